This is an optimization exercise on Yosys and OpenROAD, whose aim is small area, a short achievable clock period and few clock cycles, not a production implementation.
At most, simulation tests tie the RTL to the original design; equivalence was not proved.
The runs stand in the order in which they began. Some may have run side by side, so a run need not build on the results above it, and the first need not be the original design.
Some runs may be left out. An edit can pass the tests and still lose a function that they never use.
Function not checked in run 1: the RTL went through the layout flow alone.
No activity file was given, so power comes from the tool's default toggle rates.

## flow/design.v

```verilog
module axi4_lite_system_top #(
    parameter ADDR_WIDTH = 32,
    parameter DATA_WIDTH = 32,
    parameter STRB_WIDTH = DATA_WIDTH/8
)(
    input wire clk,
    input wire reset_n,
    input wire                    write_req,
    input wire [ADDR_WIDTH-1:0]   write_addr,
    input wire [DATA_WIDTH-1:0]   write_data,
    input wire [STRB_WIDTH-1:0]   write_strb,
    output reg                    write_done,
    output reg [1:0]              write_resp,
    input wire                    read_req,
    input wire [ADDR_WIDTH-1:0]   read_addr,
    output reg [DATA_WIDTH-1:0]   read_data,
    output reg                    read_done,
    output reg [1:0]              read_resp
);
    localparam RESP_OKAY   = 2'b00;
    localparam RESP_SLVERR = 2'b10;
    wire wr_valid = (write_addr[ADDR_WIDTH-1:10] == 0);
    wire rd_valid = (read_addr[ADDR_WIDTH-1:10] == 0);
    wire wr_en    = write_req & reset_n & wr_valid;
    wire [31:0] mem [0:255];
    genvar w, b;
    generate
        for (w = 0; w < 256; w = w + 1) begin : g_word
            for (b = 0; b < 4; b = b + 1) begin : g_byte
                reg [7:0] q;
                always @(posedge clk)
                    if (wr_en && write_addr[9:2] == w && write_strb[b])
                        q <= write_data[8*b +: 8];
                assign mem[w][8*b +: 8] = q;
            end
        end
    endgenerate
    always @(posedge clk or negedge reset_n) begin
        if (!reset_n) begin
            write_done <= 1'b0;
            read_done  <= 1'b0;
        end else begin
            write_done <= write_req;
            read_done  <= read_req;
        end
    end
    always @(posedge clk) begin
        write_resp <= wr_valid ? RESP_OKAY : RESP_SLVERR;
        read_resp  <= rd_valid ? RESP_OKAY : RESP_SLVERR;
        read_data  <= rd_valid ? mem[read_addr[9:2]] : {DATA_WIDTH{1'b0}};
    end
endmodule
```

## flow/run.sh

```bash
#!/bin/bash
# synth_recipe.tcl (not shown) runs the flow's synth.tcl, then flattens the netlist and writes it again
# the make line also repeats each setting of config.mk as NAME=value (left out here)
make -C /OpenROAD-flow-scripts/flow DESIGN_CONFIG=/design/flow/config.mk WORK_HOME=/design/flow/orfs CLKGATE_MAP_FILE= SYNTH_SCRIPT=/design/flow/synth_recipe.tcl finish
```

## flow/config.mk

```make
export PLATFORM = sky130hd
export DESIGN_NAME = axi4_lite_system_top
export DESIGN_NICKNAME = axi4_lite_system_top
export VERILOG_FILES = /design/flow/design.v
export SDC_FILE = /design/flow/constraint.sdc
export NUM_CORES = 8
export LEC_CHECK = 0
export ABC_CLOCK_PERIOD_IN_PS = 3000
export CAP_MARGIN = 30
export CORE_MARGIN = 2
export CORE_UTILIZATION = 60
export SETUP_SLACK_MARGIN = 3.8
export SLEW_MARGIN = 50
```

## flow/constraint.sdc

```tcl
create_clock -name core_clock -period 7.0 [get_ports {clk}]
set_input_delay 1.4000 -clock core_clock [delete_from_list [all_inputs] [get_ports {clk}]]
set_output_delay 1.4000 -clock core_clock [all_outputs]
set_load 0.01 [all_outputs]
```

==> metrics.yaml, run 1 <==
outcome: "aborted with a tool error"
lastStage: "5_1_grt"
firstError: "[ERROR GRT-0116] Global routing finished with congestion. Check the congestion regions in the DRC Viewer."
gp_congestion: 1.25
overflow: 10404
fp.dieW_um: 714
synth_seq_area_share_pct: 81.6
first_global_vias: 284626
syn-cell-area_sq_um: 302000
synth_top_cell_area_share_pct: 81.4
synthTopCellsByArea: "edfxtp_1, a22oi_1, nor2_1"
grt_util_all_layers_pct: 95.8
num_rows: 260
numCtsBuffers: 794
netlist_instances: 17160
die_y_um: 714
dp_hpwl_mm: 1480
yosysWarnings: 1
synth_cell_type_count: 85
htree_levels: 6
clock_sinks: 8228
cts_hold_buffers: 0
cts.path.max_buffers: 4
synth_seq_cells: 8228
ioPinCount: 142
async_flop_share_pct: 0.0243
grt_pass1_wl_mm: 3200
initial_utilization_pct: 60.3
postSynthAreaPerCell_sq_um: 17.6
synth_flop_cell: "edfxtp_1"
synth_top_area_cell: "edfxtp_1"
grt_max_degree: 155
io_buffers: 135
clockRootBuffer: "clkbuf_16"
synth_edf_count: 8192
[cells in the mapped netlist, types with 59 or more instances]
library cell / n
nor3_1: 115
o22ai_1: 359
edfxtp_1: 8192
clkbuf_1: 657
nand3_1: 226
nand4_1: 306
a222oi_1: 278
nand2_1: 503
nor2_1: 1358
o21ai_0: 87
a221oi_1: 181
buf_2: 365
a21oi_1: 121
nor4_1: 234
buf_1: 99
a22o_1: 360
and3_1: 159
a22oi_1: 2988
or4_1: 59
[cells by family after synthesis]
kind of cell,share of synthesized area [%]
AOI/OAI and AO/OA,11.8
and+or+nand+nor,4.93
DFF,81.6
buffers and inverters,1.67
other,0.00124
muxes,0.0315
xor gates and xnor gates,0.00290
[stage by stage]
stage / area, sq um / std cells / hold WS (ps) / setup slack, ps
detailed placement: 343000 / 25461 / 516 / 723
floorplan: 309000 / 17161 / 493 / 2950
CTS: 404000 / 28554 / 337 / 3340
global placement: 333000 / 24938 / 510 / 443
[power by group through the flow]
stage,Clock (mW),Combinational (mW),Sequential [mW]
after floorplan,0,0.769,55.2
after global placement,0,3.01,55.2
after detailed placement,0,3.21,55.2
after CTS,42.6,3.61,54.1
[how the worst max path moves through the flow]
stage / from / to / cells past startpoint
after detailed placement: read_addr[3] / read_data[4] / 17
after global placement: read_addr[3] / read_data[4] / 15
after CTS: read_addr[6] / read_data[11] / 13
after floorplan: write_addr[14] / g_word[146].g_byte[2].q[0] / 6
[metal layers]
metal | overflow | track usage, %
met2 | 4337 | 100
met5 | 197 | 85.8
met1 | 1743 | 95.5
met3 | 1540 | 92.9
met4 | 2587 | 93.7
[timing repair]
action                     4_1_cts
setup endpoints to repair     8258
pin swaps                      961
gates cloned                   111
setup buffers                 1535
resized for setup             3542
==> run 2: changes to the inputs <==
--- a/flow/design.v
+++ b/flow/design.v
@@ -1,3 +1,74 @@
+module mem_rd_sel2 (
+    input  wire [31:0] a,
+    input  wire        sa,
+    input  wire [31:0] b,
+    input  wire        sb,
+    output wire [31:0] yn
+);
+    assign yn = ~((a & {32{sa}}) | (b & {32{sb}}));
+endmodule
+module mem_nand4 (
+    input  wire [31:0] a, b, c, d,
+    output wire [31:0] y
+);
+    assign y = ~(a & b & c & d);
+endmodule
+module mem_nor2 (
+    input  wire [31:0] a, b,
+    output wire [31:0] y
+);
+    assign y = ~(a | b);
+endmodule
+module mem_nand2 (
+    input  wire [31:0] a, b,
+    output wire [31:0] y
+);
+    assign y = ~(a & b);
+endmodule
+module mem_dec2 (
+    input  wire [1:0] a,
+    input  wire       en,
+    output wire [3:0] y
+);
+    assign y[0] = en & ~a[1] & ~a[0];
+    assign y[1] = en & ~a[1] &  a[0];
+    assign y[2] = en &  a[1] & ~a[0];
+    assign y[3] = en &  a[1] &  a[0];
+endmodule
+module mem_nor4 (
+    input  wire [3:0] a,
+    output wire       y
+);
+    assign y = ~|a;
+endmodule
+module mem_nor3 (
+    input  wire [2:0] a,
+    output wire       y
+);
+    assign y = ~|a;
+endmodule
+module mem_nand3 (
+    input  wire [2:0] a,
+    output wire       y
+);
+    assign y = ~&a;
+endmodule
+module mem_in_range (
+    input  wire [21:0] a,
+    output wire        y
+);
+    wire [5:0] z;
+    wire [1:0] n;
+    mem_nor4  u_z0 (.a(a[3:0]),   .y(z[0]));
+    mem_nor4  u_z1 (.a(a[7:4]),   .y(z[1]));
+    mem_nor4  u_z2 (.a(a[11:8]),  .y(z[2]));
+    mem_nor4  u_z3 (.a(a[15:12]), .y(z[3]));
+    mem_nor3  u_z4 (.a(a[18:16]), .y(z[4]));
+    mem_nor3  u_z5 (.a(a[21:19]), .y(z[5]));
+    mem_nand3 u_n0 (.a(z[2:0]),   .y(n[0]));
+    mem_nand3 u_n1 (.a(z[5:3]),   .y(n[1]));
+    assign y = ~(n[0] | n[1]);
+endmodule
 module axi4_lite_system_top #(
     parameter ADDR_WIDTH = 32,
     parameter DATA_WIDTH = 32,
@@ -19,22 +90,73 @@
 );
     localparam RESP_OKAY   = 2'b00;
     localparam RESP_SLVERR = 2'b10;
-    wire wr_valid = (write_addr[ADDR_WIDTH-1:10] == 0);
-    wire rd_valid = (read_addr[ADDR_WIDTH-1:10] == 0);
-    wire wr_en    = write_req & reset_n & wr_valid;
-    wire [31:0] mem [0:255];
-    genvar w, b;
+    wire wr_valid, rd_valid;
+    mem_in_range u_wr_range (.a(write_addr[31:10]), .y(wr_valid));
+    mem_in_range u_rd_range (.a(read_addr[31:10]),  .y(rd_valid));
+    wire [3:0] wstrb = write_strb & {4{write_req & reset_n & wr_valid}};
+    wire [3:0] wp0, wp1, wp2, wp3;
+    mem_dec2 u_wdec0 (.a(write_addr[3:2]), .en(1'b1),  .y(wp0));
+    mem_dec2 u_wdec1 (.a(write_addr[5:4]), .en(1'b1),  .y(wp1));
+    mem_dec2 u_wdec2 (.a(write_addr[7:6]), .en(1'b1),  .y(wp2));
+    mem_dec2 u_wdec3 (.a(write_addr[9:8]), .en(1'b1),  .y(wp3));
+    wire [15:0] whi = {{4{wp3[3]}} & wp2, {4{wp3[2]}} & wp2, {4{wp3[1]}} & wp2, {4{wp3[0]}} & wp2};
+    wire [15:0] wlo = {{4{wp1[3]}} & wp0, {4{wp1[2]}} & wp0, {4{wp1[1]}} & wp0, {4{wp1[0]}} & wp0};
+    wire [63:0] whb;    
+    genvar h, b, w;
+    generate
+        for (h = 0; h < 16; h = h + 1) begin : g_whb
+            assign whb[4*h +: 4] = wstrb & {4{whi[h]}};
+        end
+    endgenerate
+    wire [3:0] rp0, rp1, rp2, rp3;
+    mem_dec2 u_rdec0 (.a(read_addr[3:2]), .en(1'b1),     .y(rp0));
+    mem_dec2 u_rdec1 (.a(read_addr[5:4]), .en(1'b1),     .y(rp1));
+    mem_dec2 u_rdec2 (.a(read_addr[7:6]), .en(1'b1),     .y(rp2));
+    mem_dec2 u_rdec3 (.a(read_addr[9:8]), .en(1'b1),     .y(rp3));
+    wire [15:0] rhi = {{4{rp3[3]}} & rp2, {4{rp3[2]}} & rp2, {4{rp3[1]}} & rp2, {4{rp3[0]}} & rp2};
+    wire [15:0] rlo = {{4{rp1[3]}} & rp0, {4{rp1[2]}} & rp0, {4{rp1[1]}} & rp0, {4{rp1[0]}} & rp0};
+    wire [31:0] word [0:255];
+    wire [255:0] rsel;
     generate
         for (w = 0; w < 256; w = w + 1) begin : g_word
+            assign rsel[w] = rhi[w / 16] & rlo[w % 16];
             for (b = 0; b < 4; b = b + 1) begin : g_byte
                 reg [7:0] q;
                 always @(posedge clk)
-                    if (wr_en && write_addr[9:2] == w && write_strb[b])
+                    if (whb[4 * (w / 16) + b] & wlo[w % 16])
                         q <= write_data[8*b +: 8];
-                assign mem[w][8*b +: 8] = q;
+                assign word[w][8*b +: 8] = q;
             end
         end
     endgenerate
+    wire [31:0] l1 [0:127];
+    wire [31:0] l2 [0:31];
+    wire [31:0] l3 [0:15];
+    wire [31:0] l4 [0:7];
+    wire [31:0] l5 [0:3];
+    wire [31:0] l6 [0:1];
+    genvar j;
+    generate
+        for (j = 0; j < 128; j = j + 1) begin : g_l1
+            mem_rd_sel2 u (.a(word[2*j]), .sa(rsel[2*j]), .b(word[2*j+1]), .sb(rsel[2*j+1]), .yn(l1[j]));
+        end
+        for (j = 0; j < 32; j = j + 1) begin : g_l2
+            mem_nand4 u (.a(l1[4*j]), .b(l1[4*j+1]), .c(l1[4*j+2]), .d(l1[4*j+3]), .y(l2[j]));
+        end
+        for (j = 0; j < 16; j = j + 1) begin : g_l3
+            mem_nor2 u (.a(l2[2*j]), .b(l2[2*j+1]), .y(l3[j]));
+        end
+        for (j = 0; j < 8; j = j + 1) begin : g_l4
+            mem_nand2 u (.a(l3[2*j]), .b(l3[2*j+1]), .y(l4[j]));
+        end
+        for (j = 0; j < 4; j = j + 1) begin : g_l5
+            mem_nor2 u (.a(l4[2*j]), .b(l4[2*j+1]), .y(l5[j]));
+        end
+        for (j = 0; j < 2; j = j + 1) begin : g_l6
+            mem_nand2 u (.a(l5[2*j]), .b(l5[2*j+1]), .y(l6[j]));
+        end
+    endgenerate
+    wire [31:0] rd_word = (l6[0] | l6[1]) & {32{rd_valid}};
     always @(posedge clk or negedge reset_n) begin
         if (!reset_n) begin
             write_done <= 1'b0;
@@ -47,6 +169,6 @@
     always @(posedge clk) begin
         write_resp <= wr_valid ? RESP_OKAY : RESP_SLVERR;
         read_resp  <= rd_valid ? RESP_OKAY : RESP_SLVERR;
-        read_data  <= rd_valid ? mem[read_addr[9:2]] : {DATA_WIDTH{1'b0}};
+        read_data  <= rd_word;
     end
 endmodule
==> flow/config.mk (replaced) <==
export PLATFORM = sky130hd
export DESIGN_NAME = axi4_lite_system_top
export DESIGN_NICKNAME = axi4_lite_system_top
export VERILOG_FILES = /design/flow/design.v
export SDC_FILE = /design/flow/constraint.sdc
export NUM_CORES = 8
export LEC_CHECK = 0
export CAP_MARGIN = 20
export CORE_MARGIN = 2
export CORE_UTILIZATION = 55
export CTS_CLUSTER_DIAMETER = 100
export CTS_CLUSTER_SIZE = 30
export SETUP_SLACK_MARGIN = 3.6
export SLEW_MARGIN = 20
export SYNTH_HIERARCHICAL = 1
==> run 2 against run 1 <==
Against the previous run: now clean on timing, DRC and antenna; area after synthesis increased by 0.43%; synthesized cell count decreased by 1.3%.
==> metrics.yaml, run 2 <==
outcome: "no timing/DRC/antenna violations"
internal_power_mw: 62.8
numCtsBuffers: 313
timing.rr.end: "read_data[20]"
grt_max_degree: 137
combPwrFrac_pct: 2.0
gp_congestion: 0.877
syn-cell-area_sq_um: 304000
required_ps: 7690
yosysWarnings: 7
hold_viol_final: 0
yosysMostFrequentCell: "edfxtp_1"
fill_cells: 39022
mostFrequentLayoutCell: "edfxtp_1"
synth_cell_type_count: 22
finalCritPeriodShare_pct: 54.9
maxClockFrequency_ghz: 0.260
syn2layout_area_growth_pct: 12.2
sw_frac_of_total_pct: 20.1
cts_hold_buffers: 0
htree_levels: 5
synth_seq_cells: 8228
dp_hpwl_mm: 571
rsz0062_at_grt: "yes"
arrival_ps: 4530
tns_ps: 0
path_clk_slew_ps: 110
dieArea_sq_um: 558000
ioPinCount: 142
largest_register: "g_word.g_byte.q"
ir_drop_v: 0.000209
reg_top3: "g_word.g_byte.q: 8192 flops, read_data: 32 flops"
drv_cap: 0
path_max_fanout: 32
path_class: "in2reg"
antenna_found_initial: 45
p_seq_share_pct: 68.8
num_rows: 272
synth_top_cell_area_share_pct: 81.0
setup_violations: 0
overflow: 0
firstDrtPassIters: 7
coreArea_sq_um: 549000
largest_reg_flops: 8192
synth_common_cells: "edfxtp_1, a22oi_1, nor2_1"
clkPwrFrac_pct: 29.2
worstSkewPairLatency_ps: 1070
netlist_instances: 16937
grt_util_all_layers_pct: 31.8
final_cell_mix: "edfxtp_1, a22oi_1, nand4_1"
r2r_slack_ps: 4700
drc_errors: 0
ant_nets: 0
post-route-min-period_ps: 3840
skew_ps: 79.2
vias: 171690
clock_sinks: 8228
slew_headroom_pct: 14.7
wl_per_cell_um: 36.9
reg2reg_from: "g_word[234].g_byte[2].q[4]"
leakagePower_nw: 109
io_buffers: 135
cts.path.max_buffers: 4
post-place-cells: 23979
synth_flop_cell: "edfxtp_1"
synthTopCellsByArea: "edfxtp_1, a22oi_1, nand4_1"
hold_slack_ps: 394
grt_pass1_wl_mm: 1250
drtIter0Drc: 27125
initial_utilization_pct: 55.3
drive_above_1_share_pct: 19.8
worstMarginPinSlew_ps: 1280
synth_seq_area_share_pct: 81.3
first_global_vias: 159139
synth_top_area_cell: "edfxtp_1"
nNetsFinal: 17641
async_flop_share_pct: 0.0243
report.final.slew_viol_count: 0
total_power_mw: 78.6
viasPerCell: 6.89
postSynthAreaPerCell_sq_um: 17.9
power_switching_mw: 15.8
min_path_type: "in2async"
cellPowerDensity_nw_per_um2: 231
die_y_um: 747
endpoint_kind: "flop"
fp.dieW_um: 747
clockRootBuffer: "clkbuf_16"
cts_tree: "built"
cp-start-kind: "primary input"
totalWireLength_mm: 921
synth_edf_count: 8192
layout.cells.non_filler: 24925
rr_worst_depth: 11
run 2: cell count changes after synthesis, moves of 278 or more:
cell	previous run	this run
a22o_1	360	0
a222oi_1	278	0
nand4_1	306	1072
nor3_1	115	638
buf_6	18	412
a22oi_1	2988	4096
clkbuf_1	657	139
o22ai_1	359	0
run 2: kinds of logic (layout without fill, tap and decap cells):
logic type | Yosys count | after routing | share of synthesized area (%)
buffers and inverters | 1097 | 1727 | 2.58
other | 2 | 80 | 0.00247
AND/OR/NAND/NOR | 3514 | 3533 | 6.02
flip-flops | 8228 | 8228 | 81.3
AO/OA/AOI/OAI | 4096 | 4096 | 10.1
run 2: worst max-delay path, stage by stage:
cell	delay, ps
clkdlybuf4s50_1	510
and3b_4	870
buf_4	500
nand4_1	570
nor2_2	620
run 2: per-stage QoR:
stage	setup WS, ps	util [%]	cell area, sq um
after global routing	3150	62.0	341000
final	3160	62.0	341000
after floorplan	3490	-	305000
after CTS	3240	60.9	334000
after detailed placement	611	57.5	316000
after global placement	610	57.4	315000
run 2: routing by layer:
metal  global-route usage [%]  routed length, um
met5                        0                 47
met4                     10.6              35600
met3                     6.77             115000
met2                     47.4             414000
met1                     47.2             356000
run 2: area by class of cell:
class	count	area, sq um	share of cell area, %
diodes	46	115	0.0338
clock buffers	372	8220	2.41
clock inverters	24	330	0.0970
repair buffers	1329	14700	4.31
well taps	7261	9080	2.67
flip-flops and latches	8228	247000	72.5
multi-input cells	7663	61300	18.0
inverters	2	7.51	0.00220
run 2: timing repair:
item / CTS / global route
buffers inserted: 241 / 224
pin swaps: 281 / 318
setup endpoints to repair: 8138 / 6398
resized for setup: 1769 / 513
hold endpoints to repair: 0 / 0
gates cloned: 18 / 18
run 2: worst max path at each step:
stage | from | to | slack (ps) | depth (start not counted)
finish | write_addr[6] | g_word[167].g_byte[1].q[4] | 3160 | 5
global route | write_addr[6] | g_word[167].g_byte[1].q[4] | 3150 | 5
CTS | write_addr[6] | g_word[164].g_byte[3].q[5] | 3240 | 5
detailed placement | read_addr[7] | read_data[13] | 610 | 14
global placement | read_addr[7] | read_data[13] | 610 | 14
floorplan | write_addr[23] | g_word[64].g_byte[2].q[0] | 3490 | 8
run 2: modules after synthesis (local to each module, per instance):
module / cells inside / flops+latches / area [sq um] / copies in the design
mem_in_range: 1 / 0 / 3.75 / 2
mem_rd_sel2: 38 / 0 / 289 / 128
mem_nor3: 1 / 0 / 10.0 / 4
mem_dec2: 4 / 0 / 37.5 / 8
mem_nor4: 1 / 0 / 12.5 / 8
mem_nand2: 32 / 0 / 120 / 10
mem_nand3: 1 / 0 / 5.00 / 4
axi4_lite_system_top: 10039 / 8228 / 256000 / 1
mem_nor2: 32 / 0 / 120 / 20
mem_nand4: 32 / 0 / 200 / 32
run 2: power groups by stage:
stage	combinational [mW]	sequential [mW]	clock, mW
6_report	1.56	54.1	22.9
5_1_grt	1.59	54.1	24.5
4_1_cts	1.49	54.1	23.0
3_5_place_dp	1.40	55.2	0
3_3_place_gp	1.35	55.2	0
2_1_floorplan	0.116	55.2	0
Testbench counts for the RTL of run 2, summed over its fixed seeds: cycles 4,800.
==> run 3: changes to the inputs <==
--- a/flow/config.mk
+++ b/flow/config.mk
@@ -5,11 +5,11 @@
 export SDC_FILE = /design/flow/constraint.sdc
 export NUM_CORES = 8
 export LEC_CHECK = 0
-export CAP_MARGIN = 20
+export CAP_MARGIN = 40
 export CORE_MARGIN = 2
 export CORE_UTILIZATION = 55
 export CTS_CLUSTER_DIAMETER = 100
 export CTS_CLUSTER_SIZE = 30
 export SETUP_SLACK_MARGIN = 3.6
-export SLEW_MARGIN = 20
+export SLEW_MARGIN = 60
 export SYNTH_HIERARCHICAL = 1
==> run 3 against run 2 <==
Against the previous run: global-route usage increased by 0.14 points; highest routed layer unchanged; power grew 0.11%; non-clock buffer count grew 368; area after synthesis unchanged; die area stayed put; combinational power rose by 12%; register-to-register slack got worse by 40 ps; critical endpoint is now read_data[2]; largest cell class unchanged; worst hold slack got worse by 130 ps; final cell count up 1.3%; sequential cell count stayed put; still clean on timing, DRC and antenna.
==> metrics.yaml, run 3 <==
skew_ps: 61.8
path_buf_inv: 4
vias: 173216
wl_per_cell_um: 36.4
worstSkewPairLatency_ps: 1060
htree_levels: 5
gp_congestion: 0.877
tns_ps: 0
numCtsBuffers: 313
synthTopCellsByArea: "edfxtp_1, a22oi_1, nand4_1"
synth_flop_cell: "edfxtp_1"
finalCritPeriodShare_pct: 50.1
slew_headroom_pct: 48.8
path_max_fanout: 6
overflow: 0
hold_viol_final: 0
ioPinCount: 142
fill_cells: 38428
crit_chain: "clkdlybuf4s15_2 -> and3b_4 -> nand2_8 -> buf_4 -> buf_4 -> nor2_4 -> buf_4 -> a22oi_1 -> nand4_1 -> nor2_1 -> nand2_2 -> nor2_4 -> nand2_4 -> nor2_1 -> nor2_1"
grt_util_all_layers_pct: 31.9
antenna_found_initial: 46
clockRootBuffer: "clkbuf_16"
fp.dieW_um: 747
cpPeakStageDelay_ps: 330
drtIter0Drc: 26197
final_cell_mix: "edfxtp_1, a22oi_1, nand4_1"
synth_cell_type_count: 22
synth_top_cell_area_share_pct: 81.0
cts.path.max_buffers: 4
stdcell_area_sq_um: 346000
cpLargestDelayFamily: "simple AND/OR/NAND/NOR gates"
maxClockFrequency_ghz: 0.285
postSynthAreaPerCell_sq_um: 17.9
firstDrtPassIters: 6
initial_utilization_pct: 55.3
post-route-min-period_ps: 3510
coreArea_sq_um: 549000
ir_drop_v: 0.000223
worstMarginPinSlew_ps: 765
min_path_type: "in2async"
async_flop_share_pct: 0.0243
nNetsFinal: 17994
largest_register: "g_word.g_byte.q"
drv_cap: 0
r2r_slack_ps: 4660
drive_above_1_share_pct: 21.6
synth_edf_count: 8192
endpoint_kind: "flop"
required_ps: 7900
rsz0062_at_grt: "yes"
cpMaxStageDelayCell: "nor2_1"
syn-cell-area_sq_um: 304000
yosysMostFrequentCell: "edfxtp_1"
timing.rr.end: "read_data[2]"
synth_top_area_cell: "edfxtp_1"
io_buffers: 135
reg2reg_from: "g_word[232].g_byte[0].q[2]"
netlist_instances: 16937
setup_violations: 0
grt_max_degree: 113
report.final.slew_viol_count: 0
syn2layout_area_growth_pct: 13.9
cts_tree: "built"
synth_seq_area_share_pct: 81.3
place_area_sq_um: 326000
yosysWarnings: 7
mostFrequentLayoutCell: "edfxtp_1"
num_rows: 272
synth_seq_cells: 8228
ant_nets: 0
leakagePower_nw: 112
die_y_um: 747
outcome: "no timing/DRC/antenna violations"
dieArea_sq_um: 558000
rr_worst_depth: 8
grt_pass1_wl_mm: 1250
totalWireLength_mm: 919
dp_hpwl_mm: 600
path_clk_slew_ps: 110
path_class: "in2reg"
viasPerCell: 6.86
reg_top3: "g_word.g_byte.q: 8192 flops, read_data: 32 flops"
cp-start-kind: "primary input"
drc_errors: 0
first_global_vias: 160800
clock_sinks: 8228
synth_common_cells: "edfxtp_1, a22oi_1, nor2_1"
largest_reg_flops: 8192
arrival_ps: 4410
cellPowerDensity_nw_per_um2: 227
[run 3: cell types whose count changed in the layout (fill, tap and decap cells not counted), sizes merged, moves of 2 or more]
cell / before / now
dlygate4sd2: 30 / 34
buf: 1218 / 1551
diode: 46 / 22
bufbuf: 2 / 5
clkdlybuf4s18: 0 / 9
clkinv: 11 / 8
inv: 15 / 10
clkbuf: 389 / 409
dlymetal6s2s: 3 / 6
nor2: 1169 / 1158
clkdlybuf4s15: 1 / 3
clkdlybuf4s50: 58 / 51
[run 3: through the flow]
| step | setup WS [ps] | cells | total power, mW | hold WS, ps | util, % |
|---|---|---|---|---|---|
| 2_1_floorplan | 3490 | 16969 | 55.3 | 686 | - |
| 3_3_place_gp | 610 | 23974 | 56.6 | 811 | 57.4 |
| 3_5_place_dp | 951 | 24344 | 56.8 | 810 | 59.3 |
| 4_1_cts | 3560 | 24973 | 78.7 | 176 | 62.0 |
| 5_1_grt | 3490 | 25232 | 80.3 | 220 | 63.0 |
| 6_report | 3490 | 25246 | 78.6 | 267 | 63.0 |
[run 3: kinds of logic (layout without fill, tap and decap cells)]
kind of cell	after synthesis	count (layout)	synth area share [%]
other	2	56	0.00247
buffers and inverters	1097	2087	2.58
DFF	8228	8228	81.3
AOI/OAI and AO/OA	4096	4096	10.1
and+or+nand+nor	3514	3518	6.02
[run 3: how the worst max path moves through the flow]
stage	slack (ps)	from	endpoint	cells after the start
2_1_floorplan	3490	write_addr[23]	g_word[64].g_byte[2].q[0]	8
3_3_place_gp	610	read_addr[7]	read_data[13]	14
3_5_place_dp	950	read_addr[3]	read_data[13]	15
4_1_cts	3560	write_addr[19]	g_word[72].g_byte[1].q[6]	11
5_1_grt	3490	write_addr[14]	g_word[231].g_byte[3].q[3]	11
6_report	3490	read_addr[4]	read_data[2]	15
[run 3: worst register-to-register path, stage by stage, from the launching register on]
cell	delay, ps
edfxtp_1	390
a22oi_1	320
nand4_1	220
nor2_1	330
nand2_2	230
nor2_4	300
nand2_4	200
nor2_1	150
nor2_1	50
[run 3: cell type report]
cell class | count | area, sq um | share of cell area [%]
Timing Repair Buffer | 1697 | 19600 | 5.67
Tap cell | 7261 | 9080 | 2.63
Inverter | 2 | 7.51 | 0.00217
Clock inverter | 17 | 225 | 0.0651
Antenna cell | 22 | 55.1 | 0.0159
Multi-Input combinational cell | 7648 | 61900 | 17.9
Clock buffer | 371 | 8240 | 2.38
Sequential cell | 8228 | 247000 | 71.3
[run 3: power by group]
group	total (mW)	leakage (nW)	switching (mW)	internal, mW
clock	22.8	4.13	14.3	8.53
sequential	54.1	73.9	0.000186	54.1
combinational	1.74	33.8	1.40	0.344
total	78.6	112	15.7	62.9
[run 3: what timing repair did]
item | CTS | global route
gates cloned | 8 | 25
setup buffers | 233 | 180
pin swaps | 290 | 289
gates resized for setup | 987 | 398
setup endpoints to repair | 2556 | 3190
hold buffers | 0 | 0
[run 3: layer usage]
| metal | up-vias | global-route usage, % | part of all wire, % |
|---|---|---|---|
| met1 | 90378 | 47.7 | 39 |
| met3 | 1152 | 6.46 | 12 |
| met4 | 8 | 10.8 | 4.1 |
| li1 | 71938 | - | - |
| met2 | 9740 | 47.4 | 45 |
| met5 | - | 0 | 0.0065 |
[run 3: per-module statistics from Yosys, one instance, submodules excluded]
| module | area, sq um | copies in the design | cells |
|---|---|---|---|
| axi4_lite_system_top | 256000 | 1 | 10039 |
| mem_dec2 | 37.5 | 8 | 4 |
| mem_in_range | 3.75 | 2 | 1 |
| mem_nand2 | 120 | 10 | 32 |
| mem_nand3 | 5.00 | 4 | 1 |
| mem_nand4 | 200 | 32 | 32 |
| mem_nor2 | 120 | 20 | 32 |
| mem_nor3 | 10.0 | 4 | 1 |
| mem_nor4 | 12.5 | 8 | 1 |
| mem_rd_sel2 | 289 | 128 | 38 |
==> run 4: changes to the inputs <==
--- a/flow/config.mk
+++ b/flow/config.mk
@@ -10,6 +10,6 @@
 export CORE_UTILIZATION = 55
 export CTS_CLUSTER_DIAMETER = 100
 export CTS_CLUSTER_SIZE = 30
-export SETUP_SLACK_MARGIN = 3.6
+export SETUP_SLACK_MARGIN = 4.0
 export SLEW_MARGIN = 60
 export SYNTH_HIERARCHICAL = 1
==> run 4 against run 3 <==
Against the previous run: non-clock buffer count grew 329; power is essentially flat; wire length grew 2.1%; setup slack gained 320 ps; clock skew shrank 17 ps; area after synthesis is the same; clock power is essentially flat; die area is the same; via count grew 0.54%; critical endpoint is now read_data[0].
==> metrics.yaml, run 4 <==
worstSkewPairLatency_ps: 1040
htree_levels: 5
nNetsFinal: 18325
cpLargestDelayFamily: "simple AND/OR/NAND/NOR gates"
crit_chain: "buf_8 -> and3b_4 -> nand2_8 -> buf_12 -> buf_12 -> nor2_4 -> buf_12 -> a22oi_2 -> nand4_1 -> nor2_4 -> nand2_4 -> nor2_2 -> nand2_1 -> nor2_2 -> nor2_1"
place_ws_ps: 924
synth_top_area_cell: "edfxtp_1"
grt_max_degree: 105
path_clk_slew_ps: 110
wl_per_cell_um: 36.7
grt_util_all_layers_pct: 32.6
final_util_pct: 64.4
totalWireLength_mm: 939
layout.cells.non_filler: 25585
hold_slack_ps: 332
tns_ps: 0
antenna_found_initial: 31
ioPinCount: 142
cp-start-kind: "primary input"
required_ps: 7900
clkPwrFrac_pct: 29.0
synth_common_cells: "edfxtp_1, a22oi_1, nor2_1"
synth_flop_cell: "edfxtp_1"
io_buffers: 135
skew_ps: 44.7
async_flop_share_pct: 0.0243
viasPerCell: 6.81
postSynthAreaPerCell_sq_um: 17.9
ir_drop_v: 0.000198
place_area_sq_um: 326000
cp_common_cell: "buf_12"
synth_cell_type_count: 22
synth_top_cell_area_share_pct: 81.0
post-place-cells: 24365
total_power_mw: 78.6
slew_headroom_pct: 50.0
synth_edf_count: 8192
coreArea_sq_um: 549000
overflow: 0
drive_above_1_share_pct: 25.3
cts_tree: "built"
gp_congestion: 0.915
finalCritPeriodShare_pct: 45.5
p_seq_share_pct: 68.7
dp_hpwl_mm: 613
cts.path.max_buffers: 4
outcome: "no timing/DRC/antenna violations"
grt_pass1_wl_mm: 1280
path_buf_inv: 4
report.final.slew_viol_count: 0
drv_cap: 0
initial_utilization_pct: 55.3
synth_seq_area_share_pct: 81.3
yosysWarnings: 7
rsz0062_at_grt: "yes"
num_rows: 272
yosysMostFrequentCell: "edfxtp_1"
cpMaxStageDelayCell: "nor2_4"
ant_nets: 0
busiest_layer: "met2"
fp.dieW_um: 747
drc_errors: 0
grt_util_met1_pct: 46.5
combPwrFrac_pct: 2.3
clockRootBuffer: "clkbuf_16"
largest_reg_flops: 8192
netlist_instances: 16937
power_switching_mw: 15.7
first_global_vias: 163187
die_y_um: 747
sw_frac_of_total_pct: 20.0
dieArea_sq_um: 558000
use_met3_pct: 4.98
r2r_slack_ps: 4890
synthTopCellsByArea: "edfxtp_1, a22oi_1, nand4_1"
numCtsBuffers: 312
path_class: "in2reg"
setup_violations: 0
cts_hold_buffers: 0
syn2layout_area_growth_pct: 16.5
endpoint_kind: "flop"
syn-cell-area_sq_um: 304000
final_cell_mix: "edfxtp_1, a22oi_1, nand4_1"
synth_seq_cells: 8228
drtIter0Drc: 26238
clock_sinks: 8228
fin_ws_ps: 3810
largest_register: "g_word.g_byte.q"
met2_usage_pct: 51.1
arrival_ps: 4090
path_max_fanout: 7
min_path_type: "in2async"
firstDrtPassIters: 8
stdcell_area_sq_um: 354000
internal_power_mw: 62.9
maxClockFrequency_ghz: 0.314
cpPeakStageDelay_ps: 480
mostFrequentLayoutCell: "edfxtp_1"
post-route-min-period_ps: 3190
reg_top3: "g_word.g_byte.q: 8192 flops, read_data: 32 flops"
cellPowerDensity_nw_per_um2: 222
worstMarginPinSlew_ps: 747
leakagePower_nw: 114
hold_viol_final: 0
vias: 174155
run 4: cell count changes in the layout (fill, tap and decap cells not counted), moves of 69 or more:
cell,previous run,this run
a22oi_1,3988,3741
a22oi_2,108,355
nor2_4,393,570
buf_4,766,921
buf_12,252,386
nor2_1,376,266
buf_6,160,256
nand2_4,68,146
nor2_2,389,320
run 4: Yosys stat by module, one instance, submodules excluded, a selection:
module	copies in the design	cells	area, sq um	flops+latches
mem_nand3	4	1	5.00	0
mem_rd_sel2	128	38	289	0
mem_dec2	8	4	37.5	0
mem_nor2	20	32	120	0
mem_nor3	4	1	10.0	0
mem_nand4	32	32	200	0
run 4: layout make-up:
class                      instances  area [sq um]
multi-input combinational       7651         64500
clock inverter                    16           153
antenna                           25          62.6
fill                           37659        196000
sequential                      8228        247000
clock buffer                     376          8280
inverter                           2          7.51
timing repair buffer            2026         24600
tap                             7261          9080
run 4: final timing paths:
| path | cells after the start | start | end |
|---|---|---|---|
| hold reg to reg | 8 | g_word[115].g_byte[3].q[7] | read_data[31] |
| min in group core_clock | 1 | write_data[23] | g_word[20].g_byte[2].q[7] |
| hold / removal | 1 | reset_n | read_done |
| max in group asynchronous | 1 | reset_n | write_done |
| setup reg to reg | 8 | g_word[100].g_byte[0].q[0] | read_data[0] |
| setup / recovery | 15 | read_addr[4] | read_data[0] |
run 4: layer usage:
metal | vias up | share of wire (%)
met1 | 90927 | 38
met5 | - | 0.0034
li1 | 72590 | -
met2 | 9358 | 47
met3 | 1274 | 10
met4 | 6 | 5.2
run 4: power by group through the flow:
stage               logic [mW]  registers (mW)  clock network [mW]
finish                    1.78            54.1                22.8
global route              1.81            54.1                24.4
CTS                       1.67            54.1                23.0
detailed placement        1.59            55.2                   0
global placement          1.40            55.2                   0
floorplan                0.144            55.2                   0
run 4: logic make-up (layout without fill, tap and decap cells):
| kind of cell | after synthesis | after routing | synth area share [%] |
|---|---|---|---|
| AO/OA/AOI/OAI | 4096 | 4096 | 10.1 |
| buffers and inverters | 1097 | 2420 | 2.58 |
| flip-flops | 8228 | 8228 | 81.3 |
| other | 2 | 59 | 0.00247 |
| AND/OR/NAND/NOR | 3514 | 3521 | 6.02 |
run 4: repair_timing:
action / in CTS / in global routing
gates resized for setup: 1780 / 748
pin swaps: 581 / 634
endpoints found under the setup margin: 7766 / 3740
gates cloned: 37 / 27
buffers inserted: 521 / 190
run 4: worst register-to-register path: stages (launching register included):
cell and delay [ps]:
edfxtp_1 400, a22oi_2 210, nand4_1 410, nor2_4 480, nand2_4 160, nor2_2 130
nand2_1 60, nor2_2 90, nor2_1 40
==> run 5: changes to the inputs <==
--- a/flow/design.v
+++ b/flow/design.v
@@ -25,15 +25,65 @@
 );
     assign y = ~(a & b);
 endmodule
-module mem_dec2 (
-    input  wire [1:0] a,
-    input  wire       en,
-    output wire [3:0] y
-);
-    assign y[0] = en & ~a[1] & ~a[0];
-    assign y[1] = en & ~a[1] &  a[0];
-    assign y[2] = en &  a[1] & ~a[0];
-    assign y[3] = en &  a[1] &  a[0];
+module mem_dec4 (
+    input  wire [3:0]  a,
+    output wire [15:0] y
+);
+    genvar k;
+    generate
+        for (k = 0; k < 16; k = k + 1) begin : g_k
+            assign y[k] = (a == k);
+        end
+    endgenerate
+endmodule
+module mem_dec4_n (
+    input  wire [3:0]  a,
+    output wire [15:0] y_n
+);
+    genvar k;
+    generate
+        for (k = 0; k < 16; k = k + 1) begin : g_k
+            assign y_n[k] = ~(a == k);
+        end
+    endgenerate
+endmodule
+module mem_whb (
+    input  wire [15:0] whi,
+    input  wire [3:0]  wstrb,
+    output wire [63:0] whb_n
+);
+    genvar h;
+    generate
+        for (h = 0; h < 16; h = h + 1) begin : g_h
+            assign whb_n[4*h +: 4] = ~(wstrb & {4{whi[h]}});
+        end
+    endgenerate
+endmodule
+module mem_wen (
+    input  wire [3:0] whb_n,
+    input  wire       wlo_n,
+    output wire [3:0] en
+);
+    assign en = ~(whb_n | {4{wlo_n}});
+endmodule
+module mem_rsel (
+    input  wire [15:0]  hi_n,
+    input  wire [15:0]  lo_n,
+    output wire [255:0] sel
+);
+    genvar w;
+    generate
+        for (w = 0; w < 256; w = w + 1) begin : g_w
+            assign sel[w] = ~(hi_n[w / 16] | lo_n[w % 16]);
+        end
+    endgenerate
+endmodule
+module mem_rd_out (
+    input  wire [31:0] a, b,
+    input  wire        v,
+    output wire [31:0] y
+);
+    assign y = (a | b) & {32{v}};
 endmodule
 module mem_nor4 (
     input  wire [3:0] a,
@@ -93,37 +143,27 @@
     wire wr_valid, rd_valid;
     mem_in_range u_wr_range (.a(write_addr[31:10]), .y(wr_valid));
     mem_in_range u_rd_range (.a(read_addr[31:10]),  .y(rd_valid));
-    wire [3:0] wstrb = write_strb & {4{write_req & reset_n & wr_valid}};
-    wire [3:0] wp0, wp1, wp2, wp3;
-    mem_dec2 u_wdec0 (.a(write_addr[3:2]), .en(1'b1),  .y(wp0));
-    mem_dec2 u_wdec1 (.a(write_addr[5:4]), .en(1'b1),  .y(wp1));
-    mem_dec2 u_wdec2 (.a(write_addr[7:6]), .en(1'b1),  .y(wp2));
-    mem_dec2 u_wdec3 (.a(write_addr[9:8]), .en(1'b1),  .y(wp3));
-    wire [15:0] whi = {{4{wp3[3]}} & wp2, {4{wp3[2]}} & wp2, {4{wp3[1]}} & wp2, {4{wp3[0]}} & wp2};
-    wire [15:0] wlo = {{4{wp1[3]}} & wp0, {4{wp1[2]}} & wp0, {4{wp1[1]}} & wp0, {4{wp1[0]}} & wp0};
-    wire [63:0] whb;    
-    genvar h, b, w;
-    generate
-        for (h = 0; h < 16; h = h + 1) begin : g_whb
-            assign whb[4*h +: 4] = wstrb & {4{whi[h]}};
-        end
-    endgenerate
-    wire [3:0] rp0, rp1, rp2, rp3;
-    mem_dec2 u_rdec0 (.a(read_addr[3:2]), .en(1'b1),     .y(rp0));
-    mem_dec2 u_rdec1 (.a(read_addr[5:4]), .en(1'b1),     .y(rp1));
-    mem_dec2 u_rdec2 (.a(read_addr[7:6]), .en(1'b1),     .y(rp2));
-    mem_dec2 u_rdec3 (.a(read_addr[9:8]), .en(1'b1),     .y(rp3));
-    wire [15:0] rhi = {{4{rp3[3]}} & rp2, {4{rp3[2]}} & rp2, {4{rp3[1]}} & rp2, {4{rp3[0]}} & rp2};
-    wire [15:0] rlo = {{4{rp1[3]}} & rp0, {4{rp1[2]}} & rp0, {4{rp1[1]}} & rp0, {4{rp1[0]}} & rp0};
+    wire [3:0]  wstrb = write_strb & {4{write_req & reset_n & wr_valid}};
+    wire [15:0] whi, wlo_n;
+    wire [63:0] whb_n;
+    mem_dec4   u_wdec_hi (.a(write_addr[9:6]), .y(whi));
+    mem_dec4_n u_wdec_lo (.a(write_addr[5:2]), .y_n(wlo_n));
+    mem_whb    u_whb     (.whi(whi), .wstrb(wstrb), .whb_n(whb_n));
+    wire [15:0]  rhi_n, rlo_n;
+    wire [255:0] rsel;
+    mem_dec4_n u_rdec_hi (.a(read_addr[9:6]), .y_n(rhi_n));
+    mem_dec4_n u_rdec_lo (.a(read_addr[5:2]), .y_n(rlo_n));
+    mem_rsel   u_rsel    (.hi_n(rhi_n), .lo_n(rlo_n), .sel(rsel));
     wire [31:0] word [0:255];
-    wire [255:0] rsel;
+    genvar b, w;
     generate
         for (w = 0; w < 256; w = w + 1) begin : g_word
-            assign rsel[w] = rhi[w / 16] & rlo[w % 16];
+            wire [3:0] wen;
+            mem_wen u_wen (.whb_n(whb_n[4 * (w / 16) +: 4]), .wlo_n(wlo_n[w % 16]), .en(wen));
             for (b = 0; b < 4; b = b + 1) begin : g_byte
                 reg [7:0] q;
                 always @(posedge clk)
-                    if (whb[4 * (w / 16) + b] & wlo[w % 16])
+                    if (wen[b])
                         q <= write_data[8*b +: 8];
                 assign word[w][8*b +: 8] = q;
             end
@@ -156,7 +196,8 @@
             mem_nand2 u (.a(l5[2*j]), .b(l5[2*j+1]), .y(l6[j]));
         end
     endgenerate
-    wire [31:0] rd_word = (l6[0] | l6[1]) & {32{rd_valid}};
+    wire [31:0] rd_word;
+    mem_rd_out u_rd_out (.a(l6[0]), .b(l6[1]), .v(rd_valid), .y(rd_word));
     always @(posedge clk or negedge reset_n) begin
         if (!reset_n) begin
             write_done <= 1'b0;
==> run 5 against run 4 <==
Against the previous run: still clean; register-to-register slack hardly changed; sequential cell count stayed put; wire length is 3.8% lower; fmax is 0.58% lower; sequential share of layout area is 2.2 points higher; clock power hardly changed; power is 1.1% higher; sequential power hardly changed; worst hold slack better by 240 ps.
==> metrics.yaml, run 5 <==
outcome: "no timing/DRC/antenna violations"
cpPeakStageDelay_ps: 620
mostFrequentLayoutCell: "edfxtp_1"
num_rows: 271
finalCritPeriodShare_pct: 45.8
cpMaxStageDelayCell: "or4_4"
clockRootBuffer: "clkbuf_16"
worstSkewPairLatency_ps: 1030
die_y_um: 744
total_power_mw: 79.5
synth_cell_type_count: 30
path_buf_inv: 6
ant_nets: 0
post-place-cells: 23903
postSynthAreaPerCell_sq_um: 18.1
dieArea_sq_um: 553000
clock_sinks: 8228
initial_utilization_pct: 55.2
synth_edf_count: 8192
synth_top_area_cell: "edfxtp_1"
drv_cap: 0
report.final.slew_viol_count: 0
multiInputGateArea_sq_um: 60100
cts.path.max_buffers: 4
dp_hpwl_mm: 593
timing.rr.end: "read_data[14]"
fp.dieW_um: 744
first_global_vias: 157797
min_path_type: "in2async"
yosysWarnings: 7
overflow: 0
nNetsFinal: 17603
cp-start-kind: "primary input"
rr_worst_depth: 7
cp_common_cell: "buf_12"
layout.cells.non_filler: 24810
path_class: "in2reg"
required_ps: 7960
tns_ps: 0
largest_register: "g_word.g_byte.q"
antenna_found_initial: 22
slew_headroom_pct: 54.3
skew_ps: 54.7
gp_congestion: 0.898
r2r_slack_ps: 4890
synth_seq_area_share_pct: 82.0
drc_errors: 0
vias: 169163
setup_violations: 0
place_ws_ps: 1460
cellPowerDensity_nw_per_um2: 232
htree_levels: 5
rsz0062_at_grt: "yes"
leakagePower_nw: 101
grt_pass1_wl_mm: 1230
crit_chain: "buf_12 -> or4_4 -> buf_12 -> buf_6 -> buf_12 -> nor2_4 -> buf_12 -> buf_12 -> a22oi_2 -> nand4_1 -> nor2_4 -> nand2_4 -> nor2_4 -> nand2_4 -> o21a_1"
syn2layout_area_growth_pct: 13.9
reg_top3: "g_word.g_byte.q: 8192 flops, read_data: 32 flops"
fill_cells: 37759
endpoint_kind: "flop"
cpLargestDelayFamily: "simple AND/OR/NAND/NOR gates"
final_cell_mix: "edfxtp_1, a22oi_1, nand4_1, nor2_4, nor2_2"
synth_top_cell_area_share_pct: 81.7
worstMarginPinSlew_ps: 685
path_clk_slew_ps: 110
ir_drop_v: 0.000196
grt_util_all_layers_pct: 31.8
netlist_instances: 16634
synth_common_cells: "edfxtp_1, a22oi_1, nor2_1"
wl_per_cell_um: 36.4
async_flop_share_pct: 0.0243
synthTopCellsByArea: "edfxtp_1, a22oi_1, nor2_1"
yosysMostFrequentCell: "edfxtp_1"
hold_viol_final: 0
largest_reg_flops: 8192
drive_above_1_share_pct: 22.8
viasPerCell: 6.82
grt_max_degree: 99
drtIter0Drc: 24821
path_max_fanout: 8
cts_tree: "built"
totalWireLength_mm: 903
final_util_pct: 62.9
final-seq-area_sq_um: 247000
maxClockFrequency_ghz: 0.312
post-route-min-period_ps: 3210
synth_flop_cell: "edfxtp_1"
io_buffers: 135
coreArea_sq_um: 545000
stdcell_area_sq_um: 343000
fin_ws_ps: 3790
syn-cell-area_sq_um: 301000
hold_slack_ps: 576
numCtsBuffers: 312
path_depth: 15
firstDrtPassIters: 6
arrival_ps: 4170
reg2reg_from: "g_word[120].g_byte[1].q[6]"
ioPinCount: 142
place_area_sq_um: 320000
synth_seq_cells: 8228
run 5: cell count changes after synthesis, moves of 16 or more:
cell	before	now
clkbuf_1	139	9
nor3_1	638	0
nand4bb_1	0	18
nand4_1	1072	1027
nand2_1	402	382
o21a_1	0	32
and3b_1	16	0
buf_1	58	0
buf_2	476	390
nor3_2	198	4
nor2_1	1154	1907
buf_6	412	453
run 5: per-module statistics from Yosys (local to each module, per instance), a selection:
module	flip-flops and latches	cell area (sq um)	cells inside	times used
mem_nor2	0	120	32	20
mem_wen	0	15.0	4	256
mem_nand4	0	200	32	32
mem_in_range	0	3.75	1	2
mem_whb	0	339	72	1
mem_rd_out	0	274	35	1
run 5: kinds of logic (layout without fill, tap and decap cells):
group           count (synthesis)  after routing  share of synthesized area, %
buf+inv                       863           1779                          2.39
compound gates               4128           4128                          10.3
flops                        8228           8228                          82.0
other cells                     1             15                       0.00125
simple gates                 3414           3426                          5.32
run 5: per-layer routing:
metal	track usage, %	up-vias	share of wire, %
met4	11.1	14	4.2
li1	-	70170	-
met5	0	-	0.010
met1	47.9	88764	40
met2	48.1	9095	45
met3	4.60	1120	10
run 5: worst reg2reg max path: cells and delay by family, from the launching register on:
kind | cells | cell delay (ps)
AO/OA/AOI/OAI | 2 | 470
flip-flops | 1 | 380
AND/OR/NAND/NOR | 5 | 1220
run 5: final cells by class:
| class | count | area share (%) |
|---|---|---|
| timing repair buffer | 1399 | 5.31 |
| tap | 7234 | 2.64 |
| sequential | 8228 | 72.0 |
| inverter | 2 | 0.00219 |
| antenna | 13 | 0.00949 |
| clock buffer | 362 | 2.41 |
| multi-input combinational | 7556 | 17.5 |
| clock inverter | 16 | 0.0559 |
run 5: how the worst max path moves through the flow:
stage / startpoint / to / slack [ps]
after floorplan: write_addr[5] / g_word[103].g_byte[0].q[0] / 2740
after global placement: read_addr[4] / read_data[16] / 850
after detailed placement: read_addr[7] / read_data[1] / 1460
after CTS: read_addr[2] / read_data[12] / 3870
after global routing: read_addr[7] / read_data[12] / 3880
final: read_addr[4] / read_data[1] / 3790
run 5: where the power goes:
part           switching, mW  leakage [nW]  internal (mW)
logic                   2.16          23.0          0.623
registers           0.000160          73.9           54.1
clock network           14.1          4.13           8.53
total                   16.3           101           63.2
run 5: timing repair:
action / 4_1_cts / 5_1_grt
buffers inserted: 312 / 134
setup endpoints to repair: 7412 / 3987
gates cloned: 18 / 23
resized for setup: 1496 / 647
hold buffers: 0 / 0
pin swaps: 366 / 433
Testbench counts for the RTL of run 5, summed over its fixed seeds: cycles 4,800.
==> run 6: changes to the inputs <==
--- a/flow/config.mk
+++ b/flow/config.mk
@@ -7,7 +7,7 @@
 export LEC_CHECK = 0
 export CAP_MARGIN = 40
 export CORE_MARGIN = 2
-export CORE_UTILIZATION = 55
+export CORE_UTILIZATION = 65
 export CTS_CLUSTER_DIAMETER = 100
 export CTS_CLUSTER_SIZE = 30
 export SETUP_SLACK_MARGIN = 4.0
==> run 6 against run 5 <==
Against the previous run: global-route usage increased by 5.7 points; first-iteration DRC count grew 8.2%; area after synthesis is the same; power fell by 0.37%; die area fell by 15%; wire length is 0.76% lower; via count rose by 2.0%; setup slack improved by 33 ps.
==> metrics.yaml, run 6 <==
clock_sinks: 8228
yosysMostFrequentCell: "edfxtp_1"
path_clk_slew_ps: 110
worstMarginPinSlew_ps: 740
antenna_found_initial: 18
report.final.slew_viol_count: 0
ant_nets: 0
gp_congestion: 0.915
synth_top_cell_area_share_pct: 81.7
vias: 172512
synthTopCellsByArea: "edfxtp_1, a22oi_1, nor2_1"
cpMaxStageDelayCell: "a22oi_1"
crit_chain: "clkbuf_16 -> buf_12 -> nand4bb_4 -> buf_12 -> buf_8 -> nor2_2 -> buf_4 -> a22oi_1 -> nand4_1 -> nor2_1 -> nand2_2 -> nor2_2 -> nand2_4 -> o21a_1"
htree_levels: 5
overflow: 0
largest_reg_flops: 8192
ioPinCount: 142
total_power_mw: 79.2
die_y_um: 684
min_path_type: "in2async"
initial_utilization_pct: 65.4
path_buf_inv: 5
final_util_pct: 74.6
async_flop_share_pct: 0.0243
yosysWarnings: 7
dp_hpwl_mm: 588
synth_top_area_cell: "edfxtp_1"
place_area_sq_um: 319000
leakagePower_nw: 101
largest_register: "g_word.g_byte.q"
rsz0062_at_grt: "yes"
maxClockFrequency_ghz: 0.315
cts.path.max_buffers: 4
r2r_slack_ps: 4920
grt_util_all_layers_pct: 37.5
syn-cell-area_sq_um: 301000
drtIter0Drc: 26859
fp.dieW_um: 684
mostFrequentLayoutCell: "edfxtp_1"
synth_common_cells: "edfxtp_1, a22oi_1, nor2_1"
num_rows: 249
cp-start-kind: "primary input"
cpPeakStageDelay_ps: 350
path_max_fanout: 32
postSynthAreaPerCell_sq_um: 18.1
drive_above_1_share_pct: 22.8
firstDrtPassIters: 7
reg_top3: "g_word.g_byte.q: 8192 flops, read_data: 32 flops"
arrival_ps: 4080
viasPerCell: 7.27
syn2layout_area_growth_pct: 14.2
hold_viol_final: 0
cellPowerDensity_nw_per_um2: 231
worstSkewPairLatency_ps: 1030
tns_ps: 0
drv_cap: 0
wl_per_cell_um: 37.8
fill_cells: 26276
totalWireLength_mm: 896
io_buffers: 135
cts_tree: "built"
post-route-min-period_ps: 3170
synth_seq_area_share_pct: 82.0
synth_edf_count: 8192
finalCritPeriodShare_pct: 45.3
synth_flop_cell: "edfxtp_1"
stdcell_area_sq_um: 344000
coreArea_sq_um: 460000
skew_ps: 42.4
ir_drop_v: 0.000209
first_global_vias: 163299
outcome: "no timing/DRC/antenna violations"
required_ps: 7910
synth_cell_type_count: 30
slew_headroom_pct: 50.7
grt_pass1_wl_mm: 1220
drc_errors: 0
synth_seq_cells: 8228
grt_max_degree: 107
cpLargestDelayFamily: "simple AND/OR/NAND/NOR gates"
netlist_instances: 16634
path_class: "in2reg"
cts_hold_buffers: 0
dieArea_sq_um: 468000
numCtsBuffers: 312
setup_violations: 0
endpoint_kind: "flop"
clockRootBuffer: "clkbuf_16"
nNetsFinal: 17615
final_cell_mix: "edfxtp_1, a22oi_1, nor2_4"
[run 6: cell counts after synthesis]
No cell type changed its count.
[run 6: report_power, final]
part / switching (mW) / total (mW) / internal [mW]
Clock: 13.8 / 22.3 / 8.51
Combinational: 2.24 / 2.85 / 0.610
Sequential: 0.000175 / 54.1 / 54.1
[run 6: per-module statistics from Yosys, one instance, submodules excluded, excerpt]
module	flops+latches	area [sq um]
mem_whb	0	339
mem_nand2	0	120
axi4_lite_system_top	8228	247000
mem_dec4	0	277
mem_rd_out	0	274
mem_in_range	0	3.75
[run 6: kinds of logic after synthesis]
| family | Yosys count | share of synthesized area (%) |
|---|---|---|
| flops | 8228 | 82.0 |
| simple gates | 3414 | 5.32 |
| other cells | 1 | 0.00125 |
| buf+inv | 863 | 2.39 |
| compound gates | 4128 | 10.3 |
[run 6: area by class of cell]
| type | count | area, sq um | share of cell area (%) |
|---|---|---|---|
| antenna | 12 | 30.0 | 0.00874 |
| clock buffer | 368 | 8290 | 2.41 |
| multi-input combinational | 7584 | 62300 | 18.1 |
| tap | 6149 | 7690 | 2.24 |
| timing repair buffer | 1383 | 18300 | 5.33 |
| inverter | 2 | 7.51 | 0.00218 |
| sequential | 8228 | 247000 | 71.8 |
| clock inverter | 10 | 95.1 | 0.0277 |
[run 6: layer usage]
metal  up-vias  global-route usage [%]  part of all wire [%]
met5         -                       0                     0
met4         0                    18.5                   5.9
met3      1734                    7.54                    13
met2     11806                    57.1                    46
met1     88667                    52.7                    35
li1      70305                       -                     -
[run 6: path summary, 6_finish.rpt]
path	from	cells past startpoint	end
min in group core_clock	write_data[27]	1	g_word[0].g_byte[3].q[3]
worst max register to register	g_word[254].g_byte[0].q[1]	7	read_data[1]
max in group asynchronous	reset_n	1	write_done
worst min-delay path	reset_n	1	read_done
worst max-delay path	read_addr[5]	14	read_data[4]
worst min register to register	g_word[187].g_byte[1].q[2]	7	read_data[10]
[run 6: through the flow]
step	hold WS, ps	setup WS [ps]	cells
finish	586	3830	23736
detailed placement	777	1480	22801
global route	569	3830	23726
CTS	524	3920	23454
global placement	788	220	22526
floorplan	680	2740	16635
[run 6: what timing repair did]
item	4_1_cts	5_1_grt
cloned	28	27
setup buffers	247	220
endpoints found under the setup margin	8260	7066
resized for setup	2069	567
pin swaps	367	465
==> run 7: changes to the inputs <==
--- a/flow/design.v
+++ b/flow/design.v
@@ -44,6 +44,18 @@
     generate
         for (k = 0; k < 16; k = k + 1) begin : g_k
             assign y_n[k] = ~(a == k);
+        end
+    endgenerate
+endmodule
+module mem_dec4_en_n (
+    input  wire [3:0]  a,
+    input  wire        en,
+    output wire [15:0] y_n
+);
+    genvar k;
+    generate
+        for (k = 0; k < 16; k = k + 1) begin : g_k
+            assign y_n[k] = ~((a == k) & en);
         end
     endgenerate
 endmodule
@@ -143,11 +155,11 @@
     wire wr_valid, rd_valid;
     mem_in_range u_wr_range (.a(write_addr[31:10]), .y(wr_valid));
     mem_in_range u_rd_range (.a(read_addr[31:10]),  .y(rd_valid));
-    wire [3:0]  wstrb = write_strb & {4{write_req & reset_n & wr_valid}};
+    wire [3:0]  wstrb = write_strb & {4{write_req & reset_n}};
     wire [15:0] whi, wlo_n;
     wire [63:0] whb_n;
-    mem_dec4   u_wdec_hi (.a(write_addr[9:6]), .y(whi));
-    mem_dec4_n u_wdec_lo (.a(write_addr[5:2]), .y_n(wlo_n));
+    mem_dec4      u_wdec_hi (.a(write_addr[9:6]), .y(whi));
+    mem_dec4_en_n u_wdec_lo (.a(write_addr[5:2]), .en(wr_valid), .y_n(wlo_n));
     mem_whb    u_whb     (.whi(whi), .wstrb(wstrb), .whb_n(whb_n));
     wire [15:0]  rhi_n, rlo_n;
     wire [255:0] rsel;
==> run 7 against run 6 <==
Against the previous run: cell area down 1.3%; wire length is 2.4% lower; clock-buffer cell count up 22; highest routed layer is now met5; synthesized cell count about the same; largest power group unchanged; critical path depth is 3 higher.
==> metrics.yaml, run 7 <==
antenna_found_initial: 26
drtIter0Drc: 25938
synth_edf_count: 8192
path_max_fanout: 7
syn2layout_area_growth_pct: 12.7
reg2reg_from: "g_word[128].g_byte[1].q[7]"
numCtsBuffers: 312
synth_cell_type_count: 34
reg_top3: "g_word.g_byte.q: 8192 flops, read_data: 32 flops"
rsz0062_at_grt: "yes"
worstSkewPairLatency_ps: 1030
mostFrequentLayoutCell: "edfxtp_1"
required_ps: 7900
endpoint_kind: "flop"
largest_reg_flops: 8192
cpLargestDelayFamily: "simple AND/OR/NAND/NOR gates"
viasPerCell: 7.19
grt_util_all_layers_pct: 36.6
place_area_sq_um: 316000
first_global_vias: 161849
synth_flop_cell: "edfxtp_1"
arrival_ps: 4260
cts.path.max_buffers: 4
ir_drop_v: 0.000230
clock_sinks: 8228
cts_hold_buffers: 0
ioPinCount: 142
clockRootBuffer: "clkbuf_16"
stdcell_area_sq_um: 339000
crit_chain: "buf_12 -> buf_8 -> nand4b_1 -> buf_6 -> buf_6 -> buf_8 -> buf_12 -> nor2_4 -> buf_12 -> a22oi_1 -> nand4_1 -> nor2_4 -> nand2_4 -> nor2_4 -> nand2_4 -> buf_4 -> o21a_1"
die_y_um: 684
setup_violations: 0
syn-cell-area_sq_um: 301000
yosysWarnings: 7
cellPowerDensity_nw_per_um2: 233
cts_tree: "built"
ant_nets: 0
maxClockFrequency_ghz: 0.298
totalWireLength_mm: 875
synth_seq_area_share_pct: 82.0
cpMaxStageDelayCell: "nor2_4"
worstMarginPinSlew_ps: 753
outcome: "no timing/DRC/antenna violations"
overflow: 0
cpPeakStageDelay_ps: 310
num_rows: 249
largest_register: "g_word.g_byte.q"
io_buffers: 135
drive_above_1_share_pct: 21.7
min_path_type: "in2async"
post-route-min-period_ps: 3350
vias: 169947
htree_levels: 5
initial_utilization_pct: 65.3
cp-start-kind: "primary input"
grt_max_degree: 102
place_ws_ps: 650
finalCritPeriodShare_pct: 47.9
grt_pass1_wl_mm: 1200
fp.dieW_um: 684
synth_seq_cells: 8228
firstDrtPassIters: 6
worstSetupStartpoint: "read_addr[8]"
r2r_slack_ps: 4680
path_clk_slew_ps: 110
gp_congestion: 0.909
leakagePower_nw: 100
synth_top_cell_area_share_pct: 81.8
slew_headroom_pct: 49.8
path_depth: 17
coreArea_sq_um: 460000
async_flop_share_pct: 0.0243
fin_ws_ps: 3650
path_class: "in2reg"
report.final.slew_viol_count: 0
synth_common_cells: "edfxtp_1, a22oi_1, nor2_1"
timing.rr.end: "read_data[15]"
synthTopCellsByArea: "edfxtp_1, a22oi_1, nor2_1"
dieArea_sq_um: 468000
hold_viol_final: 0
path_buf_inv: 8
drv_cap: 0
yosysMostFrequentCell: "edfxtp_1"
dp_hpwl_mm: 577
final_cell_mix: "edfxtp_1, a22oi_1, nand4_1"
wl_per_cell_um: 37.0
synth_top_area_cell: "edfxtp_1"
tns_ps: 0
skew_ps: 50.9
postSynthAreaPerCell_sq_um: 18.1
critPathCapture: "read_data[17]"
rr_worst_depth: 7
nNetsFinal: 17508
drc_errors: 0
netlist_instances: 16637
-- run 7: cell type report --
class	instances	area [sq um]
Antenna cell	7	17.5
Timing Repair Buffer	1307	16900
Multi-Input combinational cell	7553	59200
Clock buffer	390	8360
Sequential cell	8228	247000
Tap cell	6149	7690
Inverter	2	7.51
Fill cell	26978	121000
Clock inverter	9	108
-- run 7: report_power, final --
group	switching (mW)	internal [mW]	total [mW]
Combinational	1.94	0.575	2.51
Sequential	0.000132	54.1	54.1
Clock	13.8	8.54	22.3
Total	15.7	63.2	78.9
-- run 7: cell families (layout without fill, tap and decap cells) --
logic type | count (synthesis) | in the layout | synth area share (%)
DFF | 8228 | 8228 | 82.0
AOI/OAI and AO/OA | 4128 | 4128 | 10.3
and+or+nand+nor | 3421 | 3423 | 5.31
other | 1 | 9 | 0.00125
buffers and inverters | 859 | 1708 | 2.39
-- run 7: how the worst min path moves through the flow --
stage | slack, ps | from | endpoint | cells past startpoint
floorplan | 680 | g_word[83].g_byte[0].q[0] | read_data[0] | 7
global placement | 760 | g_word[89].g_byte[0].q[1] | read_data[1] | 7
detailed placement | 760 | g_word[89].g_byte[0].q[1] | read_data[1] | 7
CTS | 540 | reset_n | write_done | 1
global route | 590 | reset_n | write_done | 1
finish | 610 | reset_n | read_done | 1
-- run 7: per-module statistics from Yosys, one instance, submodules excluded, a selection --
module                copies in the design  flops+latches  area (sq um)
axi4_lite_system_top                     1           8228        247000
mem_whb                                  1              0           339
mem_rd_out                               1              0           274
mem_dec4                                 1              0           277
mem_nand2                               10              0           120
mem_nand4                               32              0           200
mem_nor4                                 8              0          12.5
mem_in_range                             2              0          3.75
mem_wen                                256              0          15.0
mem_rd_sel2                            128              0           289
mem_nor3                                 4              0          10.0
mem_nand3                                4              0          5.00
-- run 7: timing repair --
action / CTS / global route
setup endpoints to repair: 7766 / 3508
gates resized for setup: 1901 / 401
setup buffers: 264 / 131
cloned: 31 / 14
pin swaps: 460 / 337
-- run 7: metal layers --
layer | vias up | global-route usage (%) | wire length (um)
li1 | 69898 | - | -
met1 | 87654 | 51.9 | 314000
met2 | 10996 | 56.6 | 406000
met3 | 1395 | 7.35 | 109000
met4 | 4 | 15.6 | 45500
met5 | - | 0 | 46
-- run 7: stage by stage --
step | total power, mW | instances | util, % | hold WS, ps
final | 78.9 | 23645 | 73.7 | 610
after global routing | 80.6 | 23640 | 73.6 | 592
after CTS | 78.8 | 23455 | 72.7 | 541
after detailed placement | 57.3 | 22761 | 68.6 | 759
after global placement | 57.1 | 22555 | 67.2 | 760
after floorplan | 55.6 | 16638 | - | 680
Testbench counts for the RTL of run 7, summed over its fixed seeds: cycles 4,800.
==> run 8: changes to the inputs <==
==> flow/flow/run.sh (new file) <==
#!/bin/bash
# Layout flow: the standard ORFS flow (standard.sh) in two calls.
#  1. synthesis and floorplan with no setup margin, so the floorplan step
#     does not upsize gates before placement (it has no wire loads yet);
#  2. the rest of the flow with the settings of config.mk, and port buffers
#     of type buf_4.
# Each call's output goes to its own log here; ORFS keeps per-step logs
# under orfs/logs.
set -euo pipefail
bash standard.sh SETUP_SLACK_MARGIN=0 floorplan > flow_floorplan.log 2>&1
bash standard.sh "BUFFER_PORTS_ARGS=-buffer_cell sky130_fd_sc_hd__buf_4" finish > flow_finish.log 2>&1
==> flow/standard.sh (new file) <==
#!/bin/bash
# synth_recipe.tcl (not shown) runs the flow's synth.tcl, then flattens the netlist and writes it again
# the make line also repeats each setting of config.mk as NAME=value (left out here)
make -C /OpenROAD-flow-scripts/flow DESIGN_CONFIG=/design/flow/config.mk WORK_HOME=/design/flow/orfs CLKGATE_MAP_FILE= SYNTH_SCRIPT=/design/flow/synth_recipe.tcl "${@:-finish}"
removed: flow/run.sh
==> run 8 against run 7 <==
Against the previous run: die area unchanged; first-iteration DRC count increased by 1.4%; critical path type unchanged; clock power about the same; area after synthesis unchanged; fmax increased by 3.6%; power decreased by 0.26%; critical path depth decreased by 4.
==> metrics.yaml, run 8 <==
leakagePower_nw: 99.5
grt_max_degree: 101
maxClockFrequency_ghz: 0.309
first_global_vias: 159938
worstMarginPinSlew_ps: 717
nNetsFinal: 17308
synth_top_area_cell: "edfxtp_1"
htree_levels: 5
drv_cap: 0
arrival_ps: 4140
path_clk_slew_ps: 100
cellPowerDensity_nw_per_um2: 234
report.final.slew_viol_count: 0
grt_util_all_layers_pct: 36.3
dp_hpwl_mm: 570
cts_hold_buffers: 0
firstDrtPassIters: 10
initial_utilization_pct: 65.3
die_y_um: 684
slew_headroom_pct: 52.1
syn-cell-area_sq_um: 301000
overflow: 0
mostFrequentLayoutCell: "edfxtp_1"
skew_ps: 42.7
async_flop_share_pct: 0.0243
crit_chain: "clkbuf_16 -> nand4_1 -> buf_12 -> buf_4 -> nor2_2 -> buf_8 -> a22oi_1 -> nand4_1 -> nor2_2 -> nand2_2 -> nor2_4 -> nand2_4 -> o21a_1"
fp.dieW_um: 684
num_rows: 249
io_buffers: 135
ioPinCount: 142
netlist_instances: 16637
viasPerCell: 7.22
cts.path.max_buffers: 4
synth_flop_cell: "edfxtp_1"
cpMaxStageDelayCell: "buf_4"
cpPeakStageDelay_ps: 290
total_power_mw: 78.7
min_path_type: "in2async"
post-route-min-period_ps: 3240
final_cell_mix: "edfxtp_1, a22oi_1, nand4_1"
wl_per_cell_um: 37.1
clockRootBuffer: "clkbuf_16"
totalWireLength_mm: 870
drtIter0Drc: 26291
synthTopCellsByArea: "edfxtp_1, a22oi_1, nor2_1"
rsz0062_at_grt: "yes"
yosysMostFrequentCell: "edfxtp_1"
endpoint_kind: "flop"
largest_reg_flops: 8192
required_ps: 7900
coreArea_sq_um: 460000
clock_sinks: 8228
reg_top3: "g_word.g_byte.q: 8192 flops, read_data: 32 flops"
numCtsBuffers: 312
syn2layout_area_growth_pct: 11.7
dieArea_sq_um: 468000
synth_seq_cells: 8228
yosysWarnings: 7
tns_ps: 0
finalCritPeriodShare_pct: 46.3
synth_edf_count: 8192
drc_errors: 0
hold_viol_final: 0
postSynthAreaPerCell_sq_um: 18.1
largest_register: "g_word.g_byte.q"
path_max_fanout: 32
fill_cells: 27106
synth_cell_type_count: 34
ir_drop_v: 0.000211
ant_nets: 0
r2r_slack_ps: 4880
worstSkewPairLatency_ps: 1020
synth_seq_area_share_pct: 82.0
outcome: "no timing/DRC/antenna violations"
antenna_found_initial: 30
vias: 169055
cts_tree: "built"
cp-start-kind: "primary input"
synth_top_cell_area_share_pct: 81.8
path_class: "in2reg"
synth_common_cells: "edfxtp_1, a22oi_1, nor2_1"
grt_pass1_wl_mm: 1190
gp_congestion: 0.944
setup_violations: 0
drive_above_1_share_pct: 22.0
## run 8: worst paths after layout
path                                             from           end  cells after the start
max                                      read_addr[5]  read_data[0]                     13
min                                           reset_n    write_done                      1
max reg2reg                 g_word[30].g_byte[0].q[0]  read_data[0]                      7
min reg2reg                g_word[177].g_byte[0].q[1]  read_data[1]                      7
max in group asynchronous                     reset_n     read_done                      1
min in group core_clock                      read_req     read_done                      1
## run 8: critical path: cells and delay by family
family / cells / cell delay [ps]
simple gates: 7 / 1410
buf+inv: 4 / 850
compound gates: 2 / 430
## run 8: kinds of logic after synthesis
| family | count (synthesis) | share of synthesized area [%] |
|---|---|---|
| other cells | 1 | 0.00125 |
| simple gates | 3421 | 5.31 |
| compound gates | 4128 | 10.3 |
| flops | 8228 | 82.0 |
| buf+inv | 859 | 2.39 |
## run 8: report_power, final
group          internal (mW)  switching [mW]  total (mW)
Clock                   8.50            13.6        22.1
Sequential              54.1         0.00248        54.1
Combinational          0.565            1.94        2.51
Total                   63.1            15.6        78.7
## run 8: metal layers
metal | share of wire [%] | up-vias | track usage (%)
li1 | - | 69462 | -
met1 | 36 | 87332 | 50.9
met2 | 46 | 10789 | 56.1
met3 | 12 | 1470 | 7.81
met4 | 5.5 | 2 | 16.1
met5 | 0.0013 | - | 0
## run 8: metrics by stage
step / utilization [%] / instances / area [sq um] / worst slack (ps) / hold slack (ps)
6_report: 73.0 / 23421 / 336000 / 3760 / 162
5_1_grt: 73.0 / 23406 / 336000 / 3830 / 132
4_1_cts: 71.7 / 23212 / 330000 / 3780 / 107
3_5_place_dp: 68.2 / 22647 / 314000 / 1620 / 797
3_3_place_gp: 66.8 / 22484 / 307000 / 1180 / 788
2_1_floorplan: - / 16638 / 301000 / 2520 / 680
## run 8: timing repair
| action | in CTS | in global routing |
|---|---|---|
| buffers inserted | 196 | 131 |
| cloned | 7 | 19 |
| endpoints found under the setup margin | 6877 | 3975 |
| gates resized for setup | 1555 | 636 |
| pin swaps | 355 | 380 |
## run 8: Yosys stat by module, one instance, submodules excluded, excerpt
module | flops+latches | area, sq um | cells inside | times used
axi4_lite_system_top | 8228 | 247000 | 8237 | 1
mem_dec4 | 0 | 277 | 20 | 1
mem_rd_out | 0 | 274 | 35 | 1
mem_nand4 | 0 | 200 | 32 | 32
mem_nand2 | 0 | 120 | 32 | 10
mem_nor2 | 0 | 120 | 32 | 20
mem_wen | 0 | 15.0 | 4 | 256
mem_nor4 | 0 | 12.5 | 1 | 8
mem_nand3 | 0 | 5.00 | 1 | 4
mem_in_range | 0 | 3.75 | 1 | 2
## run 8: layout make-up
class                   count  area [sq um]  share of cell area, %
multi-input cells        7556         58300                   17.3
diodes                     20          50.0                 0.0149
clock buffers             358          8260                   2.46
inverters                   2          7.51                0.00223
repair buffers           1104         15000                   4.46
clock inverters             4          53.8                 0.0160
flip-flops and latches   8228        247000                   73.4
well taps                6149          7690                   2.29
==> run 9: changes to the inputs <==
==> flow/flow/run.sh (replaced) <==
#!/bin/bash
# Layout flow: the standard ORFS flow (standard.sh) in two calls.
#  1. synthesis and floorplan with no setup margin, so the floorplan step
#     does not upsize gates before placement (it has no wire loads yet);
#  2. the rest of the flow with the settings of config.mk, port buffers of
#     type buf_4, and an area-recovery step after global routing
#     (grt_post.tcl, with recover.tcl).
# Each call's output goes to its own log here; ORFS keeps per-step logs
# under orfs/logs.
set -euo pipefail
F=$(pwd)/flow
bash standard.sh SETUP_SLACK_MARGIN=0 floorplan > flow_floorplan.log 2>&1
bash standard.sh "BUFFER_PORTS_ARGS=-buffer_cell sky130_fd_sc_hd__buf_4" \
  "POST_GLOBAL_ROUTE_TCL=$F/grt_post.tcl" finish > flow_finish.log 2>&1
==> flow/flow/grt_post.tcl (new file) <==
# POST_GLOBAL_ROUTE hook: after the global-route timing repair, which works
# to the setup margin of config.mk, give back area on paths that have slack
# to spare (recover.tcl): cells are downsized while every path through them
# keeps at least the design's worst slack plus a guard band. Then the
# changed nets are routed again and the route guides rewritten.
source [file join [file dirname [info script]] recover.tcl]
global_route -start_incremental
rc_area_recover 0.08 {0.6 0.4 0.3 0.2 0.15 0.1 0.1 0.08 0.08}
detailed_placement
global_route -end_incremental
estimate_parasitics -global_routing
report_worst_slack
report_worst_slack -min
report_design_area
write_guides $::env(RESULTS_DIR)/route.guide
==> flow/flow/recover.tcl (new file) <==
# Area recovery after global routing: downsize logic cells by one drive
# step (same footprint) where paths through them have slack to spare, then
# re-estimate parasitics and undo the changes on any path that fell below
# the design's worst slack plus a guard band. Repeat a few rounds.
proc rc_inst_slack {inst} {
  set worst 1e9
  foreach p [get_pins -of_objects $inst -filter "direction==output"] {
    set s [get_property $p slack_max]
    if {$s ne "" && $s < $worst} { set worst $s }
  }
  return $worst
}

proc rc_smaller {m} {
  if {![regexp {^(sky130_fd_sc_hd__\w+?)_(\d+)$} $m -> base drv]} { return "" }
  set best ""
  foreach d {1 2 3 4 6 8 12 16} {
    if {$d >= $drv} break
    if {[llength [get_lib_cells -quiet */${base}_$d]]} { set best ${base}_$d }
  }
  return $best
}

proc rc_skip {m} {
  foreach pat {*clkbuf* *df* *edf* *dly* *clkinv* *conb* *tap* *fill* *diode*} {
    if {[string match $pat $m]} { return 1 }
  }
  return 0
}

set ::rc_max_slew 0.9
proc rc_wns {} { return [expr {[sta::worst_slack_cmd max] * 1e9}] }

proc rc_area_recover {guard rounds} {
  estimate_parasitics -global_routing
  set floor [expr {[rc_wns] + 0}]
  set floor [expr {$floor + $guard}]
  set slew0 [sta::max_slew_violation_count]
  set cap0 [sta::max_capacitance_violation_count]
  puts "recover: start wns [rc_wns] floor $floor area [rsz::design_area]"
  foreach delta $rounds {
    # downsize one step where the slack exceeds floor + delta
    set changed {}
    foreach inst [get_cells *] {
      set m [get_property $inst ref_name]
      if {[rc_skip $m]} continue
      set new [rc_smaller $m]
      if {$new eq ""} continue
      if {[rc_inst_slack $inst] < $floor + $delta} continue
      lappend changed [list $inst $m]
    }
    foreach c $changed { lassign $c inst m; replace_cell $inst [rc_smaller $m] }
    estimate_parasitics -global_routing
    puts "recover: delta $delta downsized [llength $changed], wns [rc_wns]"
    # undo on failing paths until clean
    array unset orig
    foreach c $changed { set orig([get_full_name [lindex $c 0]]) [lindex $c 1] }
    for {set it 0} {$it < 20} {incr it} {
      set bad {}
      foreach path [find_timing_paths -path_delay max -slack_max $floor -group_path_count 100000 -endpoint_path_count 1] {
        foreach pt [get_property $path points] {
          set pin [get_property $pt pin]
          if {[catch {set iname [get_full_name [get_cells -of_objects $pin]]}]} continue
          if {[info exists orig($iname)]} { lappend bad $iname }
        }
      }
      # changed cells whose output slew got large
      foreach iname [array names orig] {
        foreach p [get_pins -of_objects [get_cells $iname] -filter "direction==output"] {
          foreach k {slew_max_rise slew_max_fall} {
            set sl [get_property $p $k]
            if {$sl ne "" && $sl > $::rc_max_slew} { lappend bad $iname }
          }
        }
      }
      set bad [lsort -unique $bad]
      set nb 0
      foreach iname $bad {
        if {[info exists orig($iname)]} { replace_cell [get_cells $iname] $orig($iname); unset orig($iname); incr nb }
      }
      if {$nb == 0} break
      estimate_parasitics -global_routing
      puts "recover:   undo $nb, wns [rc_wns]"
    }
    puts "recover: after delta $delta: kept [array size orig], wns [rc_wns], area [rsz::design_area], slew [sta::max_slew_violation_count] cap [sta::max_capacitance_violation_count]"
  }
}
==> run 9 against run 8 <==
Against the previous run: still clean; sequential share of layout area up 1.8 points; first-iteration DRC count up 1.9%; wire length up 0.11%; critical endpoint is now read_data[29]; largest power group unchanged.
==> metrics.yaml, run 9 <==
timing.rr.end: "read_data[29]"
path_depth: 13
cpPeakStageDelay_ps: 380
cts.path.max_buffers: 4
synth_edf_count: 8192
synth_cell_type_count: 34
ir_drop_v: 0.000213
nNetsFinal: 17308
drv_cap: 0
grt_pass1_wl_mm: 1190
path_buf_inv: 4
io_buffers: 135
vias: 168904
ioPinCount: 142
antenna_found_initial: 30
synth_top_area_cell: "edfxtp_1"
final_util_pct: 71.3
finalCritPeriodShare_pct: 46.3
outcome: "no timing/DRC/antenna violations"
yosysWarnings: 7
grt_max_degree: 101
first_global_vias: 159938
cts_resized: 1555
dp_hpwl_mm: 570
fp.dieW_um: 684
gp_congestion: 0.944
crit_chain: "buf_16 -> nand4b_1 -> buf_12 -> clkbuf_16 -> nor2_2 -> buf_6 -> a22oi_1 -> nand4_1 -> nor2_2 -> nand2_1 -> nor2_4 -> nand2_1 -> o21a_1"
coreArea_sq_um: 460000
totalWireLength_mm: 871
synth_common_cells: "edfxtp_1, a22oi_1, nor2_1"
synthTopCellsByArea: "edfxtp_1, a22oi_1, nor2_1"
htree_levels: 5
clockRootBuffer: "clkbuf_16"
largest_register: "g_word.g_byte.q"
dieArea_sq_um: 468000
rr_worst_depth: 7
cellPowerDensity_nw_per_um2: 239
syn-cell-area_sq_um: 301000
drc_errors: 0
skew_ps: 36.5
initial_utilization_pct: 65.3
cpLargestDelayFamily: "simple AND/OR/NAND/NOR gates"
path_max_fanout: 32
netlist_instances: 16637
die_y_um: 684
syn2layout_area_growth_pct: 9.13
cts_tree: "built"
clock_sinks: 8228
synth_flop_cell: "edfxtp_1"
min_path_type: "in2async"
maxClockFrequency_ghz: 0.308
yosysMostFrequentCell: "edfxtp_1"
reg2reg_from: "g_word[238].g_byte[3].q[5]"
numCtsBuffers: 312
mostFrequentLayoutCell: "edfxtp_1"
viasPerCell: 7.21
cts_setup_buffers: 196
final_cell_mix: "edfxtp_1, a22oi_1, nand4_1"
leakagePower_nw: 97.2
ant_nets: 0
slew_headroom_pct: 33.9
cts_hold_buffers: 0
firstDrtPassIters: 6
total_power_mw: 78.5
cp-start-kind: "primary input"
synth_seq_cells: 8228
overflow: 0
grt_util_all_layers_pct: 36.3
r2r_slack_ps: 4800
drtIter0Drc: 26792
tns_ps: 0
arrival_ps: 4160
num_rows: 249
largest_reg_flops: 8192
worstSkewPairLatency_ps: 1020
required_ps: 7920
async_flop_share_pct: 0.0243
post-route-min-period_ps: 3240
endpoint_kind: "flop"
cpMaxStageDelayCell: "nor2_4"
setup_violations: 0
synth_seq_area_share_pct: 82.0
report.final.slew_viol_count: 0
hold_viol_final: 0
drive_above_1_share_pct: 16.9
postSynthAreaPerCell_sq_um: 18.1
wl_per_cell_um: 37.2
worstMarginPinSlew_ps: 991
path_class: "in2reg"
path_clk_slew_ps: 110
synth_top_cell_area_share_pct: 81.8
reg_top3: "g_word.g_byte.q: 8192 flops, read_data: 32 flops"
run 9: logic make-up (layout without fill, tap and decap cells):
logic type             Yosys count  in the layout  share of synthesized area, %
and+or+nand+nor               3421           3426                          5.31
other                            1             27                       0.00125
AOI/OAI and AO/OA             4128           4128                          10.3
DFF                           8228           8228                          82.0
buffers and inverters          859           1468                          2.39
run 9: layer usage:
| layer | global-route usage (%) | up-vias | wire (um) |
|---|---|---|---|
| met3 | 7.81 | 1476 | 107000 |
| met4 | 16.1 | 6 | 46200 |
| met1 | 50.9 | 87039 | 312000 |
| li1 | - | 69367 | - |
| met2 | 56.1 | 11016 | 405000 |
| met5 | 0 | - | 53 |
run 9: worst max path at each step:
stage	start	endpoint	slack, ps
global placement	read_addr[8]	read_data[24]	1180
finish	read_addr[6]	read_data[29]	3760
CTS	write_done	write_done	3780
detailed placement	read_addr[9]	read_data[0]	1620
floorplan	write_addr[23]	g_word[106].g_byte[0].q[0]	2520
run 9: cell type report:
type | instances | area (sq um)
flip-flops and latches | 8228 | 247000
fillers | 28475 | 132000
multi-input cells | 7556 | 53900
repair buffers | 1104 | 11500
clock buffers | 358 | 8260
well taps | 6149 | 7690
diodes | 25 | 62.6
clock inverters | 4 | 33.8
inverters | 2 | 7.51
run 9: Yosys stat by module, one instance, submodules excluded, a selection:
module,cells inside,times used,cell area [sq um]
axi4_lite_system_top,8237,1,247000
mem_dec4,20,1,277
mem_dec4_en_n,23,1,123
mem_dec4_n,20,2,186
mem_in_range,1,2,3.75
mem_nand2,32,10,120
mem_nand3,1,4,5.00
mem_nand4,32,32,200
mem_nor2,32,20,120
mem_nor3,1,4,10.0
mem_rd_out,35,1,274
mem_rd_sel2,38,128,289
mem_rsel,320,1,1690
mem_wen,4,256,15.0
mem_whb,72,1,339
run 9: through the flow:
stage / hold slack (ps) / std cells / setup WS (ps) / cell area, sq um
after CTS: 107 / 23212 / 3780 / 330000
final: 162 / 23426 / 3760 / 328000
after global placement: 788 / 22484 / 1180 / 307000
after detailed placement: 797 / 22647 / 1620 / 314000
after floorplan: 680 / 16638 / 2520 / 301000
run 9: where the power goes:
group	internal, mW	switching (mW)	leakage [nW]
sequential	54.1	0.00246	73.9
combinational	0.408	1.89	19.3
clock	8.48	13.6	4.07
total	62.9	15.5	97.2
run 9: worst reg2reg max path, stage by stage (launching register included):
cell and delay (ps):
edfxtp_1 380, a22oi_1 310, nand4_1 170, nor2_2 370, nand2_1 220, nor2_4 380, nand2_1 110, o21a_1 190
==> run 10: changes to the inputs <==
--- a/flow/config.mk
+++ b/flow/config.mk
@@ -7,7 +7,7 @@
 export LEC_CHECK = 0
 export CAP_MARGIN = 40
 export CORE_MARGIN = 2
-export CORE_UTILIZATION = 65
+export CORE_UTILIZATION = 60
 export CTS_CLUSTER_DIAMETER = 100
 export CTS_CLUSTER_SIZE = 30
 export SETUP_SLACK_MARGIN = 4.0
==> run 10 against run 9 <==
Against the previous run: still clean; wire length decreased by 1.9%; area after synthesis is the same; clock power is 2% higher; first-iteration DRC count down 14%; clock-buffer cell count is 27 higher; sequential power hardly changed; utilization shrank 5.3 points; cell area grew 0.53%; via count fell by 2.6%; worst hold slack worse by 19 ps; largest power group unchanged.
==> metrics.yaml, run 10 <==
synth_flop_cell: "edfxtp_1"
mostFrequentLayoutCell: "edfxtp_1"
cellPowerDensity_nw_per_um2: 239
num_rows: 260
viasPerCell: 6.88
skew_ps: 48.7
numCtsBuffers: 312
hold_viol_final: 0
nNetsFinal: 17231
dieArea_sq_um: 507000
fin_ws_ps: 3790
total_power_mw: 78.8
leakagePower_nw: 97.3
path_class: "in2reg"
grt_max_degree: 104
final_cell_mix: "edfxtp_1, a22oi_1, nand4_1"
clock_sinks: 8228
overflow: 0
gp_congestion: 0.920
antenna_found_initial: 21
drc_errors: 0
tns_ps: 0
reg_top3: "g_word.g_byte.q: 8192 flops, read_data: 32 flops"
path_clk_slew_ps: 110
setup_violations: 0
report.final.slew_viol_count: 0
totalWireLength_mm: 855
synth_edf_count: 8192
worstSkewPairLatency_ps: 1030
htree_levels: 5
finalCritPeriodShare_pct: 45.8
yosysWarnings: 7
cts.path.max_buffers: 4
clockRootBuffer: "clkbuf_16"
cts_tree: "built"
firstDrtPassIters: 6
post-route-min-period_ps: 3210
ir_drop_v: 0.000248
vias: 164441
place_ws_ps: 1590
maxClockFrequency_ghz: 0.312
cts_hold_buffers: 0
worstMarginPinSlew_ps: 997
io_buffers: 135
grt_util_all_layers_pct: 32.8
synthTopCellsByArea: "edfxtp_1, a22oi_1, nor2_1"
coreArea_sq_um: 500000
netlist_instances: 16637
cts_setup_buffers: 147
drv_cap: 0
first_global_vias: 153669
drive_above_1_share_pct: 17.4
wl_per_cell_um: 35.8
ant_nets: 0
final_util_pct: 66.0
async_flop_share_pct: 0.0243
grt_pass1_wl_mm: 1170
dp_hpwl_mm: 566
synth_seq_area_share_pct: 82.0
largest_reg_flops: 8192
largest_register: "g_word.g_byte.q"
arrival_ps: 4100
postSynthAreaPerCell_sq_um: 18.1
drtIter0Drc: 23116
cts_resized: 1541
outcome: "no timing/DRC/antenna violations"
syn-cell-area_sq_um: 301000
die_y_um: 712
synth_top_cell_area_share_pct: 81.8
synth_top_area_cell: "edfxtp_1"
cp-start-kind: "primary input"
fp.dieW_um: 712
synth_cell_type_count: 34
slew_headroom_pct: 33.5
synth_seq_cells: 8228
synth_common_cells: "edfxtp_1, a22oi_1, nor2_1"
min_path_type: "in2async"
initial_utilization_pct: 60.1
ioPinCount: 142
endpoint_kind: "flop"
path_max_fanout: 8
yosysMostFrequentCell: "edfxtp_1"
syn2layout_area_growth_pct: 9.70
required_ps: 7900
-- run 10: cell counts after synthesis --
No cell type changed its count.
-- run 10: power breakdown --
group          switching (mW)  total [mW]  internal [mW]
clock                    14.0        22.5           8.54
combinational            1.82        2.22          0.395
sequential           0.000270        54.1           54.1
total                    15.8        78.8           63.0
-- run 10: area by class of cell --
type / instances / area (sq um)
clock buffer: 385 / 8370
clock inverter: 6 / 35.0
timing repair buffer: 1030 / 11100
antenna: 13 / 32.5
fill: 34509 / 170000
tap: 6681 / 8360
multi-input combinational: 7553 / 55300
sequential: 8228 / 247000
inverter: 2 / 7.51
-- run 10: kinds of logic (layout without fill, tap and decap cells) --
| family | Yosys count | count (layout) | share of synthesized area, % |
|---|---|---|---|
| other | 1 | 15 | 0.00125 |
| flip-flops | 8228 | 8228 | 82.0 |
| AO/OA/AOI/OAI | 4128 | 4128 | 10.3 |
| buffers and inverters | 859 | 1423 | 2.39 |
| AND/OR/NAND/NOR | 3421 | 3423 | 5.31 |
-- run 10: modules after synthesis, one instance, submodules excluded, excerpt --
module	times used	flip-flops and latches	cells inside	cell area, sq um
mem_wen	256	0	4	15.0
mem_nand2	10	0	32	120
mem_nand3	4	0	1	5.00
mem_dec4	1	0	20	277
mem_rd_sel2	128	0	38	289
mem_nor2	20	0	32	120
mem_rsel	1	0	320	1690
mem_in_range	2	0	1	3.75
mem_nor4	8	0	1	12.5
mem_whb	1	0	72	339
mem_nor3	4	0	1	10.0
-- run 10: path summary, 6_finish.rpt --
path	start	endpoint	slack [ps]	cells past startpoint
min reg2reg	g_word[171].g_byte[0].q[0]	read_data[0]	800	7
min	reset_n	read_done	140	1
max in group asynchronous	reset_n	write_done	6760	1
max reg2reg	g_word[18].g_byte[0].q[0]	read_data[0]	4810	7
max	read_addr[2]	read_data[1]	3790	14
min in group core_clock	read_req	read_done	460	1
-- run 10: per-layer routing --
layer / wire length (um) / vias up / global-route usage, %
li1: - / 69258 / -
met3: 80300 / 956 / 5.18
met1: 347000 / 86436 / 49.4
met5: 21 / - / 0
met2: 395000 / 7787 / 50.2
met4: 32000 / 4 / 10.2
-- run 10: through the flow --
step,instance area (sq um),instances,hold slack [ps]
final,330000,23898,142
after CTS,331000,23736,70.6
after detailed placement,315000,23189,783
after global placement,308000,23041,769
after floorplan,301000,16638,680
-- run 10: worst max-delay path: stages --
cell and delay [ps]:
clkbuf_16 150, or4b_4 230, buf_12 170, buf_16 170, nor2_4 50, buf_12 140
buf_6 130, a22oi_1 160, nand4_1 310, nor2_4 360, nand2_4 150, nor2_4 230
nand2_4 160, o21a_1 220
==> run 11: changes to the inputs <==
--- a/flow/flow/grt_post.tcl
+++ b/flow/flow/grt_post.tcl
@@ -5,7 +5,7 @@
 # changed nets are routed again and the route guides rewritten.
 source [file join [file dirname [info script]] recover.tcl]
 global_route -start_incremental
-rc_area_recover 0.08 {0.6 0.4 0.3 0.2 0.15 0.1 0.1 0.08 0.08}
+rc_area_recover 0.1 {0.6 0.4 0.3 0.2 0.15 0.1 0.1 0.08 0.08}
 detailed_placement
 global_route -end_incremental
 estimate_parasitics -global_routing
--- a/flow/flow/recover.tcl
+++ b/flow/flow/recover.tcl
@@ -28,7 +28,7 @@
   return 0
 }
 
-set ::rc_max_slew 0.9
+set ::rc_max_slew 0.5
 proc rc_wns {} { return [expr {[sta::worst_slack_cmd max] * 1e9}] }
 
 proc rc_area_recover {guard rounds} {
==> run 11 against run 10 <==
Against the previous run: clock-buffer cell count did not move; sequential share of layout area fell by 0.55 points; sequential cell count did not move; cell area rose by 0.74%; combinational power rose by 2%; clock skew rose by 7.6 ps; sequential power barely moved; wire length barely moved; fmax rose by 0.31%; setup slack improved by 9.8 ps; critical endpoint unchanged.
==> metrics.yaml, run 11 <==
largest_register: "g_word.g_byte.q"
worstMarginPinSlew_ps: 804
maxClockFrequency_ghz: 0.313
die_y_um: 712
initial_utilization_pct: 60.1
fin_ws_ps: 3800
syn-cell-area_sq_um: 301000
totalWireLength_mm: 854
setup_violations: 0
firstDrtPassIters: 6
finalCritPeriodShare_pct: 45.7
skew_ps: 56.3
antenna_found_initial: 21
drc_errors: 0
hold_viol_final: 0
coreArea_sq_um: 500000
drive_above_1_share_pct: 18.9
drtIter0Drc: 22699
cts_setup_buffers: 147
stdcell_area_sq_um: 332000
ir_drop_v: 0.000248
largest_reg_flops: 8192
clockRootBuffer: "clkbuf_16"
grt_max_degree: 104
htree_levels: 5
clock_sinks: 8228
synth_edf_count: 8192
grt_util_all_layers_pct: 32.8
synth_top_area_cell: "edfxtp_1"
io_buffers: 135
tns_ps: 0
final_util_pct: 66.5
overflow: 0
synth_flop_cell: "edfxtp_1"
nNetsFinal: 17231
outcome: "no timing/DRC/antenna violations"
postSynthAreaPerCell_sq_um: 18.1
place_ws_ps: 1590
endpoint_kind: "flop"
cts_tree: "built"
dp_hpwl_mm: 566
reg_top3: "g_word.g_byte.q: 8192 flops, read_data: 32 flops"
viasPerCell: 6.87
post-place-cells: 23189
path_class: "in2reg"
cellPowerDensity_nw_per_um2: 237
post-route-min-period_ps: 3200
hold_slack_ps: 149
leakagePower_nw: 98.0
cts_resized: 1541
mostFrequentLayoutCell: "edfxtp_1"
num_rows: 260
netlist_instances: 16637
dieArea_sq_um: 507000
yosysMostFrequentCell: "edfxtp_1"
path_clk_slew_ps: 110
reg2reg_from: "g_word[16].g_byte[0].q[3]"
cts.path.max_buffers: 4
synthTopCellsByArea: "edfxtp_1, a22oi_1, nor2_1"
synth_seq_cells: 8228
required_ps: 7900
yosysWarnings: 7
ant_nets: 0
total_power_mw: 78.9
report.final.slew_viol_count: 0
synth_common_cells: "edfxtp_1, a22oi_1, nor2_1"
ioPinCount: 142
synth_seq_area_share_pct: 82.0
drv_cap: 0
synth_top_cell_area_share_pct: 81.8
vias: 164241
wl_per_cell_um: 35.7
worstSkewPairLatency_ps: 1040
layout.cells.non_filler: 23904
arrival_ps: 4090
fp.dieW_um: 712
path_max_fanout: 8
cp-start-kind: "primary input"
async_flop_share_pct: 0.0243
synth_cell_type_count: 34
syn2layout_area_growth_pct: 10.5
cts_hold_buffers: 0
min_path_type: "in2async"
numCtsBuffers: 312
gp_congestion: 0.920
first_global_vias: 153669
grt_pass1_wl_mm: 1170
final_cell_mix: "edfxtp_1, a22oi_1, nand4_1"
place_area_sq_um: 315000
slew_headroom_pct: 46.4
worstSetupStartpoint: "read_addr[2]"
## run 11: cell count changes in the layout (fill, tap and decap cells not counted), moves of 24 or more
cell | before | now
buf_12 | 133 | 171
buf_2 | 139 | 89
buf_6 | 209 | 185
buf_8 | 60 | 101
nand2_4 | 134 | 158
nor2_1 | 584 | 348
nor2_2 | 755 | 839
nor2_4 | 585 | 737
## run 11: logic make-up after synthesis
logic type	after synthesis	synth area share, %
DFF	8228	82.0
AOI/OAI and AO/OA	4128	10.3
and+or+nand+nor	3421	5.31
buffers and inverters	859	2.39
other	1	0.00125
## run 11: worst paths after layout
path / to / slack [ps] / depth (start not counted)
max: read_data[1] / 3800 / 14
min: read_done / 150 / 1
max reg2reg: read_data[3] / 4850 / 7
min reg2reg: read_data[0] / 800 / 7
max in group asynchronous: write_done / 6730 / 1
min in group core_clock: read_done / 450 / 1
## run 11: power breakdown
| part | internal [mW] | switching (mW) | total (mW) | leakage [nW] |
|---|---|---|---|---|
| clock network | 8.54 | 14.0 | 22.5 | 4.12 |
| logic | 0.437 | 1.83 | 2.27 | 20.0 |
| registers | 54.1 | 0.000265 | 54.1 | 73.9 |
| total | 63.0 | 15.8 | 78.9 | 98.0 |
## run 11: modules after synthesis (local to each module, per instance), a selection
| module | flip-flops and latches | cells inside | copies in the design |
|---|---|---|---|
| mem_nor2 | 0 | 32 | 20 |
| mem_nand2 | 0 | 32 | 10 |
| mem_rd_out | 0 | 35 | 1 |
| mem_whb | 0 | 72 | 1 |
| mem_nand4 | 0 | 32 | 32 |
| mem_rsel | 0 | 320 | 1 |
## run 11: cell type report
cell class                 count  area [sq um]
clock inverter                 6          35.0
multi-input combinational   7553         56900
tap                         6681          8360
fill                       34127        168000
timing repair buffer        1030         12000
inverter                       2          7.51
clock buffer                 385          8370
antenna                       19          47.5
sequential                  8228        247000
## run 11: per-layer routing
layer  global-route usage, %  wire, um
met5                       0       128
met4                    10.2     32000
met3                    5.18     80300
met2                    50.2    396000
met1                    49.4    346000
## run 11: critical path, cell delays in order
cell and delay (ps):
clkbuf_16 150, or4b_4 230, buf_12 160, buf_16 170, nor2_4 50, buf_12 140, buf_6 130, a22oi_1 160
nand4_1 310, nor2_4 360, nand2_4 140, nor2_4 220, nand2_4 160, o21a_1 230

separate check: timing with driven ports:
No port has a modelled driver above. Below, the same layouts with a new extraction and two added sets of constraints.
Step 1 assumes that a clkbuf_16 drives the clock port and a buf_2 every other input.
Step 2 times the ports against the registers' clock, not the clock port: input delays grow and output delays shrink by t, the midpoint of the rising clock arrivals with the driver on.
Slacks: ideal ports / drivers / drivers and shift; pairs: ideal ports / drivers.
| run | t (ns) | setup WS [ns] | cell pins on the clock port's net |
|---|---|---|---|
| run 2 | 1.155 | 3.158 / 3.158 / 2.003 | 1 |
| run 3 | 1.150 | 3.495 / 3.450 / 2.300 | 1 |
| run 4 | 1.148 | 3.813 / 3.741 / 2.593 | 1 |
| run 5 | 1.131 | 3.794 / 3.522 / 2.390 | 1 |
| run 6 | 1.135 | 3.827 / 3.699 / 2.564 | 1 |
| run 7 | 1.144 | 3.645 / 3.575 / 2.431 | 1 |
| run 8 | 1.131 | 3.760 / 3.716 / 2.586 | 1 |
| run 9 | 1.136 | 3.758 / 3.658 / 2.522 | 1 |
| run 10 | 1.147 | 3.794 / 3.715 / 2.567 | 1 |
| run 11 | 1.150 | 3.804 / 3.712 / 2.563 | 1 |
After both steps setup and hold are still met in every run listed. The setup slack of run 5, which loses most, moves by -0.272 ns with the drivers and by -1.404 ns with both steps.
